Context: an optimization exercise on an open-source flow, tuned for small area. The choices shown serve that exercise and are no tape-out recipe. Where RTL was checked, it was by simulation tests only, not by an equivalence proof against the original. Runs are listed by start time; runs that overlapped did not see each other's results, and the first one shown may already differ from the original design. The series may have gaps, and a smaller design here may also do less where the tests do not look. Only the layout flow was run in runs 7 and 8; the RTL was not checked for function there. In runs 12 to 16 the design's own scripts or RTL, not TritonCTS, make the clock network. The clock port is modelled as an ideal driver, which makes a skipped or thinned clock tree look cheaper than it is; a real chip needs a root buffer or a tree. No activity file was given, so power comes from the tool's default toggle rates.

**design/flow/design.v**
```verilog
`timescale 1ns / 1ps
module clock_divider(
    input i_clk, i_reset,
    output o_clk,
    output o_tick
    );
    reg [5:0] r_counter;
    reg r_clk;
    assign o_clk = r_clk;
    assign o_tick = (r_counter == 49) && !r_clk;
    always @(posedge i_clk or posedge i_reset) begin
        if(i_reset) begin
            r_counter <= 0;
            r_clk <= 1'b0;
        end
        else begin
            if(r_counter == 49) begin
                r_counter <= 0;
                r_clk <= ~r_clk;
            end
            else r_counter <= r_counter + 1;
        end
    end
endmodule
`timescale 1ns / 1ps
module clock_counter(
    input i_clk, i_reset, i_en,
    output [9:0] o_counter
    );
    reg [9:0] r_counter;
    assign o_counter = r_counter;
    always @(posedge i_clk or posedge i_reset) begin
        if(i_reset) begin
            r_counter <= 0;
        end
        else if(i_en) begin
            if(r_counter == 999) begin
                r_counter <= 0;
            end
            else r_counter <= r_counter + 1;
        end
    end
endmodule
`timescale 1ns / 1ps
module PWM(
    input [9:0] i_counter,
    output [3:0] o_pwm
    );
    assign o_pwm[0] = (i_counter < 300) ? 1'b1 : 1'b0;
    assign o_pwm[1] = (i_counter < 600) ? 1'b1 : 1'b0;
    assign o_pwm[2] = (i_counter < 800) ? 1'b1 : 1'b0;
    assign o_pwm[3] = (i_counter < 999) ? 1'b1 : 1'b0;
endmodule
`timescale 1ns / 1ps
module MUX_4x1(
    input [3:0] i_pwm,
    input [2:0] i_pwm_state,
    output o_pwm
    );
    reg r_pwm;
    assign o_pwm = r_pwm;
    always @(*) begin
        r_pwm <= 1'b0;
        case(i_pwm_state)
            3'b000 : r_pwm <= 1'b0;
            3'b001 : r_pwm <= i_pwm[0];
            3'b010 : r_pwm <= i_pwm[1];
            3'b011 : r_pwm <= i_pwm[2];
            3'b100 : r_pwm <= i_pwm[3];
        endcase
    end
endmodule
`timescale 1ns / 1ps
module clock_divider_FND(
    input i_clk, i_reset,
    output o_clk
    );
    reg r_clk;
    reg [15:0] r_counter;
    assign o_clk = r_clk;
    always @(posedge i_clk or posedge i_reset) begin
        if(i_reset) begin
            r_clk <= 1'b0;
            r_counter <= 0;
        end
        else begin
            if(r_counter == 49999) begin
                r_counter <= 0;
                r_clk <= ~r_clk;
            end
            else r_counter <= r_counter + 1;
        end
    end
endmodule
`timescale 1ns / 1ps
module button(
    input i_clk, i_reset, i_en, i_button,
    output o_button
    );
    parameter TRUE = 1'b1, FALSE = 1'b0, DEBOUNCE = 5_000,
                RELEASED = 1'b0, PUSHED = 1'b1;
    reg [31:0] r_counter;
    reg r_button, prevState;
    assign o_button = r_button;
    always @(posedge i_clk or posedge i_reset) begin
        if(i_reset) begin
            r_button <= FALSE;
            prevState <= RELEASED;
            r_counter <= 0;
        end
        else if(i_en) begin
            if(i_button == PUSHED && prevState == RELEASED &&  r_counter < DEBOUNCE) begin
                r_counter <= r_counter + 1;
                r_button <= FALSE;
            end
            else if(i_button == PUSHED && prevState == RELEASED && DEBOUNCE == r_counter) begin
                prevState <= PUSHED;
                r_counter <= 0;
                r_button <= FALSE;
            end
            else if(i_button == RELEASED && prevState == PUSHED && r_counter < DEBOUNCE) begin
                r_counter <= r_counter + 1;
                r_button <= FALSE;
            end
            else if(i_button == RELEASED && prevState == PUSHED && DEBOUNCE == r_counter) begin
                r_counter <= 0;
                prevState <= RELEASED;
                r_button <= TRUE;
            end
            else r_button <= FALSE;
        end
    end
endmodule
`timescale 1ns / 1ps
module FSM_motor(
    input [2:0] i_button,
    input i_reset, i_clk, i_en,
    output [2:0] o_pwm_state
    );
    parameter TRUE = 1'b1, FALSE = 1'b0;
    parameter PWM0 = 3'b000, PWM1 = 3'b001, PWM2 = 3'b010, PWM3 = 3'b011, PWM4 = 3'b100;
    reg [2:0] curState, nextState, r_pwm_state;
    assign o_pwm_state = r_pwm_state;
    always @(posedge i_clk or posedge i_reset) begin
        if(i_reset) begin
            curState <= PWM0;
        end
        else if(i_en) curState <= nextState;
    end
    always @(*) begin
        case (curState)
            PWM0:
            if(i_button[0] == TRUE) begin
                 nextState <= PWM1;
            end
            else nextState <= PWM0;
            PWM1:
            if(i_button[0] == TRUE) begin
                nextState <= PWM2;
            end
            else if(i_button[1] == TRUE) begin
                nextState <= PWM0;
            end
            else if(i_button[2] == TRUE) begin
                nextState <= PWM0;
            end
            else nextState <= PWM1;
            PWM2:
            if(i_button[0] == TRUE) begin
                nextState <= PWM3;
            end
            else if(i_button[1] == TRUE) begin
                nextState <= PWM1;
            end
            else if(i_button[2] == TRUE) begin
                nextState <= PWM0;
            end
            else nextState <= PWM2;
            PWM3:
            if(i_button[0] == TRUE) begin
                nextState <= PWM4;
            end
            else if(i_button[1] == TRUE) begin
                nextState <= PWM2;
            end
            else if(i_button[2] == TRUE) begin
                nextState <= PWM0;
            end
            else nextState <= PWM3;
            PWM4:
            if(i_button[0] == TRUE) begin
                nextState <= PWM4;
            end
            else if(i_button[1] == TRUE) begin
                nextState <= PWM3;
            end
            else if(i_button[2] == TRUE) begin
                nextState <= PWM0;
            end
            else nextState <= PWM4;
            default: nextState <= PWM0;
        endcase
    end
    always @(*) begin
        case (curState)
            PWM0 : r_pwm_state <= 3'b000;
            PWM1 : r_pwm_state <= 3'b001;
            PWM2 : r_pwm_state <= 3'b010;
            PWM3 : r_pwm_state <= 3'b011;
            PWM4 : r_pwm_state <= 3'b100;
            default: r_pwm_state <= 3'b000;
        endcase
    end
endmodule
`timescale 1ns / 1ps
module display_led_state(
    input [2:0] i_pwm_state,
    output [3:0] o_Led
    );
    reg [3:0] r_Led;
    assign o_Led = r_Led;
    always @(*) begin
        case(i_pwm_state)
            3'b000 : r_Led <= 4'b0000;
            3'b001 : r_Led <= 4'b1000;
            3'b010 : r_Led <= 4'b1100;
            3'b011 : r_Led <= 4'b1110;
            3'b100 : r_Led <= 4'b1111;
            default: r_Led <= 4'b0000;
        endcase
    end
endmodule
`timescale 1ns / 1ps
module display_fnd_state(
    input [2:0] i_pwm_state,
    output [3:0] o_Fnd
    );
    reg [3:0] r_Fnd;
    assign o_Fnd = r_Fnd;
    always @(*) begin
        case(i_pwm_state)
            3'b000 : r_Fnd <= 4'd0;
            3'b001 : r_Fnd <= 4'd1;
            3'b010 : r_Fnd <= 4'd2;
            3'b011 : r_Fnd <= 4'd3;
            3'b100 : r_Fnd <= 4'd4;
            default: r_Fnd <= 4'd0;
        endcase
    end
endmodule
`timescale 1ns / 1ps
module FND_position_decoder(
    input i_clk,
    output o_position
    );
    assign o_position = 1'b0;
endmodule
`timescale 1ns / 1ps
module BCDtoFND_decoder(
    input i_reset,
    input [3:0] i_Fnd,
    output [7:0] o_font
    );
    reg [7:0] r_font;
    assign o_font = r_font;
    always @(*) begin
        if(i_reset) begin
            r_font <= 8'hff;
        end
        else begin
            case (i_Fnd)
                4'h0 : r_font <= 8'hc0;
                4'h1 : r_font <= 8'hf9;
                4'h2 : r_font <= 8'ha4;
                4'h3 : r_font <= 8'hb0;
                4'h4 : r_font <= 8'h99;
                4'h5 : r_font <= 8'h92;
                4'h6 : r_font <= 8'h82;
                4'h7 : r_font <= 8'hf8;
                4'h8 : r_font <= 8'h80;
                4'h9 : r_font <= 8'h90;
                4'ha : r_font <= 8'h7f;
                default: r_font <= 8'hff;
            endcase
        end
    end
endmodule
`timescale 1ns / 1ps
module top_motor(
    input i_clk, i_reset,
    input [2:0] i_button,
    output o_pwm,
    output [3:0] o_Led,
    output [7:0] o_font,
    output o_position
    );
    wire w_clk_1MHz;
    wire w_tick_1MHz;
    wire [2:0] w_pwm_state;
    clock_divider clk_div(
    .i_clk(i_clk),
    .i_reset(i_reset),
    .o_clk(w_clk_1MHz),
    .o_tick(w_tick_1MHz)
    );
    wire [9:0] w_counter_pwm;
    clock_counter clk_cnt(
    .i_clk(i_clk),
    .i_reset(i_reset),
    .i_en(w_tick_1MHz),
    .o_counter(w_counter_pwm)
    );
    wire [3:0] w_pwm;
    PWM pwm(
    .i_counter(w_counter_pwm),
    .o_pwm(w_pwm)
    );
    MUX_4x1 mux_4x1(
    .i_pwm(w_pwm),
    .i_pwm_state(w_pwm_state),
    .o_pwm(o_pwm)
    );
    wire w_clk_1kHz;
    clock_divider_FND clk_div_fnd(
    .i_clk(i_clk),
    .i_reset(i_reset),
    .o_clk(w_clk_1kHz)
    );
    wire [2:0] w_button;
    button upButton(
    .i_clk(i_clk),
    .i_reset(i_reset),
    .i_en(w_tick_1MHz),
    .i_button(i_button[0]),
    .o_button(w_button[0])
    );
    button downButton(
    .i_clk(i_clk),
    .i_reset(i_reset),
    .i_en(w_tick_1MHz),
    .i_button(i_button[1]),
    .o_button(w_button[1])
    );
    button offButton(
    .i_clk(i_clk),
    .i_reset(i_reset),
    .i_en(w_tick_1MHz),
    .i_button(i_button[2]),
    .o_button(w_button[2])
    );
    FSM_motor fsm_motor(
    .i_button(w_button),
    .i_reset(i_reset),
    .i_clk(i_clk),
    .i_en(w_tick_1MHz),
    .o_pwm_state(w_pwm_state)
    );
    wire [3:0] w_Fnd;
    display_led_state display_led_state(
    .i_pwm_state(w_pwm_state),
    .o_Led(o_Led)
    );
    display_fnd_state display_fnd_state(
    .i_pwm_state(w_pwm_state),
    .o_Fnd(w_Fnd)
    );
    FND_position_decoder FND_position(
    .i_clk(w_clk_1kHz),
    .o_position(o_position)
    );
    BCDtoFND_decoder BCDtoFND_decoder(
        .i_reset(i_reset),
    .i_Fnd(w_Fnd),
    .o_font(o_font)
    );
endmodule
```
**design/flow/run.sh**
```bash
#!/bin/bash
# synth_recipe.tcl (not shown) runs the flow's synth.tcl, then flattens the netlist and writes it again
# the make line also repeats each setting of config.mk as NAME=value (left out here)
make -C /OpenROAD-flow-scripts/flow DESIGN_CONFIG=/design/flow/config.mk WORK_HOME=/design/flow/orfs CLKGATE_MAP_FILE= SYNTH_SCRIPT=/design/flow/synth_recipe.tcl finish
```
**design/flow/config.mk**
```make
export PLATFORM = sky130hd
export DESIGN_NAME = top_motor
export DESIGN_NICKNAME = top_motor
export VERILOG_FILES = /design/flow/design.v
export SDC_FILE = /design/flow/constraint.sdc
export NUM_CORES = 4
export LEC_CHECK = 0
export CAP_MARGIN = 20
export CORE_MARGIN = 2
export CORE_UTILIZATION = 40
export SLEW_MARGIN = 20
```
**design/flow/constraint.sdc**
```tcl
create_clock -name core_clock -period 10.0 [get_ports {i_clk}]
set_input_delay 2.0000 -clock core_clock [delete_from_list [all_inputs] [get_ports {i_clk}]]
set_output_delay 2.0000 -clock core_clock [all_outputs]
set_load 0.01 [all_outputs]
```
==> results.toml, run 1 <==
[outcome]
outcome = "timing/DRC/antenna clean"

[synth]
async_flop_share = 1.00
synth_top_family_by_area = "simple AND/OR/NAND/NOR gates"
yosys.area_share.simple = 0.223
ys_seq_elements = 122
synth_area_mm2 = 0.00562
yosys.area.top_type_share = 0.543
avgSynthCellArea_um2 = 10.1
yosys_warnings = 9
synth.area.mux_share = 0.0149
synth_edf_count = 0
synth_area_leaders = "dfrtp_1 (54%), clkbuf_1 (4.4%), xnor2_1 (3.3%)"
synth.largest_area_cell = "dfrtp_1"
yosysSeqAreaShare = 0.543
synth-xor-area-share = 0.0483
syn_nets = 573
synthFlopType = "dfrtp_1"
synth_compound_area_frac = 0.0793
synthCells = 554
synthAdderAreaFrac = 0.0312
synth_cell_types = 55

[critical_path]
cp-start-kind = "primary input"
path_cells = "clkdlybuf4s50_1 -> inv_4 -> o21ai_0 -> clkdlybuf4s50_1"
crit_path_end_kind = "primary output"
worst-setup-path-type = "primary input to primary output"
crit_top_cell = "clkdlybuf4s50_1"
cp.required_ns = 8.00
arrival_ns = 3.78
crit_fanout = 66
slowest_stage = "inv_4"
cp_slowest_stage_delay_ns = 0.58

[placement]
routabilityCongestion = 0.791
dpl.hpwl_um = 6600
io_buffers = 16
placed_cell_area_mm2 = 0.00575

[grt]
grt_pass1_vias = 3602
use_met1 = 0.205
grt_use_total = 0.147
overflow = 0
met2_usage = 0.211
antenna_found_initial = 0
grt_first_pass_wirelength_um = 17200
grt_max_degree = 67
grt_busiest_layer = "met2"
met3_usage = 0.0446

[cts]
h-tree-depth = 4
post_cts_resized = 0
path_clk_slew_ns = 0.05
cts_tree = "done"
numCtsBuffers = 17
cts_post_setup_buffers_inserted = 0
clock-root-buffer = "clkbuf_16"
clk_latency_ns = 0.42
clock_sinks = 122
clockBufferDepth = 2
holdBufCountCts = 0

[layout]
num_antenna_cells = 0
final_cell_mix = "dfrtp_1 (122), nand2_1 (38), nor2_1 (32)"
final_nets = 540
fin_area_mm2 = 0.00635
area_growth_pct = 13.0
final_common_cell = "dfrtp_1"
drive_gt1_frac = 0.0807
fillerInstances = 1233

[power_and_ir_drop]
combPwrFrac = 0.023
ir_drop_mv = 0.126
switchingPower_w = 0.000222
p_seq_frac = 0.438
p_leak_nw = 3.04
swShare = 0.196
clockPowerShare = 0.540
powerDensity_mw_per_mm2 = 178
p_int_w = 0.000909

[sta]
rsz0062_at_grt = "false"
slew_headroom = 0.431
tightest_slew_ns = 0.846
tns_ns = 0
slew_violations = 0
fin_crit_ns = 5.78
min_period_over_period = 0.578
max_freq_mhz = 173
hold_violations = 0
setup_viol = 0
fin_skew_ns = 0.0119

[floorplanning]
floorplan.initialDensity = 0.406
die_h_um = 123
num_rows = 43
io_pins = 19
core_area_mm2 = 0.0138
die_w_um = 123
die_area_mm2 = 0.0150

[drt]
initialDrtViolationCount = 312
route.detailed.drc = 0
totalWireLength_um = 9770
num_vias = 3753
avgViaCountPerCell = 5.26
wire_per_inst_um = 13.7
drt_first_pass_iters = 5
ant_nets = 0

[flow_run]
cap_violations = 0

[min_path]
holdCritPathClass = "flop to flop"
-- per-stage QoR --
stage	utilization	worst slack, ns	total power, W	instances	hold slack (ns)
floorplan	-	2.71	0.000521	554	0.421
global placement	0.416	4.20	0.000529	682	0.357
detailed placement	0.416	4.13	0.000530	682	0.358
CTS	0.459	4.12	0.00115	713	0.370
global route	0.459	3.98	0.00117	713	0.378
finish	0.459	4.22	0.00113	713	0.367
-- worst paths after layout --
kind	endpoint	from	slack (ns)	cells past startpoint
worst min-delay path	offButton.r_counter[18]	offButton.r_counter[18]	0.37	0
worst max-delay path	o_font[6]	i_reset	4.22	4
worst min register to register	offButton.r_counter[18]	offButton.r_counter[18]	0.37	0
min in group asynchronous	downButton.r_counter[4]	i_reset	2.13	2
max in group asynchronous	clk_div.r_counter[4]	i_reset	6.64	3
worst max register to register	upButton.r_counter[0]	clk_div.r_counter[1]	7.55	8
-- registers in the layout, indices dropped and copies added (netlist names), 3 cells and up --
signal and count:
offButton.r_counter 32, downButton.r_counter 32, fsm_motor.curState 3, clk_div.r_counter 6, clk_cnt.r_counter 10, upButton.r_counter 32
-- critical path, delay by kind of cell --
| family | cells | cell delay (ns) |
|---|---|---|
| buf+inv | 3 | 1.57 |
| compound gates | 1 | 0.20 |
-- power groups by stage --
stage | logic (W) | clock network (W) | registers [W]
2_1_floorplan | 0.0000174 | 0 | 0.000503
3_3_place_gp | 0.0000259 | 0 | 0.000503
3_5_place_dp | 0.0000264 | 0 | 0.000503
4_1_cts | 0.0000266 | 0.000628 | 0.000495
5_1_grt | 0.0000298 | 0.000650 | 0.000494
6_report | 0.0000255 | 0.000610 | 0.000495
-- area by class of cell --
type / instances / area (um^2) / area share
Inverter: 15 / 58.8 / 0.00926
Multi-Input combinational cell: 346 / 2230 / 0.352
Tap cell: 180 / 225 / 0.0355
Sequential cell: 122 / 3050 / 0.481
Timing Repair Buffer: 19 / 183 / 0.0288
Clock inverter: 9 / 120 / 0.0189
Clock buffer: 22 / 474 / 0.0747
-- cell usage after synthesis (all sizes together), types with 4 or more instances --
master / instances
and3: 12
mux2i: 5
nor2: 32
and2: 5
xnor2: 21
buf: 5
dfrtp: 122
inv: 15
nand2b: 4
o21ai: 23
nand2: 38
nand4: 22
nor2b: 5
a21oi: 17
or4: 7
nor4: 26
nor3: 21
and4: 6
xor2: 10
clkbuf: 66
nand3: 23
a22o: 4
or3: 4
ha: 14
-- kinds of logic (layout without fill, tap and decap cells) --
| kind of cell | after synthesis | in the layout |
|---|---|---|
| fa+ha+maj | 14 | 14 |
| buf+inv | 86 | 65 |
| flops | 122 | 122 |
| xor+xnor | 31 | 31 |
| mux | 8 | 8 |
| simple gates | 221 | 221 |
| compound gates | 70 | 70 |
| other cells | 2 | 2 |
-- per-layer routing --
| metal | part of all wire | vias up |
|---|---|---|
| li1 | - | 1868 |
| met1 | 0.50 | 1808 |
| met2 | 0.44 | 67 |
| met3 | 0.038 | 10 |
| met4 | 0.016 | 0 |
| met5 | 0 | - |
==> run 2: changes to the inputs <==
==> design/flow/design.v (replaced) <==
module clock_divider(
    input i_clk, i_reset,
    output o_tick
    );
    reg [6:0] r_div;
    assign o_tick = (r_div == 7'd89);
    always @(posedge i_clk or posedge i_reset) begin
        if (i_reset) r_div <= 7'd118;
        else r_div <= {r_div[5:0], r_div[6] ^ r_div[2] ^ o_tick};
    end
endmodule
module clock_counter(input i_clk, i_reset, i_en, output [3:0] o_lt);
    reg [9:0] r_counter;
    wire [10:0] c;
    assign c[0] = i_en;
    genvar i;
    generate for (i = 0; i < 10; i = i + 1) begin : g
        assign c[i+1] = c[i] & r_counter[i];
    end endgenerate
    always @(posedge i_clk or posedge i_reset)
        if (i_reset) r_counter <= 10'd24;
        else r_counter <= (r_counter ^ c[9:0]) | {5'd0, c[10], c[10], 3'd0};
    assign o_lt = {~&r_counter, r_counter < 10'd824, r_counter < 10'd624, r_counter < 10'd324};
endmodule
module button(
    input i_clk, i_reset, i_en, i_button,
    output o_release
    );
    reg [12:0] r_counter;
    reg r_state;
    wire w_step = i_en & (i_button ^ r_state);
    wire w_full = (r_counter == 13'd7232);
    wire w_flip = w_step & w_full;
    assign o_release = w_flip & r_state;
    always @(posedge i_clk or posedge i_reset) begin
        if (i_reset) begin
            r_counter <= 13'd6272;
            r_state <= 1'b0;
        end
        else begin
            if (w_step) r_counter <= {r_counter[11:0], r_counter[12] ^ r_counter[2] ^ w_full};
            r_state <= r_state ^ w_flip;
        end
    end
endmodule
module FSM_motor(
    input [2:0] i_release,
    input i_reset, i_clk, i_en,
    output [3:0] o_level
    );
    reg [1:0] r_act;
    reg [3:0] r_level;
    assign o_level = r_level;
    always @(posedge i_clk or posedge i_reset) begin
        if (i_reset) begin
            r_act <= 2'd0;
            r_level <= 4'b0000;
        end
        else if (i_en) begin
            r_act <= i_release[0] ? 2'd1 : i_release[1] ? 2'd2 : i_release[2] ? 2'd3 : 2'd0;
            case (r_act)
                2'd1: r_level <= {1'b1, r_level[3:1]};
                2'd2: r_level <= {r_level[2:0], 1'b0};
                2'd3: r_level <= 4'b0000;
                default: ;
            endcase
        end
    end
endmodule
module BCDtoFND_decoder(
    input i_reset,
    input [3:0] i_level,
    input [3:0] i_lt,
    output o_pwm,
    output [3:0] o_Led,
    output [7:0] o_font
    );
    wire t1 = i_level[3], t2 = i_level[2], t3 = i_level[1], t4 = i_level[0];
    wire l1 = t1 & ~t2;
    assign o_pwm = (t1 & i_lt[0]) | (t2 & i_lt[1]) | (t3 & i_lt[2]) | (t4 & i_lt[3]);
    assign o_Led = i_level;
    wire [7:0] w_font = {1'b1, ~t2, t1 & ~t4, l1 | t3, l1 | t4, t2 & ~t3, 1'b0, l1 | t4};
    assign o_font = w_font | {8{i_reset}};
endmodule
module top_motor(
    input i_clk, i_reset,
    input [2:0] i_button,
    output o_pwm,
    output [3:0] o_Led,
    output [7:0] o_font,
    output o_position
    );
    wire w_tick;
    clock_divider clk_div(.i_clk(i_clk), .i_reset(i_reset), .o_tick(w_tick));
    wire [3:0] w_lt;
    clock_counter clk_cnt(.i_clk(i_clk), .i_reset(i_reset), .i_en(w_tick), .o_lt(w_lt));
    wire [2:0] w_rel;
    button upButton  (.i_clk(i_clk), .i_reset(i_reset), .i_en(w_tick), .i_button(i_button[0]), .o_release(w_rel[0]));
    button downButton(.i_clk(i_clk), .i_reset(i_reset), .i_en(w_tick), .i_button(i_button[1]), .o_release(w_rel[1]));
    button offButton (.i_clk(i_clk), .i_reset(i_reset), .i_en(w_tick), .i_button(i_button[2]), .o_release(w_rel[2]));
    wire [3:0] w_level;
    FSM_motor fsm_motor(.i_release(w_rel), .i_reset(i_reset), .i_clk(i_clk), .i_en(w_tick), .o_level(w_level));
    BCDtoFND_decoder dec(.i_reset(i_reset), .i_level(w_level), .i_lt(w_lt),
        .o_pwm(o_pwm), .o_Led(o_Led), .o_font(o_font));
    assign o_position = 1'b0;
endmodule
==> design/flow/flow/run.sh (new file) <==
#!/bin/bash
# Own layout flow: the standard ORFS flow with three changes:
#  - synthesis maps the logic with an area-oriented ABC script (flow/abc.script)
#    instead of ORFS's speed script; the rest of the synthesis is unchanged;
#  - port buffers are the smallest buffer cell;
#  - clock tree synthesis uses small clock buffers and no dummy loads.
# Every make run writes its full output to a log file in the work folder.
set -euo pipefail
W=$PWD
rm -rf "$W/scripts_area"
cp -r "$FLOW_HOME/scripts" "$W/scripts_area"
cp "$W/flow/abc.script" "$W/scripts_area/abc_speed.script"

bash standard.sh synth SCRIPTS_DIR="$W/scripts_area" > "$W/log_1_synth.txt" 2>&1
bash standard.sh floorplan place \
  BUFFER_PORTS_ARGS="-buffer_cell sky130_fd_sc_hd__buf_1" > "$W/log_2_place.txt" 2>&1
bash standard.sh cts \
  CTS_ARGS="-sink_clustering_enable -repair_clock_nets -buf_list sky130_fd_sc_hd__clkbuf_8 -dont_use_dummy_load" \
  > "$W/log_3_cts.txt" 2>&1
bash standard.sh finish > "$W/log_4_finish.txt" 2>&1
==> design/flow/flow/abc.script (new file) <==
strash
ifraig
dc2
strash
dch -f
map -a
topo
==> design/flow/standard.sh (new file) <==
#!/bin/bash
# synth_recipe.tcl (not shown) runs the flow's synth.tcl, then flattens the netlist and writes it again
# the make line also repeats each setting of config.mk as NAME=value (left out here)
make -C /OpenROAD-flow-scripts/flow DESIGN_CONFIG=/design/flow/config.mk WORK_HOME=/design/flow/orfs CLKGATE_MAP_FILE= SYNTH_SCRIPT=/design/flow/synth_recipe.tcl "${@:-finish}"
--- a/design/flow/config.mk
+++ b/design/flow/config.mk
@@ -7,5 +7,6 @@
 export LEC_CHECK = 0
 export CAP_MARGIN = 20
 export CORE_MARGIN = 2
-export CORE_UTILIZATION = 40
+export CORE_UTILIZATION = 70
+export PLACE_DENSITY = 0.8
 export SLEW_MARGIN = 20
removed: design/flow/run.sh
==> run 2 against run 1 <==
- still clean
- combinational power shrank 29%
- routed wire length shrank 53%
- clock power shrank 74%
- clock skew shrank 0.0031 ns
- critical endpoint is now o_font[2]
- largest power group is now sequential cells
- highest routed layer unchanged
==> results.toml, run 2 <==
[synth]
synth_edf_count = 0
yosys_warnings = 4
synth_most_common_cell = "nand2_1"
synth_area_leaders = "dfrtp_1 (45%), dfstp_2 (15%), nand2_1 (9.2%)"
avgSynthCellArea_um2 = 9.75
yosysSeqAreaShare = 0.601
syn_nets = 299
synth.largest_area_cell = "dfrtp_1"
yosys-top-cells-count = "nand2_1 (67), dfrtp_1 (49), clkinv_1 (28)"
async_flop_share = 1.00
synth_cell_types = 24
synthCells = 281
ys_seq_elements = 65
yosys.area.top_type_share = 0.448
synthFlopType = "dfrtp_1"
synth_area_mm2 = 0.00274

[sta]
fin_skew_ns = 0.00884
setup_slack_ns = 4.83
tns_ns = 0
max_freq_mhz = 193
rsz0062_at_grt = "false"
min_period_over_period = 0.517
hold_violations = 0
slew_headroom = 0.469
setup_viol = 0
fin_crit_ns = 5.17
hold_slack_ns = 0.366
tightest_slew_ns = 0.797
slew_violations = 0

[placement]
io_buffers = 16
routabilityCongestion = 0.778
post-place-ws_ns = 4.78
dpl.hpwl_um = 3110

[layout]
fillerInstances = 258
final_common_cell = "nand2_1"
drive_gt1_frac = 0.111
final_nets = 326
area_growth_pct = 8.91
largest_registers = "downButton.r_counter (13), offButton.r_counter (13), upButton.r_counter (13)"
final_cell_mix = "nand2_1 (67), dfrtp_1 (49), clkinv_1 (27)"
num_antenna_cells = 0

[critical_path]
arrival_ns = 3.17
cp-start-kind = "primary input"
crit_fanout = 70
slowest_stage = "buf_4"
path_cells = "buf_1 -> inv_2 -> buf_4 -> o21ai_0 -> buf_1"
cp.required_ns = 8.00
crit_path_end_kind = "primary output"
worst-setup-path-type = "primary input to primary output"
crit_top_cell = "buf_1"
cp_slowest_stage_delay_ns = 0.61

[flow_run]
cap_violations = 0

[cts]
holdBufCountCts = 0
clockBufferDepth = 2
h-tree-depth = 3
path_clk_slew_ns = 0.06
post_cts_resized = 0
cts_tree = "done"
cts_post_setup_buffers_inserted = 0
clk_latency_ns = 0.33
numCtsBuffers = 9
clock-root-buffer = "clkbuf_8"
clock_sinks = 65

[drt]
initialDrtViolationCount = 121
num_vias = 1933
route.detailed.drc = 0
drt_first_pass_iters = 4
wire_per_inst_um = 13.1
ant_nets = 0
avgViaCountPerCell = 5.46
totalWireLength_um = 4640

[power_and_ir_drop]
p_total_w = 0.000455
ir_drop_mv = 0.122
powerDensity_mw_per_mm2 = 153
p_leak_nw = 1.37

[floorplanning]
die_area_mm2 = 0.00443
die_w_um = 66.6
core_area_mm2 = 0.00372
floorplan.initialDensity = 0.737
num_rows = 22
io_pins = 19
die_h_um = 66.6

[outcome]
outcome = "timing/DRC/antenna clean"

[grt]
grt_first_pass_wirelength_um = 8130
overflow = 0
grt_pass1_vias = 1861
grt_use_total = 0.256
antenna_found_initial = 0
grt_max_degree = 71

[min_path]
holdCritPathClass = "flop to flop"
run 2: cell count changes after synthesis, moves of 18 or more:
cell      change
dfrtp_1      -73
nand2_1      +29
xnor2_1      -18
clkbuf_1     -66
clkinv_1     +28
nor4_1       -18
nand4_1      -19
run 2: final cells by class:
cell class / count / area, um^2 / share of cell area
Clock buffer: 9 / 124 / 0.0415
Inverter: 28 / 105 / 0.0352
Multi-Input combinational cell: 184 / 957 / 0.321
Sequential cell: 65 / 1650 / 0.552
Timing Repair Buffer: 20 / 90.1 / 0.0302
Tap cell: 48 / 60.1 / 0.0201
run 2: critical path: cells and delay by family:
family / cells / cell delay, ns
AO/OA/AOI/OAI: 1 / 0.22
buffers and inverters: 4 / 0.92
run 2: path summary, 6_finish.rpt:
path | start | endpoint | slack [ns] | depth (start not counted)
worst min-delay path | clk_div.r_div[0] | clk_div.r_div[1] | 0.37 | 0
worst max-delay path | i_reset | o_font[2] | 4.83 | 5
max in group asynchronous | i_reset | clk_div.r_div[0] | 7.58 | 3
worst min register to register | clk_div.r_div[0] | clk_div.r_div[1] | 0.37 | 0
worst max register to register | clk_div.r_div[2] | clk_cnt.r_counter[3] | 6.64 | 15
min in group asynchronous | i_reset | upButton.r_counter[2] | 1.90 | 3
run 2: power breakdown:
group          switching [W]  internal, W  leakage (nW)
clock              0.0000813    0.0000800        0.0647
sequential        0.00000440     0.000271         0.795
combinational      0.0000125   0.00000568         0.513
run 2: layer usage:
metal	vias up	global-route usage	routed length, um
met5	-	0	0
met1	906	0.325	2130
met3	11	0.0811	164
li1	979	-	-
met4	0	0.117	99
met2	37	0.404	2240
run 2: cells by family after synthesis:
family / after synthesis / synth area share
adders and majority gates: 13 / 0.0594
AOI/OAI and AO/OA: 50 / 0.100
xor gates and xnor gates: 3 / 0.00960
buffers and inverters: 32 / 0.0493
DFF: 65 / 0.601
and+or+nand+nor: 116 / 0.178
other: 2 / 0.00274
run 2: metrics by stage:
step,std cells,cell area (um^2),utilization
final,354,2980,0.803
after global routing,354,2980,0.803
after CTS,354,2980,0.803
after detailed placement,345,2860,0.769
after global placement,345,2860,0.769
after floorplan,281,2740,-
==> run 3: changes to the inputs <==
--- a/design/flow/flow/run.sh
+++ b/design/flow/flow/run.sh
@@ -15,6 +15,6 @@
 bash standard.sh floorplan place \
   BUFFER_PORTS_ARGS="-buffer_cell sky130_fd_sc_hd__buf_1" > "$W/log_2_place.txt" 2>&1
 bash standard.sh cts \
-  CTS_ARGS="-sink_clustering_enable -repair_clock_nets -buf_list sky130_fd_sc_hd__clkbuf_8 -dont_use_dummy_load" \
+  CTS_ARGS="-sink_clustering_enable -repair_clock_nets -buf_list sky130_fd_sc_hd__clkbuf_4 -dont_use_dummy_load" \
   > "$W/log_3_cts.txt" 2>&1
 bash standard.sh finish > "$W/log_4_finish.txt" 2>&1
==> run 3 against run 2 <==
- still clean
- cell area is 1.9% lower
- critical path depth did not move
- via count is 0.26% higher
- clock power is 27% lower
- highest routed layer unchanged
==> results.toml, run 3 <==
[drt]
drt_first_pass_iters = 4
ant_nets = 0
wire_per_inst_um = 12.8
initialDrtViolationCount = 160
num_vias = 1938
totalWireLength_um = 4520
route.detailed.drc = 0
avgViaCountPerCell = 5.47

[synth]
ys_seq_elements = 65
avgSynthCellArea_um2 = 9.75
synthAdderAreaFrac = 0.0594
synth_edf_count = 0
synth.largest_area_cell = "dfrtp_1"
yosys_warnings = 4
synth_compound_area_frac = 0.100
synth_top_family_by_area = "simple AND/OR/NAND/NOR gates"
yosys.area_share.simple = 0.178
synth_most_common_cell = "nand2_1"
synth.area.mux_share = 0
synthFlopType = "dfrtp_1"
async_flop_share = 1.00
synth_cell_types = 24
yosys-top-cells-count = "nand2_1 (67), dfrtp_1 (49), clkinv_1 (28)"
synth_area_leaders = "dfrtp_1 (45%), dfstp_2 (15%), nand2_1 (9.2%)"
yosys.area.top_type_share = 0.448
yosysSeqAreaShare = 0.601
syn_nets = 299
synthCells = 281
synth_area_mm2 = 0.00274
synth-xor-area-share = 0.00959

[layout]
drive_gt1_frac = 0.111
final_nets = 326
final_util = 0.788
fillerInstances = 267
largest_registers = "downButton.r_counter (13), offButton.r_counter (13), upButton.r_counter (13)"
final_cell_mix = "nand2_1 (67), dfrtp_1 (49), clkinv_1 (27)"
final_common_cell = "nand2_1"
fin_area_mm2 = 0.00293
num_antenna_cells = 0
area_growth_pct = 6.85

[critical_path]
path_cells = "buf_1 -> inv_2 -> buf_4 -> o21ai_0 -> buf_1"
arrival_ns = 3.16
cp_num_buf_inv = 4
worstReg2RegStart = "clk_div.r_div[2]"
cp_top_family = "buffers and inverters"
cp_slowest_stage_delay_ns = 0.62
slowest_stage = "buf_4"
reg2reg_slack_ns = 6.63
crit_path_end_kind = "primary output"
crit_top_cell = "buf_1"
r2r_end = "clk_cnt.r_counter[3]"
crit_fanout = 70
cp.required_ns = 8.00
worst-setup-path-type = "primary input to primary output"
cp-start-kind = "primary input"
r2r_cells = 15

[sta]
tns_ns = 0
max_freq_mhz = 194
tightest_slew_ns = 0.804
setup_viol = 0
fin_crit_ns = 5.16
hold_slack_ns = 0.357
min_period_over_period = 0.516
slew_violations = 0
fin_skew_ns = 0.0239
slew_headroom = 0.464
hold_violations = 0
rsz0062_at_grt = "false"

[grt]
grt_max_degree = 71
use_met1 = 0.318
grt_busiest_layer = "met2"
overflow = 0
antenna_found_initial = 0
grt_use_total = 0.248
met2_usage = 0.385
grt_pass1_vias = 1863
met3_usage = 0.0861
grt_first_pass_wirelength_um = 7890

[placement]
routabilityCongestion = 0.778
dpl.hpwl_um = 3110
placed_cell_area_mm2 = 0.00286
io_buffers = 16

[floorplanning]
die_area_mm2 = 0.00443
die_h_um = 66.6
floorplan.initialDensity = 0.737
io_pins = 19
num_rows = 22
core_area_mm2 = 0.00372
die_w_um = 66.6

[cts]
cts_post_setup_buffers_inserted = 0
numCtsBuffers = 9
post_cts_resized = 0
path_clk_slew_ns = 0.10
clock-root-buffer = "clkbuf_4"
h-tree-depth = 3
clockBufferDepth = 2
clock_sinks = 65
cts_tree = "done"
holdBufCountCts = 0
clk_latency_ns = 0.40

[min_path]
min_to = "clk_div.r_div[1]"
holdCritStartpoint = "clk_div.r_div[0]"
hold_path_depth = 0
holdCritPathClass = "flop to flop"

[power_and_ir_drop]
p_leak_nw = 1.35
ir_drop_mv = 0.102
powerDensity_mw_per_mm2 = 140

[flow_run]
cap_violations = 0

[outcome]
outcome = "timing/DRC/antenna clean"
## run 3: layout make-up
type	count	area, um^2	area share
well taps	48	60.1	0.0205
inverters	28	105	0.0359
repair buffers	20	90.1	0.0308
flip-flops and latches	65	1650	0.563
clock buffers	9	67.6	0.0231
multi-input cells	184	957	0.327
## run 3: logic make-up after synthesis
kind of cell | count (synthesis)
buffers and inverters | 32
other | 2
adders and majority gates | 13
and+or+nand+nor | 116
DFF | 65
xor gates and xnor gates | 3
AOI/OAI and AO/OA | 50
## run 3: power by group
group / internal [W] / total, W / switching [W]
sequential: 0.000271 / 0.000275 / 0.00000423
combinational: 0.00000568 / 0.0000183 / 0.0000126
clock: 0.0000418 / 0.000118 / 0.0000761
## run 3: per-stage QoR
stage	worst slack (ns)	total power [W]	std cells
after global routing	4.61	0.000432	354
after CTS	4.78	0.000415	354
final	4.84	0.000411	354
after floorplan	3.73	0.000293	281
after detailed placement	4.78	0.000298	345
after global placement	4.85	0.000297	345
## run 3: worst max-delay path by stage
| stage | from | depth (start not counted) | end | slack, ns |
|---|---|---|---|---|
| after global routing | i_reset | 5 | o_font[2] | 4.61 |
| after global placement | i_reset | 5 | o_font[5] | 4.85 |
| after detailed placement | i_reset | 5 | o_font[2] | 4.78 |
| after CTS | i_reset | 5 | o_font[2] | 4.78 |
| final | i_reset | 5 | o_font[2] | 4.84 |
| after floorplan | i_reset | 3 | o_font[3] | 3.73 |
## run 3: routing by layer
| metal | part of all wire | vias to the layer above |
|---|---|---|
| li1 | - | 985 |
| met1 | 0.48 | 910 |
| met2 | 0.47 | 35 |
| met3 | 0.032 | 8 |
| met4 | 0.017 | 0 |
| met5 | 0 | - |
==> run 4: changes to the inputs <==
==> design/flow/flow/abc.script (replaced) <==
strash
dch -f
amap
topo
==> run 4 against run 3 <==
- still clean on timing, DRC and antenna
- critical path depth did not move
- synthesized cell count decreased by 23%
- cell count is 18% lower
==> results.toml, run 4 <==
[synth]
synthCells = 217
synth_most_common_cell = "dfrtp_1"
synth.largest_area_cell = "dfrtp_1"
synth_edf_count = 0
synth_area_leaders = "dfrtp_1 (46%), dfstp_2 (16%), o22a_1 (12%)"
synth_area_mm2 = 0.00268
syn_nets = 235
async_flop_share = 1.00
avgSynthCellArea_um2 = 12.3
yosysSeqAreaShare = 0.615
yosys.area.top_type_share = 0.458
yosys-top-cells-count = "dfrtp_1 (49), o22a_1 (37), clkinv_1 (17), nor2_1 (17), dfstp_2 (16)"
yosys_warnings = 4
synthFlopType = "dfrtp_1"
ys_seq_elements = 65
synth_cell_types = 28

[placement]
routabilityCongestion = 0.821
post-place-ws_ns = 4.61
dpl.hpwl_um = 3110
dp_cells = 278
io_buffers = 16

[outcome]
outcome = "timing/DRC/antenna clean"

[floorplanning]
die_area_mm2 = 0.00434
die_w_um = 65.8
io_pins = 19
core_area_mm2 = 0.00366
die_h_um = 65.8
floorplan.initialDensity = 0.731
num_rows = 22

[cts]
cts_post_setup_buffers_inserted = 0
holdBufCountCts = 0
cts_tree = "done"
numCtsBuffers = 9
clk_latency_ns = 0.40
clock_sinks = 65
h-tree-depth = 3
post_cts_resized = 0
clockBufferDepth = 2
clock-root-buffer = "clkbuf_4"
path_clk_slew_ns = 0.10

[drt]
drt_first_pass_iters = 5
initialDrtViolationCount = 87
num_vias = 1754
totalWireLength_um = 4410
ant_nets = 0
avgViaCountPerCell = 6.07
wire_per_inst_um = 15.2
route.detailed.drc = 0

[layout]
regArea_mm2 = 0.00165
final_cell_mix = "dfrtp_1 (49), o22a_1 (37), nor2_1 (17)"
fillerInstances = 255
largest_registers = "downButton.r_counter (13), offButton.r_counter (13), upButton.r_counter (13)"
final_nets = 261
final_common_cell = "dfrtp_1"
drive_gt1_frac = 0.120
final_cells = 289
area_growth_pct = 6.64
num_antenna_cells = 0
multi_input_area_um2 = 937

[critical_path]
crit_fanout = 52
worst-setup-path-type = "primary input to primary output"
cp-start-kind = "primary input"
arrival_ns = 3.33
cp.required_ns = 8.00
reg2reg_slack_ns = 6.74
r2r_end = "fsm_motor.r_act[0]"
worstReg2RegStart = "clk_div.r_div[5]"
crit_path_end_kind = "primary output"
r2r_cells = 10

[power_and_ir_drop]
switchingPower_w = 0.0000809
p_leak_nw = 1.34
swShare = 0.209
ir_drop_mv = 0.105
combPwrFrac = 0.022
p_seq_frac = 0.680
clockPowerShare = 0.299
powerDensity_mw_per_mm2 = 136
p_int_w = 0.000306

[grt]
grt_first_pass_wirelength_um = 7710
grt_use_total = 0.244
overflow = 0
grt_pass1_vias = 1746
antenna_found_initial = 0
grt_max_degree = 53

[sta]
fin_skew_ns = 0.0308
max_freq_mhz = 188
fin_crit_ns = 5.33
setup_slack_ns = 4.67
slew_violations = 0
tns_ns = 0
tightest_slew_ns = 1.05
setup_viol = 0
rsz0062_at_grt = "false"
hold_violations = 0
slew_headroom = 0.294
min_period_over_period = 0.533

[min_path]
holdCritPathClass = "flop to flop"
hold_path_depth = 0
min_to = "clk_div.r_div[5]"
holdCritStartpoint = "clk_div.r_div[4]"

[flow_run]
cap_violations = 0
-- run 4: changes by cell type after synthesis, sizes merged, moves of 3 or more --
cell | previous run | this run
nor4 | 7 | 0
nor2 | 24 | 17
nand2 | 67 | 9
xnor2 | 3 | 0
or3 | 0 | 4
or4 | 0 | 3
o22a | 0 | 37
clkinv | 28 | 17
nand3 | 7 | 3
or4b | 0 | 3
a21oi | 17 | 6
o21ai | 24 | 6
and3 | 0 | 5
-- run 4: kinds of logic (layout without fill, tap and decap cells) --
family                   Yosys count  count (layout)  synth area share
flip-flops                        65              65             0.615
adder cells (fa/ha/maj)           13              13            0.0607
buffers and inverters             21              45            0.0350
AND/OR/NAND/NOR                   51              51            0.0972
AO/OA/AOI/OAI                     65              65             0.189
other                              2               2           0.00280
-- run 4: worst max-delay path by stage --
| stage | depth (start not counted) | slack, ns | end | start |
|---|---|---|---|---|
| 2_1_floorplan | 2 | 3.96 | o_font[2] | i_reset |
| 3_3_place_gp | 5 | 4.70 | o_font[2] | i_reset |
| 3_5_place_dp | 5 | 4.61 | o_font[2] | i_reset |
| 4_1_cts | 5 | 4.60 | o_font[2] | i_reset |
| 5_1_grt | 5 | 4.47 | o_font[2] | i_reset |
| 6_report | 5 | 4.67 | o_font[2] | i_reset |
-- run 4: stage by stage --
step	util	total power, W	area [um^2]	hold slack [ns]
2_1_floorplan	-	0.000275	2680	0.354
3_3_place_gp	0.758	0.000276	2780	0.356
3_5_place_dp	0.758	0.000277	2780	0.359
4_1_cts	0.776	0.000392	2840	0.356
5_1_grt	0.780	0.000405	2860	0.357
6_report	0.780	0.000387	2860	0.348
-- run 4: power by group through the flow --
stage,logic [W],clock network (W),registers [W]
floorplan,0.00000660,0,0.000268
global placement,0.00000838,0,0.000268
detailed placement,0.00000868,0,0.000268
CTS,0.00000873,0.000120,0.000263
global route,0.00000977,0.000132,0.000263
finish,0.00000835,0.000116,0.000263
-- run 4: cell type report --
| type | instances | share of cell area |
|---|---|---|
| flip-flops and latches | 65 | 0.577 |
| multi-input cells | 131 | 0.328 |
| repair buffers | 19 | 0.0280 |
| clock buffers | 9 | 0.0237 |
| inverters | 17 | 0.0223 |
| well taps | 48 | 0.0210 |
-- run 4: routing by layer --
metal	up-vias	part of all wire	global-route usage
met5	-	0	0
li1	859	-	-
met3	6	0.044	0.0716
met2	37	0.49	0.376
met4	0	0.013	0.120
met1	852	0.45	0.321
-- run 4: critical path: stages --
cell     delay (ns)
buf_1          0.10
inv_2          0.26
buf_4          0.58
o21ai_0        0.20
buf_1          0.17
==> run 5: changes to the inputs <==
==> design/flow/design.v (replaced) <==
module top_motor(
    input i_clk, i_reset,
    input [2:0] i_button,
    output o_pwm,
    output [3:0] o_Led,
    output [7:0] o_font,
    output o_position
    );
    reg [6:0] r_div;
    wire w_tick = (r_div == 7'd99);    
    wire w_c13  = (r_div == 7'd62);    
    wire w_c26  = (r_div == 7'd102);   
    wire w_c39  = (r_div == 7'd60);    
    wire w_c49  = (r_div == 7'd67);    
    always @(posedge i_clk or posedge i_reset) begin
        if (i_reset) r_div <= 7'd12;
        else r_div <= {r_div[5:0], r_div[6] ^ r_div[0] ^ w_tick};
    end
    reg [49:0] r_ring;
    reg [2:0] r_state;    
    reg [2:1] r_diff;     
    reg r_carry;          
    reg r_clear;          
    reg [1:0] r_act;      
    reg [3:0] r_level;    
    reg r_pwm;
    wire w_full = r_ring[46] & r_ring[42] & r_ring[41] & r_ring[40] & r_ring[37];           
    wire w_wrap = &{r_ring[49:47], r_ring[44:40]};                                          
    wire w_step = w_tick ? (i_button[0] ^ r_state[0]) :
                  w_c13  ? r_diff[1] :
                  r_diff[2];
    wire w_start_n = w_tick | w_c13 | w_c26;
    wire w_clear = w_start_n ? (w_step & w_full) :
                   w_c39 ? w_wrap :
                   w_c49 ? 1'b0 : r_clear;
    wire w_carry = w_start_n ? (w_step & ~w_full) :
                   w_c39 ? ~w_wrap :
                   w_c49 ? 1'b0 : r_carry;
    wire w_head = ~w_clear & (r_ring[49] ^ w_carry);
    wire [2:0] w_flip = {w_c26, w_c13, w_tick} & {3{w_start_n & w_step & w_full}};
    wire [2:0] w_release = w_flip & r_state;
    reg [3:0] w_next_level;
    always @(*) begin
        case (r_act)
            2'd1: w_next_level = {1'b1, r_level[3:1]};
            2'd2: w_next_level = {r_level[2:0], 1'b0};
            2'd3: w_next_level = 4'b0000;
            default: w_next_level = r_level;
        endcase
    end
    wire [9:0] w_q = {r_ring[1], r_ring[2], r_ring[3], r_ring[4], r_ring[5],
                      r_ring[6], r_ring[7], r_ring[8], r_ring[9], r_ring[10]};
    wire w_pwm_next = (w_next_level[3] & (w_q < 10'd300)) | (w_next_level[2] & (w_q < 10'd600)) |
                      (w_next_level[1] & (w_q < 10'd800)) | (w_next_level[0] & (w_q != 10'd999));
    always @(posedge i_clk or posedge i_reset) begin
        if (i_reset) begin
            r_ring <= 50'd1 << 11;
            r_state <= 3'b000;
            r_diff <= 2'b00;
            r_carry <= 1'b0;
            r_clear <= 1'b0;
            r_act <= 2'd0;
            r_level <= 4'b0000;
            r_pwm <= 1'b0;
        end
        else begin
            r_ring <= {r_ring[48:0], w_head};
            r_carry <= w_carry & r_ring[49];
            r_clear <= w_clear;
            r_state <= r_state ^ w_flip;
            if (w_tick) r_diff <= i_button[2:1] ^ r_state[2:1];
            if (w_tick) begin
                r_act <= w_release[0] ? 2'd1 : 2'd0;
                r_level <= w_next_level;
                r_pwm <= w_pwm_next;
            end
            else if (r_act == 2'd0) begin
                if (w_release[1]) r_act <= 2'd2;
                else if (w_release[2]) r_act <= 2'd3;
            end
        end
    end
    wire t1 = r_level[3], t2 = r_level[2], t3 = r_level[1], t4 = r_level[0];
    wire l1 = t1 & ~t2;
    assign o_pwm = r_pwm;
    assign o_Led = r_level;
    assign o_font = {1'b1, ~t2, t1 & ~t4, l1 | t3, l1 | t4, t2 & ~t3, 1'b0, l1 | t4} | {8{i_reset}};
    assign o_position = 1'b0;
endmodule
==> run 5 against run 4 <==
- still clean on timing, DRC and antenna
- synthesized cell count is 15% lower
- die area down 9.4%
- clock skew increased by 0.0045 ns
- register-to-register slack better by 0.12 ns
- hold slack lost 0.034 ns
- setup slack gained 0.16 ns
- sequential power rose by 9.1%
- cell count decreased by 14%
- critical endpoint is now o_font[6]
- largest power group unchanged
==> results.toml, run 5 <==
[floorplanning]
core_area_mm2 = 0.00331
die_w_um = 62.7
num_rows = 21
io_pins = 19
die_h_um = 62.7
floorplan.initialDensity = 0.728
die_area_mm2 = 0.00393

[sta]
slew_violations = 0
min_period_over_period = 0.517
slew_headroom = 0.488
setup_viol = 0
fin_crit_ns = 5.17
hold_violations = 0
fin_skew_ns = 0.0352
tightest_slew_ns = 0.767
rsz0062_at_grt = "false"
tns_ns = 0
max_freq_mhz = 194

[grt]
grt_busiest_layer = "met2"
met3_usage = 0.103
use_met1 = 0.315
grt_use_total = 0.238
met2_usage = 0.356
overflow = 0
grt_max_degree = 68
antenna_found_initial = 0
grt_pass1_vias = 1440
grt_first_pass_wirelength_um = 6810

[critical_path]
crit_top_cell = "buf_1"
worst-setup-path-type = "primary input to primary output"
r2r_end = "r_act[0]"
reg2reg_slack_ns = 6.86
cp_num_buf_inv = 4
r2r_cells = 13
crit_fanout = 67
path_cells = "buf_1 -> inv_2 -> buf_4 -> nand2_1 -> buf_1"
cp_slowest_stage_delay_ns = 0.64
cp_top_family = "buffers and inverters"
slowest_stage = "buf_4"
crit_path_end_kind = "primary output"
arrival_ns = 3.17
cp.required_ns = 8.00
cp-start-kind = "primary input"
worstReg2RegStart = "r_div[0]"

[synth]
synth.area.mux_share = 0
synth.largest_area_cell = "dfrtp_1"
avgSynthCellArea_um2 = 13.0
async_flop_share = 1.00
synth-xor-area-share = 0.00363
ys_seq_elements = 71
synth_area_leaders = "dfrtp_1 (71%), dfstp_2 (3.3%), buf_4 (2.5%)"
syn_nets = 194
synth_area_mm2 = 0.00241
yosys_warnings = 1
yosys.area_share.simple = 0.102
yosysSeqAreaShare = 0.738
synth_most_common_cell = "dfrtp_1"
synth_cell_types = 30
yosys.area.top_type_share = 0.706
yosys-top-cells-count = "dfrtp_1 (68), nand2_1 (16), clkinv_1 (15)"
synth_compound_area_frac = 0.0841
synthAdderAreaFrac = 0.0208
synth_edf_count = 0
synthCells = 185
synthFlopType = "dfrtp_1"
synth_top_family_by_area = "simple AND/OR/NAND/NOR gates"

[power_and_ir_drop]
combPwrFrac = 0.022
p_int_w = 0.000330
ir_drop_mv = 0.134
p_leak_nw = 1.19
swShare = 0.206
p_seq_frac = 0.690
powerDensity_mw_per_mm2 = 164
clockPowerShare = 0.288
switchingPower_w = 0.0000856

[drt]
ant_nets = 0
num_vias = 1418
initialDrtViolationCount = 189
drt_first_pass_iters = 4
totalWireLength_um = 3820
wire_per_inst_um = 15.3
avgViaCountPerCell = 5.69
route.detailed.drc = 0

[cts]
cts_tree = "done"
clk_latency_ns = 0.41
h-tree-depth = 3
clock_sinks = 71
cts_post_setup_buffers_inserted = 0
path_clk_slew_ns = 0.12
holdBufCountCts = 0
clockBufferDepth = 2
clock-root-buffer = "clkbuf_4"
post_cts_resized = 0
numCtsBuffers = 9

[outcome]
outcome = "timing/DRC/antenna clean"

[layout]
drive_gt1_frac = 0.0690
final_nets = 214
top_register = "r_ring"
area_growth_pct = 5.50
largest_reg_flops = 50
final_util = 0.768
largest_registers = "r_ring (50), r_div (7), r_level (4)"
num_antenna_cells = 0
fin_area_mm2 = 0.00254
final_cell_mix = "dfrtp_1 (68), nand2_1 (16), buf_1 (16)"
final_common_cell = "dfrtp_1"

[placement]
routabilityCongestion = 0.867
dpl.hpwl_um = 2540
placed_cell_area_mm2 = 0.00248
io_buffers = 16

[min_path]
hold_path_depth = 0
holdCritPathClass = "flop to flop"
min_to = "r_ring[24]"
holdCritStartpoint = "r_ring[23]"

[flow_run]
cap_violations = 0
-- run 5: cell count changes after synthesis, sizes merged, moves of 4 or more --
cell / change
ha: -9
dfstp: -13
dfrtp: +19
buf: +4
and3: -5
nor2: -6
nand2: +7
o21ai: +5
nor4: +4
o22a: -36
-- run 5: layer usage --
layer	wire length (um)	share of wire	vias up
met1	1670	0.44	702
li1	-	-	660
met2	1860	0.49	48
met3	249	0.065	8
met5	0	0	-
met4	30	0.0079	0
-- run 5: worst reg2reg max path, cell delays in order (launching register included) --
cell and delay [ns]:
dfrtp_1 0.35, clkinv_1 0.12, or2_0 0.26, nor4_1 0.37
nand2_1 0.35, o311ai_0 0.31, nand4b_1 0.19, or2_0 0.30
nor4_1 0.21, ha_1 0.20, o21ai_0 0.10, nor2_1 0.11
nor2_1 0.04, o21ai_0 0.15
-- run 5: layout make-up --
| cell class | instances | area, um^2 |
|---|---|---|
| Clock buffer | 9 | 67.6 |
| Fill cell | 238 | 767 |
| Inverter | 15 | 56.3 |
| Multi-Input combinational cell | 91 | 514 |
| Sequential cell | 71 | 1780 |
| Tap cell | 46 | 57.6 |
| Timing Repair Buffer | 17 | 67.6 |
-- run 5: metrics by stage --
stage               std cells  power, W  hold slack, ns  worst slack (ns)
global route              249  0.000436           0.324              4.60
detailed placement        240  0.000302           0.335              4.77
CTS                       249  0.000421           0.319              4.77
finish                    249  0.000416           0.314              4.83
floorplan                 185  0.000300           0.331              3.77
global placement          240  0.000302           0.337              4.86
-- run 5: power by group through the flow --
stage | logic, W | clock network [W] | registers, W
after global placement | 0.00000898 | 0 | 0.000293
after floorplan | 0.00000744 | 0 | 0.000293
after detailed placement | 0.00000956 | 0 | 0.000293
after global routing | 0.0000110 | 0.000138 | 0.000287
after CTS | 0.00000958 | 0.000125 | 0.000287
final | 0.00000916 | 0.000120 | 0.000287
-- run 5: worst max-delay path by stage --
stage	start	endpoint	slack, ns	cells past startpoint
floorplan	i_reset	o_font[2]	3.77	2
global placement	i_reset	o_font[6]	4.86	5
detailed placement	i_reset	o_font[6]	4.77	5
CTS	i_reset	o_font[6]	4.77	5
global route	i_reset	o_font[6]	4.60	5
finish	i_reset	o_font[6]	4.83	5
-- run 5: logic make-up (layout without fill, tap and decap cells) --
group,Yosys count,count (layout)
buffers and inverters,23,41
other,2,2
and+or+nand+nor,50,50
AOI/OAI and AO/OA,34,34
DFF,71,71
adders and majority gates,4,4
xor gates and xnor gates,1,1
==> run 6: changes to the inputs <==
--- a/design/flow/design.v
+++ b/design/flow/design.v
@@ -12,11 +12,15 @@
     wire w_c26  = (r_div == 7'd102);   
     wire w_c39  = (r_div == 7'd60);    
     wire w_c49  = (r_div == 7'd67);    
+    wire w_c89  = (r_div == 7'd93);    
     always @(posedge i_clk or posedge i_reset) begin
         if (i_reset) r_div <= 7'd12;
         else r_div <= {r_div[5:0], r_div[6] ^ r_div[0] ^ w_tick};
     end
-    reg [49:0] r_ring;
+    reg [49:1] r_ring_hi;
+    reg r_ring_lo;
+    wire [49:0] r_ring = {r_ring_hi, r_ring_lo};
+    reg r_init;           
     reg [2:0] r_state;    
     reg [2:1] r_diff;     
     reg r_carry;          
@@ -36,7 +40,8 @@
     wire w_carry = w_start_n ? (w_step & ~w_full) :
                    w_c39 ? ~w_wrap :
                    w_c49 ? 1'b0 : r_carry;
-    wire w_head = ~w_clear & (r_ring[49] ^ w_carry);
+    wire w_head_run = ~w_clear & (r_ring[49] ^ w_carry);
+    wire w_head = (r_init & ~w_tick) ? w_c89 : w_head_run;
     wire [2:0] w_flip = {w_c26, w_c13, w_tick} & {3{w_start_n & w_step & w_full}};
     wire [2:0] w_release = w_flip & r_state;
     reg [3:0] w_next_level;
@@ -54,22 +59,18 @@
                       (w_next_level[1] & (w_q < 10'd800)) | (w_next_level[0] & (w_q != 10'd999));
     always @(posedge i_clk or posedge i_reset) begin
         if (i_reset) begin
-            r_ring <= 50'd1 << 11;
+            r_ring_lo <= 1'b0;
+            r_init <= 1'b1;
             r_state <= 3'b000;
-            r_diff <= 2'b00;
-            r_carry <= 1'b0;
-            r_clear <= 1'b0;
             r_act <= 2'd0;
             r_level <= 4'b0000;
             r_pwm <= 1'b0;
         end
         else begin
-            r_ring <= {r_ring[48:0], w_head};
-            r_carry <= w_carry & r_ring[49];
-            r_clear <= w_clear;
+            r_ring_lo <= w_head;
             r_state <= r_state ^ w_flip;
-            if (w_tick) r_diff <= i_button[2:1] ^ r_state[2:1];
             if (w_tick) begin
+                r_init <= 1'b0;
                 r_act <= w_release[0] ? 2'd1 : 2'd0;
                 r_level <= w_next_level;
                 r_pwm <= w_pwm_next;
@@ -80,6 +81,12 @@
             end
         end
     end
+    always @(posedge i_clk) begin
+        r_ring_hi <= r_ring[48:0];
+        r_carry <= w_carry & r_ring[49];
+        r_clear <= w_clear;
+        if (w_tick) r_diff <= i_button[2:1] ^ r_state[2:1];
+    end
     wire t1 = r_level[3], t2 = r_level[2], t3 = r_level[1], t4 = r_level[0];
     wire l1 = t1 & ~t2;
     assign o_pwm = r_pwm;
==> design/flow/flow/abc.script (replaced) <==
strash
ifraig
dc2
strash
dch -f
amap
topo
==> run 6 against run 5 <==
- core utilization shrank 0.26 points
- still clean on timing, DRC and antenna
- global-route usage fell by 0.41 points
- count of clock-buffer cells in the layout stayed put
- setup slack improved by 0.027 ns
- critical path depth down 1
- clock power about the same
- hold slack better by 0.0089 ns
- flip-flop and latch count up 1
- area after synthesis fell by 8.9%
- routed wire length decreased by 13%
- combinational power is 44% lower
- non-clock buffer count shrank 1
- largest cell class unchanged
==> results.toml, run 6 <==
[cts]
cts_post_setup_buffers_inserted = 0
clock-root-buffer = "clkbuf_4"
numCtsBuffers = 9
h-tree-depth = 3
holdBufCountCts = 0
clock_sinks = 72
clk_latency_ns = 0.39
clockBufferDepth = 2
post_cts_resized = 0
path_clk_slew_ns = 0.09
cts_tree = "done"

[grt]
grt_max_degree = 23
overflow = 0
grt_use_total = 0.234
grt_first_pass_wirelength_um = 5730
antenna_found_initial = 0
grt_pass1_vias = 1282

[synth]
yosys-top-cells-count = "dfxtp_1 (51), nor2_1 (19), clkinv_1 (17)"
syn_nets = 199
synthCells = 190
synthFlopType = "dfxtp_1"
yosys.area.top_type_share = 0.465
synth_area_mm2 = 0.00220
synth_cell_types = 29
synth_area_leaders = "dfxtp_1 (46%), dfrtp_1 (18%), dfstp_2 (3.6%)"
async_flop_share = 0.264
synth.largest_area_cell = "dfxtp_1"
yosys_warnings = 1
synth_edf_count = 2
synth_most_common_cell = "dfxtp_1"
yosysSeqAreaShare = 0.711
avgSynthCellArea_um2 = 11.6
ys_seq_elements = 72

[floorplanning]
io_pins = 19
die_h_um = 60.0
floorplan.initialDensity = 0.725
num_rows = 20
core_area_mm2 = 0.00303
die_area_mm2 = 0.00360
die_w_um = 60.0

[sta]
setup_viol = 0
tns_ns = 0
max_freq_mhz = 195
slew_headroom = 0.423
hold_violations = 0
tightest_slew_ns = 0.863
rsz0062_at_grt = "false"
fin_skew_ns = 0.0284
fin_crit_ns = 5.14
min_period_over_period = 0.514
slew_violations = 0

[drt]
avgViaCountPerCell = 5.39
totalWireLength_um = 3330
num_vias = 1354
route.detailed.drc = 0
ant_nets = 0
initialDrtViolationCount = 105
wire_per_inst_um = 13.3
drt_first_pass_iters = 4

[power_and_ir_drop]
powerDensity_mw_per_mm2 = 177
p_seq_frac = 0.703
combPwrFrac = 0.013
p_leak_nw = 0.906
swShare = 0.192
ir_drop_mv = 0.146
p_int_w = 0.000332
switchingPower_w = 0.0000788
clockPowerShare = 0.284

[layout]
final_cell_mix = "dfxtp_1 (51), nor2_1 (19), clkinv_1 (17)"
final_common_cell = "dfxtp_1"
final_nets = 218
largest_reg_flops = 49
fin_area_mm2 = 0.00232
num_antenna_cells = 0
top_register = "r_ring_hi"
largest_registers = "r_ring_hi (49), r_div (7), r_level (4)"
area_growth_pct = 5.58
drive_gt1_frac = 0.0580
fillerInstances = 197

[placement]
dpl.hpwl_um = 2360
placed_cell_area_mm2 = 0.00225
io_buffers = 16
routabilityCongestion = 0.861

[min_path]
holdCritStartpoint = "r_ring_hi[38]"
hold_path_depth = 0
holdCritPathClass = "flop to flop"
min_to = "r_ring_hi[39]"

[outcome]
outcome = "timing/DRC/antenna clean"

[critical_path]
slowest_stage = "clkinv_1"
crit_top_cell = "buf_1"
cp-start-kind = "primary input"
r2r_end = "r_act[0]"
worst-setup-path-type = "primary input to primary output"
r2r_cells = 11
crit_fanout = 22
crit_path_end_kind = "primary output"
reg2reg_slack_ns = 6.59
arrival_ns = 3.14
path_cells = "buf_1 -> clkinv_1 -> o21ai_0 -> buf_1"
cp_slowest_stage_delay_ns = 0.58
cp.required_ns = 8.00
cp_top_family = "buffers and inverters"
worstReg2RegStart = "r_div[2]"
cp_num_buf_inv = 3

[flow_run]
cap_violations = 0
[run 6: changes by cell type in the layout (fill, tap and decap cells not counted), sizes merged, moves of 3 or more]
cell,previous run,this run
clkinv,14,17
nor3,3,7
nand2,16,11
dfxtp,0,51
o21ai,11,7
dfrtp,68,16
nor2,11,19
[run 6: power groups by stage]
stage	sequential (W)	clock (W)	combinational, W
CTS	0.000289	0.000123	0.00000528
global placement	0.000295	0	0.00000509
floorplan	0.000295	0	0.00000435
global route	0.000289	0.000135	0.00000596
finish	0.000289	0.000117	0.00000517
detailed placement	0.000295	0	0.00000529
[run 6: cell families after synthesis]
| family | synth area share |
|---|---|
| other | 0.00342 |
| and+or+nand+nor | 0.117 |
| AOI/OAI and AO/OA | 0.0900 |
| adders and majority gates | 0.0228 |
| DFF | 0.711 |
| buffers and inverters | 0.0564 |
[run 6: per-layer routing]
layer / vias to the layer above / global-route usage / wire length [um] / share of wire
li1: 676 / - / - / -
met1: 636 / 0.282 / 1490 / 0.45
met2: 36 / 0.345 / 1570 / 0.47
met3: 6 / 0.123 / 193 / 0.058
met4: 0 / 0.111 / 80 / 0.024
met5: - / 0 / 0 / 0
[run 6: worst max-delay path by stage]
stage / startpoint / to / cells past startpoint
global route: i_reset / o_font[5] / 4
finish: i_reset / o_font[2] / 4
global placement: i_reset / o_font[2] / 4
detailed placement: i_reset / o_font[5] / 4
CTS: i_reset / o_font[2] / 4
floorplan: i_reset / o_font[2] / 2
[run 6: area by class of cell]
type                       instances  area [um^2]  share of cell area
sequential                        72         1560               0.673
multi-input combinational         93          512               0.221
clock buffer                       9         67.6              0.0291
inverter                          17         63.8              0.0275
timing repair buffer              16         60.1              0.0259
tap                               44         55.1              0.0237
[run 6: per-stage QoR]
stage	power, W	hold WS [ns]	cells	setup WS, ns	util
finish	0.000411	0.323	251	4.86	0.766
global route	0.000430	0.321	251	4.64	0.766
CTS	0.000417	0.323	251	4.82	0.766
detailed placement	0.000301	0.312	242	4.82	0.743
global placement	0.000300	0.310	242	4.89	0.743
floorplan	0.000300	0.310	190	5.22	-
[run 6: worst register-to-register path, cell delays in order, from the launching register on]
cell and delay (ns):
dfstp_2 0.39, nor2_1 0.09, nand3_1 0.10, nor2_1 0.69, clkinv_1 0.50, a211oi_1 0.30, o21ai_0 0.13, or3_1 0.38
nor2_1 0.13, ha_1 0.17, nor2_1 0.06, o32a_1 0.33
==> run 7: changes to the inputs <==
--- a/design/flow/design.v
+++ b/design/flow/design.v
@@ -11,7 +11,8 @@
     wire w_c13  = (r_div == 7'd62);    
     wire w_c26  = (r_div == 7'd102);   
     wire w_c39  = (r_div == 7'd60);    
-    wire w_c49  = (r_div == 7'd67);    
+    wire w_c46  = (r_div == 7'd40);    
+    wire w_c50  = (r_div == 7'd6);     
     wire w_c89  = (r_div == 7'd93);    
     always @(posedge i_clk or posedge i_reset) begin
         if (i_reset) r_div <= 7'd12;
@@ -29,17 +30,20 @@
     reg [3:0] r_level;    
     reg r_pwm;
     wire w_full = r_ring[46] & r_ring[42] & r_ring[41] & r_ring[40] & r_ring[37];           
-    wire w_wrap = &{r_ring[49:47], r_ring[44:40]};                                          
+    wire w_wrap_l = r_ring[49] & r_ring[48] & r_ring[44] & r_ring[43];                      
+    wire w_wrap_h = r_ring[49] & r_ring[46];                                                
     wire w_step = w_tick ? (i_button[0] ^ r_state[0]) :
                   w_c13  ? r_diff[1] :
                   r_diff[2];
     wire w_start_n = w_tick | w_c13 | w_c26;
     wire w_clear = w_start_n ? (w_step & w_full) :
-                   w_c39 ? w_wrap :
-                   w_c49 ? 1'b0 : r_clear;
+                   w_c39 ? w_wrap_l :
+                   w_c46 ? (r_clear & w_wrap_h) :
+                   w_c50 ? 1'b0 : r_clear;
     wire w_carry = w_start_n ? (w_step & ~w_full) :
-                   w_c39 ? ~w_wrap :
-                   w_c49 ? 1'b0 : r_carry;
+                   w_c39 ? ~w_wrap_l :
+                   w_c46 ? (r_clear & ~w_wrap_h) :
+                   w_c50 ? 1'b0 : r_carry;
     wire w_head_run = ~w_clear & (r_ring[49] ^ w_carry);
     wire w_head = (r_init & ~w_tick) ? w_c89 : w_head_run;
     wire [2:0] w_flip = {w_c26, w_c13, w_tick} & {3{w_start_n & w_step & w_full}};
@@ -53,10 +57,10 @@
             default: w_next_level = r_level;
         endcase
     end
-    wire [9:0] w_q = {r_ring[1], r_ring[2], r_ring[3], r_ring[4], r_ring[5],
-                      r_ring[6], r_ring[7], r_ring[8], r_ring[9], r_ring[10]};
-    wire w_pwm_next = (w_next_level[3] & (w_q < 10'd300)) | (w_next_level[2] & (w_q < 10'd600)) |
-                      (w_next_level[1] & (w_q < 10'd800)) | (w_next_level[0] & (w_q != 10'd999));
+    wire [6:0] w_ql = {r_ring[4], r_ring[5], r_ring[6], r_ring[7], r_ring[8], r_ring[9], r_ring[10]};
+    wire [3:0] w_qh = {r_ring[0], r_ring[1], r_ring[2], r_ring[3]};
+    wire w_pwm_next = (w_next_level[3] & (w_qh < 4'd3)) | (w_next_level[2] & (w_qh < 4'd6)) |
+                      (w_next_level[1] & ~w_qh[3]) | (w_next_level[0] & ~(w_qh == 4'd9 && w_ql == 7'd99));
     always @(posedge i_clk or posedge i_reset) begin
         if (i_reset) begin
             r_ring_lo <= 1'b0;
==> run 7 against run 6 <==
- clock skew fell by 0.0095 ns
- non-clock buffer count rose by 1
- largest power group unchanged
- via count fell by 1.0%
- core utilization barely moved
- still clean on timing, DRC and antenna
- area after synthesis fell by 0.57%
- synthesized cell count fell by 2.6%
- critical endpoint unchanged
- combinational power barely moved
- highest routed layer unchanged
- setup slack improved by 0.018 ns
- critical path depth did not move
- count of clock-buffer cells in the layout did not move
==> results.toml, run 7 <==
[sta]
slew_headroom = 0.553
min_period_over_period = 0.512
fin_skew_ns = 0.0189
setup_viol = 0
fin_crit_ns = 5.12
hold_violations = 0
slew_violations = 0
tightest_slew_ns = 0.667
tns_ns = 0
max_freq_mhz = 195
rsz0062_at_grt = "false"

[critical_path]
worst-path-stages = 4
cp.required_ns = 8.00
crit_end = "o_font[2]"
cp_top_family = "buffers and inverters"
cp_num_buf_inv = 3
arrival_ns = 3.12
path_cells = "buf_1 -> clkinv_1 -> o21ai_0 -> buf_1"
cp-start-kind = "primary input"
reg2reg_slack_ns = 6.99
r2r_cells = 13
worstReg2RegStart = "r_div[0]"
crit_top_cell = "buf_1"
worst-setup-path-type = "primary input to primary output"
cp_slowest_stage_delay_ns = 0.56
crit_fanout = 22
r2r_end = "r_act[0]"
startpoint = "i_reset"
crit_path_end_kind = "primary output"
slowest_stage = "clkinv_1"

[floorplanning]
core_area_mm2 = 0.00300
floorplan.initialDensity = 0.727
die_w_um = 59.9
die_area_mm2 = 0.00358
io_pins = 19
die_h_um = 59.9
num_rows = 20

[power_and_ir_drop]
p_leak_nw = 0.921
p_total_w = 0.000415
ir_drop_mv = 0.141
powerDensity_mw_per_mm2 = 180

[drt]
dr_wl_met3_um = 132
met1Wirelength_um = 1530
avgViaCountPerCell = 5.68
num_vias = 1340
ant_nets = 0
initialDrtViolationCount = 95
wire_per_inst_um = 14.7
route.detailed.drc = 0
drt_first_pass_iters = 4
totalWireLength_um = 3460
dr.max_layer_used = "met4"
wl_met2_um = 1740

[layout]
num_antenna_cells = 0
largest_registers = "r_ring_hi (49), r_div (7), r_level (4)"
final_cell_mix = "dfxtp_1 (51), nor2_1 (20), clkinv_1 (17)"
final_nets = 214
drive_gt1_frac = 0.0640
largest_reg_flops = 49
area_growth_pct = 5.33
fin_area_mm2 = 0.00230
final_common_cell = "dfxtp_1"
final_cells = 236
fillerInstances = 197
top_register = "r_ring_hi"
final_util = 0.766

[cts]
holdBufCountCts = 0
numCtsBuffers = 9
clockBufferDepth = 2
cts_tree = "done"
clk_latency_ns = 0.38
clock_sinks = 72
clock-root-buffer = "clkbuf_4"
h-tree-depth = 3
path_clk_slew_ns = 0.10
cts_post_setup_buffers_inserted = 0
post_cts_resized = 0

[grt]
antenna_found_initial = 0
grt_use_total = 0.227
grt_pass1_vias = 1285
grt_max_degree = 23
grt_first_pass_wirelength_um = 5730
overflow = 0

[synth]
yosysSeqAreaShare = 0.715
syn_nets = 194
ys_seq_elements = 72
synth_edf_count = 2
async_flop_share = 0.264
synth_area_leaders = "dfxtp_1 (47%), dfrtp_1 (18%), dfstp_2 (3.6%)"
yosys_warnings = 1
yosys.area.top_type_share = 0.468
synth_most_common_cell = "dfxtp_1"
synth_area_mm2 = 0.00218
synth_cell_types = 32
synthCells = 185
avgSynthCellArea_um2 = 11.8
synthFlopType = "dfxtp_1"
synth.largest_area_cell = "dfxtp_1"
yosys-top-cells-count = "dfxtp_1 (51), nor2_1 (20), clkinv_1 (17)"

[min_path]
holdCritStartpoint = "r_ring_hi[19]"
holdCritPathClass = "flop to flop"

[placement]
io_buffers = 16
placed_cell_area_mm2 = 0.00223
routabilityCongestion = 0.773
dpl.hpwl_um = 2460
dp_cells = 227

[flow_run]
cap_violations = 0

[outcome]
outcome = "timing/DRC/antenna clean"
## run 7: cell types whose count changed after synthesis, moves of 2 or more
cell,delta
o22ai_1,-2
nor3_1,-5
a211oi_1,-2
nor4_1,-2
o21ai_0,+2
a21oi_1,-2
o32ai_1,+2
## run 7: area by class of cell
type	count	area [um^2]	share of cell area
sequential	72	1560	0.678
multi-input combinational	88	499	0.217
clock buffer	9	67.6	0.0294
timing repair buffer	17	67.6	0.0294
inverter	17	63.8	0.0277
tap	33	41.3	0.0180
## run 7: metal layers
metal / vias up / track usage
li1: 661 / -
met1: 639 / 0.271
met2: 32 / 0.359
met3: 8 / 0.0866
met4: 0 / 0.114
met5: - / 0
## run 7: cell families after synthesis
logic type | share of synthesized area
AO/OA/AOI/OAI | 0.0957
buffers and inverters | 0.0567
flip-flops | 0.715
adder cells (fa/ha/maj) | 0.0229
other | 0.00344
AND/OR/NAND/NOR | 0.107
## run 7: power by group
group | leakage [nW] | total (W) | internal [W] | switching (W)
logic | 0.201 | 0.00000515 | 0.00000136 | 0.00000379
clock network | 0.0414 | 0.000121 | 0.0000419 | 0.0000791
registers | 0.678 | 0.000289 | 0.000289 | 0
total | 0.921 | 0.000415 | 0.000332 | 0.0000828
## run 7: stage by stage
| step | setup slack, ns | hold WS, ns |
|---|---|---|
| 2_1_floorplan | 5.22 | 0.310 |
| 3_3_place_gp | 4.90 | 0.312 |
| 3_5_place_dp | 4.83 | 0.312 |
| 4_1_cts | 4.83 | 0.327 |
| 5_1_grt | 4.67 | 0.336 |
| 6_report | 4.88 | 0.328 |
## run 7: worst min path at each step
stage	end	slack (ns)	cells after the start
2_1_floorplan	r_ring_hi[12]	0.31	0
3_3_place_gp	r_ring_hi[13]	0.31	0
3_5_place_dp	r_ring_hi[25]	0.31	0
4_1_cts	r_ring_hi[15]	0.33	0
5_1_grt	r_ring_hi[17]	0.34	0
6_report	r_ring_hi[20]	0.33	0
==> run 8: changes to the inputs <==
==> design/flow/flow/abc.script (replaced) <==
strash
&get -n
&deepsyn -T 20
&put
dch -f
amap
topo
==> run 8 against run 7 <==
- power is 0.11% lower
- sequential share of layout area increased by 0.19 points
- routed wire length up 2.1%
- via count fell by 3.2%
- combinational power rose by 14%
- largest power group unchanged
==> results.toml, run 8 <==
[layout]
fillerInstances = 196
final_cell_mix = "dfxtp_1 (51), nor2_1 (17), clkinv_1 (16), buf_1 (16), dfrtp_1 (16)"
drive_gt1_frac = 0.0647
num_antenna_cells = 0
final_nets = 212
area_growth_pct = 5.34
top_register = "r_ring_hi"
final_common_cell = "dfxtp_1"
largest_reg_flops = 49
regArea_mm2 = 0.00156
largest_registers = "r_ring_hi (49), r_div (7), r_level (4)"
fin_area_mm2 = 0.00229
multi_input_area_um2 = 497

[sta]
setup_viol = 0
slew_violations = 0
tns_ns = 0
min_period_over_period = 0.533
rsz0062_at_grt = "false"
slew_headroom = 0.510
fin_crit_ns = 5.33
hold_violations = 0
max_freq_mhz = 188
fin_skew_ns = 0.0392
tightest_slew_ns = 0.731

[floorplanning]
die_area_mm2 = 0.00357
num_rows = 20
core_area_mm2 = 0.00300
io_pins = 19
floorplan.initialDensity = 0.725
die_h_um = 59.8
die_w_um = 59.8

[synth]
synthFlopType = "dfxtp_1"
syn_nets = 192
synth_area_leaders = "dfxtp_1 (47%), dfrtp_1 (18%), dfstp_2 (3.6%)"
synthCells = 183
yosys-top-cells-count = "dfxtp_1 (51), nor2_1 (17), clkinv_1 (16), dfrtp_1 (16)"
yosysSeqAreaShare = 0.717
synth_cell_types = 31
synth.largest_area_cell = "dfxtp_1"
async_flop_share = 0.264
avgSynthCellArea_um2 = 11.9
ys_seq_elements = 72
yosys.area.top_type_share = 0.469
synth_area_mm2 = 0.00218
yosys_warnings = 1
synth_most_common_cell = "dfxtp_1"
synth_edf_count = 2

[flow_run]
cap_violations = 0

[grt]
grt_pass1_vias = 1210
grt_max_degree = 24
grt_first_pass_wirelength_um = 5710
overflow = 0
antenna_found_initial = 0
grt_use_total = 0.239

[cts]
post_cts_resized = 0
cts_post_setup_buffers_inserted = 0
holdBufCountCts = 0
clock_sinks = 72
clk_latency_ns = 0.40
clockBufferDepth = 2
path_clk_slew_ns = 0.11
clock-root-buffer = "clkbuf_4"
numCtsBuffers = 9
h-tree-depth = 3
cts_tree = "done"

[placement]
routabilityCongestion = 0.793
dpl.hpwl_um = 2570
placed_cell_area_mm2 = 0.00223
io_buffers = 16

[drt]
wire_per_inst_um = 15.1
ant_nets = 0
drt_first_pass_iters = 4
route.detailed.drc = 0
initialDrtViolationCount = 25
num_vias = 1297
totalWireLength_um = 3530
avgViaCountPerCell = 5.54

[min_path]
holdCritPathClass = "flop to flop"

[power_and_ir_drop]
ir_drop_mv = 0.134
p_leak_nw = 0.891
powerDensity_mw_per_mm2 = 181

[critical_path]
worst-setup-path-type = "primary input to primary output"
arrival_ns = 3.33
cp-start-kind = "primary input"
crit_fanout = 23
cp.required_ns = 8.00
crit_path_end_kind = "primary output"

[outcome]
outcome = "timing/DRC/antenna clean"
==> run 8: where the power goes <==
group	internal (W)	switching [W]	total [W]	leakage, nW
Sequential	0.000290	0.000000583	0.000290	0.677
Combinational	0.00000164	0.00000424	0.00000588	0.172
Clock	0.0000418	0.0000766	0.000118	0.0414
Total	0.000333	0.0000815	0.000415	0.891
==> run 8: critical path: stages <==
cell and delay [ns]:
buf_1 0.10, clkinv_1 0.59, o21ai_0 0.30, or2_0 0.17
buf_1 0.17
==> run 8: stage by stage <==
stage	hold WS (ns)	total power, W	setup WS [ns]	cells	util
2_1_floorplan	0.310	0.000301	4.93	183	-
3_3_place_gp	0.311	0.000302	4.72	225	0.741
3_5_place_dp	0.312	0.000303	4.61	225	0.741
4_1_cts	0.318	0.000419	4.62	234	0.764
5_1_grt	0.297	0.000433	4.45	234	0.764
6_report	0.317	0.000415	4.67	234	0.764
==> run 8: final timing paths <==
| path | slack, ns | to | from | cells past startpoint |
|---|---|---|---|---|
| worst max-delay path | 4.67 | o_font[3] | i_reset | 5 |
| worst min-delay path | 0.32 | r_ring_hi[36] | r_ring_hi[35] | 0 |
| worst max register to register | 7.28 | r_ring_lo | r_div[0] | 12 |
| worst min register to register | 0.32 | r_ring_hi[36] | r_ring_hi[35] | 0 |
| max in group asynchronous | 7.98 | r_div[3] | i_reset | 2 |
| min in group asynchronous | 1.61 | r_div[5] | i_reset | 2 |
==> run 8: cell type report <==
type                       count  area share
sequential                    72       0.680
multi-input combinational     87       0.217
timing repair buffer          17      0.0295
tap                           33      0.0180
clock buffer                   9      0.0295
inverter                      16      0.0262
==> run 8: routing by layer <==
layer,track usage,up-vias,part of all wire
met5,0,-,0
met1,0.288,615,0.43
li1,-,645,-
met2,0.356,25,0.50
met4,0.165,0,0.032
met3,0.0866,12,0.037
==> run 8: cells by family (layout without fill, tap and decap cells) <==
| kind of cell | after synthesis | count (layout) | share of synthesized area |
|---|---|---|---|
| compound gates | 30 | 30 | 0.0868 |
| fa+ha+maj | 4 | 4 | 0.0230 |
| buf+inv | 24 | 42 | 0.0552 |
| flops | 72 | 72 | 0.717 |
| other cells | 2 | 2 | 0.00345 |
| simple gates | 51 | 51 | 0.115 |
==> run 9: changes to the inputs <==
==> design/flow/design.v: back to that of run 6 <==
==> run 9 against run 8 <==
- hold slack got worse by 0.012 ns
- sequential power about the same
- fmax rose by 1.5%
- via count is 1.6% lower
- routed wire length down 5.4%
- clock skew decreased by 0.0020 ns
- cell count down 2.6%
- critical path type unchanged
- highest routed layer unchanged
==> results.toml, run 9 <==
[outcome]
outcome = "timing/DRC/antenna clean"

[synth]
avgSynthCellArea_um2 = 12.2
synthFlopType = "dfxtp_1"
yosys.area.top_type_share = 0.472
yosysSeqAreaShare = 0.721
synthCells = 178
async_flop_share = 0.264
synth_edf_count = 2
synth_most_common_cell = "dfxtp_1"
synth_area_mm2 = 0.00216
synth_cell_types = 32
syn_nets = 187
synth.largest_area_cell = "dfxtp_1"
yosys_warnings = 1
yosys-top-cells-count = "dfxtp_1 (51), clkinv_1 (16), dfrtp_1 (16)"
ys_seq_elements = 72
synth_area_leaders = "dfxtp_1 (47%), dfrtp_1 (19%), dfstp_2 (3.6%)"

[power_and_ir_drop]
p_seq_frac = 0.700
p_int_w = 0.000332
p_leak_nw = 0.938
powerDensity_mw_per_mm2 = 182
switchingPower_w = 0.0000807
ir_drop_mv = 0.125
clockPowerShare = 0.288
combPwrFrac = 0.013
swShare = 0.196

[drt]
wire_per_inst_um = 14.6
avgViaCountPerCell = 5.60
num_vias = 1276
totalWireLength_um = 3340
drt_first_pass_iters = 4
initialDrtViolationCount = 81
route.detailed.drc = 0
ant_nets = 0

[layout]
fin_area_mm2 = 0.00227
largest_registers = "r_ring_hi (49), r_div (7), r_level (4)"
final_cell_mix = "dfxtp_1 (51), clkinv_1 (16), buf_1 (16), dfrtp_1 (16), nor2_1 (14)"
drive_gt1_frac = 0.0615
final_common_cell = "dfxtp_1"
area_growth_pct = 5.03
top_register = "r_ring_hi"
final_nets = 206
largest_reg_flops = 49
num_antenna_cells = 0
final_cells = 228

[critical_path]
crit_top_cell = "buf_1"
path_cells = "buf_1 -> clkinv_1 -> o21ai_0 -> or2_0 -> buf_1"
cp-start-kind = "primary input"
cp_num_buf_inv = 3
crit_fanout = 23
crit_path_end_kind = "primary output"
cp_slowest_stage_delay_ns = 0.56
arrival_ns = 3.26
cp_top_family = "buffers and inverters"
slowest_stage = "clkinv_1"
cp.required_ns = 8.00
worst-setup-path-type = "primary input to primary output"

[floorplanning]
die_w_um = 59.6
core_area_mm2 = 0.00300
die_h_um = 59.6
die_area_mm2 = 0.00355
num_rows = 20
io_pins = 19
floorplan.initialDensity = 0.720

[flow_run]
cap_violations = 0

[cts]
holdBufCountCts = 0
path_clk_slew_ns = 0.11
clockBufferDepth = 2
cts_tree = "done"
cts_post_setup_buffers_inserted = 0
clock_sinks = 72
h-tree-depth = 3
clock-root-buffer = "clkbuf_4"
clk_latency_ns = 0.40
numCtsBuffers = 9
post_cts_resized = 0

[sta]
rsz0062_at_grt = "false"
min_period_over_period = 0.526
fin_skew_ns = 0.0372
hold_slack_ns = 0.305
tightest_slew_ns = 0.690
hold_violations = 0
tns_ns = 0
setup_viol = 0
max_freq_mhz = 190
slew_headroom = 0.537
fin_crit_ns = 5.26
slew_violations = 0

[grt]
grt_pass1_vias = 1341
overflow = 0
grt_max_degree = 24
antenna_found_initial = 0
grt_first_pass_wirelength_um = 5700
grt_use_total = 0.234

[placement]
routabilityCongestion = 0.824
placed_cell_area_mm2 = 0.00220
dp_cells = 219
dpl.hpwl_um = 2380
io_buffers = 16

[min_path]
holdCritPathClass = "flop to flop"
==> run 9: metal layers <==
| layer | global-route usage | vias up | wire (um) |
|---|---|---|---|
| met2 | 0.355 | 35 | 1580 |
| met5 | 0 | - | 0 |
| met4 | 0.121 | 0 | 77 |
| met1 | 0.269 | 599 | 1500 |
| li1 | - | 636 | - |
| met3 | 0.124 | 6 | 180 |
==> run 9: worst register-to-register path: stages (launching register included) <==
cell	delay, ns
dfstp_2	0.54
clkinv_1	0.09
nand4_1	0.12
nor3_1	0.08
nand2_1	0.27
clkinv_1	0.31
o32a_1	0.42
nand4b_1	0.24
nand2_1	0.12
o22ai_1	0.08
ha_1	0.28
clkinv_1	0.06
o32ai_1	0.39
==> run 9: final timing paths <==
| path | cells past startpoint | end | slack [ns] | startpoint |
|---|---|---|---|---|
| setup / recovery | 5 | o_font[3] | 4.74 | i_reset |
| hold / removal | 0 | r_ring_hi[30] | 0.31 | r_ring_hi[29] |
| setup reg to reg | 12 | r_ring_lo | 6.89 | r_div[3] |
| hold reg to reg | 0 | r_ring_hi[30] | 0.31 | r_ring_hi[29] |
| max in group asynchronous | 2 | r_init | 8.00 | i_reset |
| min in group asynchronous | 2 | r_div[0] | 1.59 | i_reset |
==> run 9: kinds of logic (layout without fill, tap and decap cells) <==
group	Yosys count	count (layout)	synth area share
AND/OR/NAND/NOR	45	45	0.103
adder cells (fa/ha/maj)	4	4	0.0231
buffers and inverters	24	41	0.0555
other	2	2	0.00347
AO/OA/AOI/OAI	31	31	0.0937
flip-flops	72	72	0.721
==> run 9: final cells by class <==
type,count,area [um^2]
multi-input cells,82,483
clock buffers,9,67.6
well taps,33,41.3
flip-flops and latches,72,1560
repair buffers,16,60.1
inverters,16,60.1
fillers,216,731
==> run 9: through the flow <==
step / total power (W) / util / setup slack [ns]
6_report: 0.000413 / 0.757 / 4.74
5_1_grt: 0.000429 / 0.757 / 4.44
4_1_cts: 0.000418 / 0.757 / 4.69
3_5_place_dp: 0.000301 / 0.734 / 4.68
3_3_place_gp: 0.000300 / 0.734 / 4.75
2_1_floorplan: 0.000300 / - / 4.93
==> run 9: power by group through the flow <==
stage / clock (W) / combinational [W] / sequential (W)
finish: 0.000119 / 0.00000522 / 0.000289
global route: 0.000134 / 0.00000617 / 0.000289
CTS: 0.000123 / 0.00000533 / 0.000289
detailed placement: 0 / 0.00000533 / 0.000295
global placement: 0 / 0.00000513 / 0.000295
floorplan: 0 / 0.00000444 / 0.000295
==> run 10: changes to the inputs <==
--- a/design/flow/design.v
+++ b/design/flow/design.v
@@ -21,7 +21,8 @@
     reg r_ring_lo;
     wire [49:0] r_ring = {r_ring_hi, r_ring_lo};
     reg r_init;           
-    reg [2:0] r_state;    
+    reg [2:1] r_state;    
+    wire [2:0] w_state = {r_state, r_ring[0]};
     reg [2:1] r_diff;     
     reg r_carry;          
     reg r_clear;          
@@ -30,7 +31,7 @@
     reg r_pwm;
     wire w_full = r_ring[46] & r_ring[42] & r_ring[41] & r_ring[40] & r_ring[37];           
     wire w_wrap = &{r_ring[49:47], r_ring[44:40]};                                          
-    wire w_step = w_tick ? (i_button[0] ^ r_state[0]) :
+    wire w_step = w_tick ? (i_button[0] ^ w_state[0]) :
                   w_c13  ? r_diff[1] :
                   r_diff[2];
     wire w_start_n = w_tick | w_c13 | w_c26;
@@ -43,7 +44,7 @@
     wire w_head_run = ~w_clear & (r_ring[49] ^ w_carry);
     wire w_head = (r_init & ~w_tick) ? w_c89 : w_head_run;
     wire [2:0] w_flip = {w_c26, w_c13, w_tick} & {3{w_start_n & w_step & w_full}};
-    wire [2:0] w_release = w_flip & r_state;
+    wire [2:0] w_release = w_flip & w_state;
     reg [3:0] w_next_level;
     always @(*) begin
         case (r_act)
@@ -61,14 +62,14 @@
         if (i_reset) begin
             r_ring_lo <= 1'b0;
             r_init <= 1'b1;
-            r_state <= 3'b000;
+            r_state <= 2'b00;
             r_act <= 2'd0;
             r_level <= 4'b0000;
             r_pwm <= 1'b0;
         end
         else begin
             r_ring_lo <= w_head;
-            r_state <= r_state ^ w_flip;
+            r_state <= r_state ^ w_flip[2:1];
             if (w_tick) begin
                 r_init <= 1'b0;
                 r_act <= w_release[0] ? 2'd1 : 2'd0;
@@ -82,10 +83,10 @@
         end
     end
     always @(posedge i_clk) begin
-        r_ring_hi <= r_ring[48:0];
+        r_ring_hi <= {r_ring[48:1], r_ring[0] ^ w_flip[0]};
         r_carry <= w_carry & r_ring[49];
         r_clear <= w_clear;
-        if (w_tick) r_diff <= i_button[2:1] ^ r_state[2:1];
+        if (w_tick) r_diff <= i_button[2:1] ^ r_state;
     end
     wire t1 = r_level[3], t2 = r_level[2], t3 = r_level[1], t4 = r_level[0];
     wire l1 = t1 & ~t2;
==> run 10 against run 9 <==
- hold slack better by 0.019 ns
- flip-flop and latch count fell by 1
- via count is 0.47% lower
- power fell by 1.6%
- non-clock buffer count stayed put
- core utilization fell by 0.25 points
- sequential power decreased by 1%
- critical path type unchanged
- critical endpoint is now o_font[0]
- largest cell class unchanged
==> results.toml, run 10 <==
[synth]
yosys-top-cells-count = "dfxtp_1 (51), clkinv_1 (18), dfrtp_1 (15)"
synth_cell_types = 31
synth_edf_count = 2
synthCells = 180
ys_seq_elements = 71
yosysSeqAreaShare = 0.718
yosys_warnings = 1
synth_most_common_cell = "dfxtp_1"
avgSynthCellArea_um2 = 11.9
syn_nets = 189
synth.largest_area_cell = "dfxtp_1"
synth_area_mm2 = 0.00214
yosys.area.top_type_share = 0.478
async_flop_share = 0.254
synthFlopType = "dfxtp_1"
synth_area_leaders = "dfxtp_1 (48%), dfrtp_1 (18%), dfstp_2 (3.7%)"

[sta]
fin_skew_ns = 0.0240
setup_viol = 0
tns_ns = 0
max_freq_mhz = 191
slew_headroom = 0.337
tightest_slew_ns = 0.986
min_period_over_period = 0.524
slew_violations = 0
setup_slack_ns = 4.76
rsz0062_at_grt = "false"
fin_crit_ns = 5.24
hold_violations = 0

[cts]
cts_post_setup_buffers_inserted = 0
holdBufCountCts = 0
clk_latency_ns = 0.39
cts_tree = "done"
h-tree-depth = 3
path_clk_slew_ns = 0.09
post_cts_resized = 0
clock-root-buffer = "clkbuf_4"
clock_sinks = 71
clockBufferDepth = 2
numCtsBuffers = 9

[layout]
top_register = "r_ring_hi"
num_antenna_cells = 0
largest_reg_flops = 49
fin_area_mm2 = 0.00225
final_util = 0.754
area_growth_pct = 5.09
drive_gt1_frac = 0.0609
fillerInstances = 190
largest_registers = "r_ring_hi (49), r_div (7), r_level (4)"
final_common_cell = "dfxtp_1"
final_cell_mix = "dfxtp_1 (51), clkinv_1 (18), buf_1 (16)"
final_nets = 208
final_cells = 230

[grt]
grt_use_total = 0.223
grt_max_degree = 23
grt_pass1_vias = 1233
antenna_found_initial = 0
overflow = 0
grt_first_pass_wirelength_um = 5380

[critical_path]
crit_path_end_kind = "primary output"
arrival_ns = 3.24
worst-setup-path-type = "primary input to primary output"
cp.required_ns = 8.00
crit_fanout = 22
cp-start-kind = "primary input"

[outcome]
outcome = "timing/DRC/antenna clean"

[drt]
initialDrtViolationCount = 85
drt_first_pass_iters = 4
route.detailed.drc = 0
ant_nets = 0
totalWireLength_um = 3330
avgViaCountPerCell = 5.52
num_vias = 1270
wire_per_inst_um = 14.5

[floorplanning]
core_area_mm2 = 0.00298
die_h_um = 59.3
num_rows = 20
io_pins = 19
die_area_mm2 = 0.00351
die_w_um = 59.3
floorplan.initialDensity = 0.718

[power_and_ir_drop]
powerDensity_mw_per_mm2 = 181
ir_drop_mv = 0.140
p_int_w = 0.000328
clockPowerShare = 0.286
swShare = 0.193
combPwrFrac = 0.013
switchingPower_w = 0.0000783
p_seq_frac = 0.701
p_leak_nw = 0.860

[placement]
dp_cells = 221
dpl.hpwl_um = 2420
placed_cell_area_mm2 = 0.00218
io_buffers = 16
post-place-ws_ns = 4.71
routabilityCongestion = 0.862

[min_path]
holdCritPathClass = "flop to flop"

[flow_run]
cap_violations = 0
==> run 10: worst max-delay path, cell delays in order <==
cell and delay [ns]:
buf_1 0.09, clkinv_1 0.55, o21ai_0 0.29, or2_0 0.16
buf_1 0.16
==> run 10: final timing paths <==
path / endpoint / slack, ns / cells after the start / from
worst max-delay path: o_font[0] / 4.76 / 5 / i_reset
worst min-delay path: r_ring_hi[18] / 0.32 / 0 / r_ring_hi[17]
worst max register to register: r_ring_lo / 6.90 / 10 / r_div[3]
worst min register to register: r_ring_hi[18] / 0.32 / 0 / r_ring_hi[17]
max in group asynchronous: r_init / 8.01 / 2 / i_reset
min in group asynchronous: r_level[2] / 1.60 / 2 / i_reset
==> run 10: layout make-up <==
type,instances,area [um^2],area share
Timing Repair Buffer,16,60.1,0.0267
Inverter,18,67.6,0.0301
Multi-Input combinational cell,83,474,0.211
Tap cell,33,41.3,0.0184
Clock buffer,9,67.6,0.0301
Sequential cell,71,1540,0.684
==> run 10: logic make-up (layout without fill, tap and decap cells) <==
family	Yosys count	count (layout)	synth area share
AOI/OAI and AO/OA	31	31	0.0931
adders and majority gates	4	4	0.0234
and+or+nand+nor	46	46	0.102
buffers and inverters	26	43	0.0597
other	2	2	0.00351
DFF	71	71	0.718
==> run 10: layer usage <==
metal | up-vias | global-route usage | part of all wire | wire, um
met1 | 601 | 0.256 | 0.41 | 1370
met5 | - | 0 | 0 | 0
li1 | 629 | - | - | -
met2 | 32 | 0.353 | 0.52 | 1750
met3 | 8 | 0.0983 | 0.050 | 167
met4 | 0 | 0.114 | 0.015 | 49
==> run 10: metrics by stage <==
step / total power [W] / hold WS, ns
after floorplan: 0.000296 / 0.310
after global placement: 0.000296 / 0.313
after detailed placement: 0.000296 / 0.312
after CTS: 0.000410 / 0.329
after global routing: 0.000421 / 0.329
final: 0.000406 / 0.325
==> run 10: power groups by stage <==
stage	clock, W	combinational (W)	sequential [W]
after global routing	0.000131	0.00000600	0.000285
after detailed placement	0	0.00000526	0.000291
after CTS	0.000120	0.00000526	0.000285
after floorplan	0	0.00000430	0.000291
final	0.000116	0.00000514	0.000285
after global placement	0	0.00000496	0.000291
==> run 11: changes to the inputs <==
==> design/flow/flow/abc.script (replaced) <==
strash
&get -n
&deepsyn -T 20
&put
&get -n
&dch -f
&nf -a -R 1000
&put
strash
&get -n
&dch -f
&nf -a -R 1000
&put
topo
==> run 11 against run 10 <==
- still clean on timing, DRC and antenna
- register-to-register slack better by 0.33 ns
- cell count is 5.7% lower
- hold slack worse by 0.0097 ns
- setup slack better by 0.15 ns
- first-iteration DRC count is 21% higher
- largest power group unchanged
- highest routed layer unchanged
==> results.toml, run 11 <==
[placement]
dpl.hpwl_um = 2330
routabilityCongestion = 0.804
io_buffers = 16
dp_cells = 208

[cts]
numCtsBuffers = 9
h-tree-depth = 3
post_cts_resized = 0
cts_tree = "done"
clock_sinks = 71
cts_post_setup_buffers_inserted = 0
clk_latency_ns = 0.40
clock-root-buffer = "clkbuf_4"
clockBufferDepth = 2
path_clk_slew_ns = 0.11
holdBufCountCts = 0

[drt]
drt_first_pass_iters = 17
route.detailed.drc = 0
totalWireLength_um = 3310
ant_nets = 0
wire_per_inst_um = 15.3
initialDrtViolationCount = 103
avgViaCountPerCell = 5.69
num_vias = 1234

[synth]
yosys.area.top_type_share = 0.483
yosysSeqAreaShare = 0.726
synth.largest_area_cell = "dfxtp_1"
ys_seq_elements = 71
synth_area_leaders = "dfxtp_1 (48%), dfrtp_1 (18%), dfstp_2 (3.7%)"
avgSynthCellArea_um2 = 12.5
synthFlopType = "dfxtp_1"
synth_most_common_cell = "dfxtp_1"
synth_cell_types = 36
syn_nets = 178
synth_edf_count = 2
yosys_warnings = 1
async_flop_share = 0.254
synth_area_mm2 = 0.00211
synthCells = 169
yosys-top-cells-count = "dfxtp_1 (51), nand2_1 (18), dfrtp_1 (15)"

[sta]
hold_violations = 0
tns_ns = 0
rsz0062_at_grt = "false"
setup_viol = 0
tightest_slew_ns = 0.726
fin_crit_ns = 5.09
min_period_over_period = 0.509
slew_violations = 0
slew_headroom = 0.511
fin_skew_ns = 0.0301
max_freq_mhz = 196

[grt]
grt_use_total = 0.227
overflow = 0
grt_pass1_vias = 1216
grt_first_pass_wirelength_um = 5430
antenna_found_initial = 0
grt_max_degree = 22

[critical_path]
crit_fanout = 21
crit_top_cell = "buf_1"
cp_slowest_stage_delay_ns = 0.54
cp-start-kind = "primary input"
path_cells = "buf_1 -> clkinv_1 -> o21ai_0 -> buf_1"
slowest_stage = "clkinv_1"
cp_num_buf_inv = 3
cp_top_family = "buffers and inverters"
cp.required_ns = 8.00
arrival_ns = 3.09
crit_path_end_kind = "primary output"
worst-setup-path-type = "primary input to primary output"

[outcome]
outcome = "timing/DRC/antenna clean"

[layout]
largest_reg_flops = 49
final_nets = 197
final_util = 0.792
area_growth_pct = 5.03
final_cells = 217
top_register = "r_ring_hi"
final_cell_mix = "dfxtp_1 (51), nand2_1 (18), buf_1 (16)"
num_antenna_cells = 0
final_common_cell = "dfxtp_1"
drive_gt1_frac = 0.0645
largest_registers = "r_ring_hi (49), r_div (7), r_level (4)"

[floorplanning]
num_rows = 19
die_w_um = 59.0
floorplan.initialDensity = 0.754
io_pins = 19
core_area_mm2 = 0.00281
die_h_um = 59.0
die_area_mm2 = 0.00348

[power_and_ir_drop]
powerDensity_mw_per_mm2 = 184
p_leak_nw = 0.925
ir_drop_mv = 0.164

[flow_run]
cap_violations = 0

[min_path]
holdCritPathClass = "flop to flop"
run 11: cells by family (layout without fill, tap and decap cells):
group | Yosys count | count (layout) | share of synthesized area
buf+inv | 13 | 30 | 0.0373
fa+ha+maj | 4 | 4 | 0.0237
other cells | 2 | 2 | 0.00355
simple gates | 49 | 49 | 0.112
compound gates | 26 | 26 | 0.0811
flops | 71 | 71 | 0.726
xor+xnor | 4 | 4 | 0.0166
run 11: power breakdown:
part	switching [W]	internal, W
clock network	0.0000774	0.0000418
registers	0	0.000285
logic	0.00000375	0.00000137
total	0.0000811	0.000328
run 11: final cells by class:
| class | instances | area [um^2] |
|---|---|---|
| fillers | 183 | 584 |
| multi-input cells | 85 | 500 |
| inverters | 5 | 18.8 |
| clock buffers | 9 | 67.6 |
| well taps | 31 | 38.8 |
| flip-flops and latches | 71 | 1540 |
| repair buffers | 16 | 60.1 |
run 11: final timing paths:
kind / start / to / slack, ns / cells past startpoint
worst min register to register: r_ring_hi[17] / r_ring_hi[18] / 0.31 / 0
worst max register to register: r_div[4] / r_ring_lo / 7.23 / 10
worst min-delay path: r_ring_hi[17] / r_ring_hi[18] / 0.31 / 0
max in group asynchronous: i_reset / r_init / 8.01 / 2
min in group asynchronous: i_reset / r_act[1] / 1.62 / 2
worst max-delay path: i_reset / o_font[5] / 4.91 / 4
run 11: through the flow:
stage / hold slack [ns] / setup slack, ns / cell area [um^2] / power (W)
2_1_floorplan: 0.310 / 5.25 / 2110 / 0.000296
3_3_place_gp: 0.313 / 4.93 / 2150 / 0.000296
3_5_place_dp: 0.314 / 4.85 / 2150 / 0.000296
4_1_cts: 0.321 / 4.86 / 2220 / 0.000414
5_1_grt: 0.326 / 4.72 / 2220 / 0.000425
6_report: 0.315 / 4.91 / 2220 / 0.000409
run 11: metal layers:
| layer | GRT usage | share of wire | vias up |
|---|---|---|---|
| li1 | - | - | 599 |
| met4 | 0.114 | 0.0088 | 0 |
| met2 | 0.349 | 0.52 | 43 |
| met3 | 0.123 | 0.064 | 2 |
| met5 | 0 | 0 | - |
| met1 | 0.256 | 0.41 | 590 |
==> run 12: changes to the inputs <==
==> design/flow/flow/run.sh (replaced) <==
#!/bin/bash
# Own layout flow: the standard ORFS flow with four changes:
#  - synthesis maps the logic with an area-oriented ABC script (flow/abc.script)
#    instead of ORFS's speed script; the rest of the synthesis is unchanged;
#  - port buffers are the smallest buffer cell;
#  - the clock tree is a balanced two-level tree built by flow/clock_tree.tcl
#    (two clkbuf_16 leaf buffers under one clkbuf_2 root) in place of
#    TritonCTS's H-tree; the rest of ORFS's CTS step (timing repair,
#    detailed placement) runs as usual.
# Every make run writes its full output to a log file in the work folder.
set -euo pipefail
W=$PWD
rm -rf "$W/scripts_area" "$W/scripts_cts"
cp -r "$FLOW_HOME/scripts" "$W/scripts_area"
cp "$W/flow/abc.script" "$W/scripts_area/abc_speed.script"
cp -r "$FLOW_HOME/scripts" "$W/scripts_cts"
python3 - "$W/scripts_cts/cts.tcl" "$W/flow/clock_tree.tcl" <<'PY'
import sys
path, tree = sys.argv[1], sys.argv[2]
t = open(path).read()
old = "log_cmd clock_tree_synthesis {*}$cts_args\n"
assert old in t
t = t.replace(old, "source %s\nbuild_tree 2 sky130_fd_sc_hd__clkbuf_16 sky130_fd_sc_hd__clkbuf_2\nset_propagated_clock [all_clocks]\n" % tree)
open(path, "w").write(t)
PY

bash standard.sh synth SCRIPTS_DIR="$W/scripts_area" > "$W/log_1_synth.txt" 2>&1
bash standard.sh floorplan place \
  BUFFER_PORTS_ARGS="-buffer_cell sky130_fd_sc_hd__buf_1" > "$W/log_2_place.txt" 2>&1
bash standard.sh cts SCRIPTS_DIR="$W/scripts_cts" > "$W/log_3_cts.txt" 2>&1
bash standard.sh finish > "$W/log_4_finish.txt" 2>&1
==> design/flow/flow/clock_tree.tcl (new file) <==
# Two-level clock tree built by hand, in place of TritonCTS's H-tree: the
# clock sinks are split into k clusters of nearly equal size (a capacitated
# k-means on their placed positions), each cluster gets one leaf buffer at its
# centroid, and one root buffer at the centroid of the leaves is the only
# cell the clock port drives. The tree is balanced: every sink is two buffers
# from the port. Detailed placement legalizes the new buffers afterwards.
proc build_tree {k leafcell rootcell} {
  set block [ord::get_db_block]
  set clk_net [$block findNet i_clk]
  set sinks {}
  foreach it [$clk_net getITerms] { lappend sinks $it }
  set pts {}
  foreach it $sinks {
    set bb [[$it getInst] getBBox]
    lappend pts [list [expr {([$bb xMin] + [$bb xMax]) / 2.0}] [expr {([$bb yMin] + [$bb yMax]) / 2.0}]]
  }
  set n [llength $pts]
  # init centers: spread by sorting on x+y
  set idx [lsort -integer -indices [lmap p $pts {expr {int([lindex $p 0] + [lindex $p 1])}}]]
  set centers {}
  for {set c 0} {$c < $k} {incr c} {
    lappend centers [lindex $pts [lindex $idx [expr {int(($c + 0.5) * $n / $k)}]]]
  }
  set cap [expr {int(ceil(double($n) / $k))}]
  for {set iter 0} {$iter < 30} {incr iter} {
    # capacitated assignment: greedy by distance
    set pairs {}
    for {set i 0} {$i < $n} {incr i} {
      set p [lindex $pts $i]
      for {set c 0} {$c < $k} {incr c} {
        set q [lindex $centers $c]
        lappend pairs [list [expr {abs([lindex $p 0]-[lindex $q 0]) + abs([lindex $p 1]-[lindex $q 1])}] $i $c]
      }
    }
    set pairs [lsort -real -index 0 $pairs]
    set assign [lrepeat $n -1]; set cnt [lrepeat $k 0]
    foreach pr $pairs {
      lassign $pr d i c
      if {[lindex $assign $i] >= 0 || [lindex $cnt $c] >= $cap} continue
      lset assign $i $c; lset cnt $c [expr {[lindex $cnt $c] + 1}]
    }
    set sx [lrepeat $k 0.0]; set sy [lrepeat $k 0.0]
    for {set i 0} {$i < $n} {incr i} {
      set c [lindex $assign $i]; set p [lindex $pts $i]
      lset sx $c [expr {[lindex $sx $c] + [lindex $p 0]}]; lset sy $c [expr {[lindex $sy $c] + [lindex $p 1]}]
    }
    set centers {}
    for {set c 0} {$c < $k} {incr c} { lappend centers [list [expr {[lindex $sx $c] / max(1,[lindex $cnt $c])}] [expr {[lindex $sy $c] / max(1,[lindex $cnt $c])}]] }
  }
  set rmaster [[ord::get_db] findMaster $rootcell]
  set lmaster [[ord::get_db] findMaster $leafcell]
  set root [odb::dbInst_create $block $rmaster clkbuf_root]
  set rnet [odb::dbNet_create $block clknet_root]
  $rnet setSigType CLOCK
  [$root findITerm A] connect $clk_net
  [$root findITerm X] connect $rnet
  set rx 0; set ry 0
  for {set c 0} {$c < $k} {incr c} {
    set leaf [odb::dbInst_create $block $lmaster clkbuf_leaf_$c]
    set lnet [odb::dbNet_create $block clknet_leaf_$c]
    $lnet setSigType CLOCK
    [$leaf findITerm A] connect $rnet
    [$leaf findITerm X] connect $lnet
    set q [lindex $centers $c]
    $leaf setLocation [expr {int([lindex $q 0])}] [expr {int([lindex $q 1])}]
    $leaf setPlacementStatus PLACED
    set rx [expr {$rx + [lindex $q 0]}]; set ry [expr {$ry + [lindex $q 1]}]
    for {set i 0} {$i < $n} {incr i} {
      if {[lindex $assign $i] == $c} { set it [lindex $sinks $i]; $it disconnect; $it connect $lnet }
    }
  }
  $root setLocation [expr {int($rx / $k)}] [expr {int($ry / $k)}]
  $root setPlacementStatus PLACED
}
--- a/design/flow/config.mk
+++ b/design/flow/config.mk
@@ -7,6 +7,6 @@
 export LEC_CHECK = 0
 export CAP_MARGIN = 20
 export CORE_MARGIN = 2
-export CORE_UTILIZATION = 70
+export CORE_UTILIZATION = 55
 export PLACE_DENSITY = 0.8
 export SLEW_MARGIN = 20
==> run 12 against run 11 <==
- sequential power is essentially flat
- flip-flop and latch count is the same
- cell count grew 5.1%
- highest routed layer unchanged
- via count shrank 4.0%
- power shrank 1.4%
- setup slack lost 0.0087 ns
- global-route usage shrank 7.5 points
- critical path type unchanged
- cell area grew 0.39%
- sequential share of layout area shrank 0.27 points
==> results.toml, run 12 <==
[grt]
grt_use_total = 0.153
grt_pass1_vias = 1116
grt_first_pass_wirelength_um = 5290
grt_max_degree = 37
overflow = 0
grt_busiest_layer = "met2"
met2_usage = 0.255
use_met1 = 0.229
antenna_found_initial = 0
met3_usage = 0.00681

[critical_path]
worst-setup-path-type = "primary input to primary output"
cp.required_ns = 8.00
crit_path_end_kind = "primary output"
crit_fanout = 21
r2r_cells = 9
arrival_ns = 3.10
cp-start-kind = "primary input"

[synth]
avgSynthCellArea_um2 = 12.5
synth_area_mm2 = 0.00211
ys_seq_elements = 71
synth_edf_count = 2
yosys.area.top_type_share = 0.483
synthFlopType = "dfxtp_1"
yosys_warnings = 1
synthCells = 169
synth_most_common_cell = "dfxtp_1"
synth_cell_types = 36
synth_area_leaders = "dfxtp_1 (48%), dfrtp_1 (18%), dfstp_2 (3.7%)"
yosysSeqAreaShare = 0.726
yosys-top-cells-count = "dfxtp_1 (51), nand2_1 (18), dfrtp_1 (15)"
async_flop_share = 0.254
syn_nets = 178
synth.largest_area_cell = "dfxtp_1"

[power_and_ir_drop]
clockPowerShare = 0.280
p_total_w = 0.000403
p_int_w = 0.000326
ir_drop_mv = 0.0964
powerDensity_mw_per_mm2 = 181
combPwrFrac = 0.013
p_leak_nw = 0.912
swShare = 0.192
p_seq_frac = 0.707
switchingPower_w = 0.0000774

[layout]
drive_gt1_frac = 0.0333
final_cell_mix = "dfxtp_1 (51), nand2_1 (18), buf_1 (16)"
num_antenna_cells = 0
largest_reg_flops = 49
final_common_cell = "dfxtp_1"
area_growth_pct = 5.44
largest_registers = "r_ring_hi (49), r_div (7), r_level (4)"
fin_area_mm2 = 0.00223
final_nets = 191
fillerInstances = 293
top_register = "r_ring_hi"

[min_path]
hold_path_depth = 0
holdCritPathClass = "flop to flop"

[floorplanning]
die_w_um = 66.0
floorplan.initialDensity = 0.573
io_pins = 19
die_h_um = 66.0
num_rows = 22
core_area_mm2 = 0.00369
die_area_mm2 = 0.00436

[drt]
ant_nets = 0
totalWireLength_um = 3110
num_vias = 1185
drt_first_pass_iters = 4
avgViaCountPerCell = 5.20
wire_per_inst_um = 13.6
route.detailed.drc = 0
initialDrtViolationCount = 96

[cts]
path_clk_slew_ns = 0.12
cts_post_setup_buffers_inserted = 0
holdBufCountCts = 0
clk_latency_ns = 0.37
post_cts_resized = 0

[sta]
min_period_over_period = 0.510
setup_slack_ns = 4.90
rsz0062_at_grt = "false"
slew_violations = 0
max_freq_mhz = 196
setup_viol = 0
fin_crit_ns = 5.10
tightest_slew_ns = 0.849
tns_ns = 0
slew_headroom = 0.429
fin_skew_ns = 0.00816
hold_violations = 0

[flow_run]
cap_violations = 0

[placement]
routabilityCongestion = 0.847
post-place-ws_ns = 4.86
placed_cell_area_mm2 = 0.00217
dpl.hpwl_um = 2180
io_buffers = 16

[outcome]
outcome = "timing/DRC/antenna clean"
[run 12: cell type report]
type / instances / area [um^2] / share of cell area
Buffer: 3 / 55.1 / 0.0247
Inverter: 5 / 18.8 / 0.00842
Multi-Input combinational cell: 85 / 500 / 0.224
Sequential cell: 71 / 1540 / 0.689
Tap cell: 48 / 60.1 / 0.0269
Timing Repair Buffer: 16 / 60.1 / 0.0269
[run 12: worst paths after layout]
kind                               startpoint             to  slack (ns)
min in group asynchronous             i_reset     r_level[1]        1.64
worst max register to register       r_div[3]      r_ring_lo        7.24
max in group asynchronous             i_reset         r_init        8.02
worst min-delay path            r_ring_hi[45]  r_ring_hi[46]        0.34
worst min register to register  r_ring_hi[45]  r_ring_hi[46]        0.34
worst max-delay path                  i_reset      o_font[5]        4.90
[run 12: power groups by stage]
stage / Clock [W] / Sequential, W / Combinational (W)
finish: 0.000113 / 0.000285 / 0.00000513
global route: 0.000124 / 0.000285 / 0.00000598
CTS: 0.000114 / 0.000285 / 0.00000528
detailed placement: 0 / 0.000291 / 0.00000526
global placement: 0 / 0.000291 / 0.00000514
floorplan: 0 / 0.000291 / 0.00000429
[run 12: through the flow]
step,utilization,hold WS [ns],cells
final,0.604,0.338,228
after global routing,0.604,0.346,228
after CTS,0.604,0.342,228
after detailed placement,0.590,0.312,225
after global placement,0.590,0.313,225
after floorplan,-,0.310,169
[run 12: critical path, cell delays in order]
cell and delay [ns]:
buf_1 0.13, clkinv_1 0.54, o21ai_0 0.24, buf_1 0.17
[run 12: cell families (layout without fill, tap and decap cells)]
group / count (synthesis) / in the layout / share of synthesized area
DFF: 71 / 71 / 0.726
AOI/OAI and AO/OA: 26 / 26 / 0.0811
adders and majority gates: 4 / 4 / 0.0237
buffers and inverters: 13 / 24 / 0.0373
and+or+nand+nor: 49 / 49 / 0.112
xor gates and xnor gates: 4 / 4 / 0.0166
other: 2 / 2 / 0.00355
[run 12: metal layers]
layer  up-vias  routed length [um]  share of wire
li1        587                   -              -
met1       579                1480           0.48
met2        14                1510           0.49
met3         5                  60          0.019
met4         0                  48          0.015
met5         -                   0              0
==> run 13: changes to the inputs <==
--- a/design/flow/config.mk
+++ b/design/flow/config.mk
@@ -7,6 +7,6 @@
 export LEC_CHECK = 0
 export CAP_MARGIN = 20
 export CORE_MARGIN = 2
-export CORE_UTILIZATION = 55
+export CORE_UTILIZATION = 45
 export PLACE_DENSITY = 0.8
 export SLEW_MARGIN = 20
==> run 13 against run 12 <==
- die area rose by 21%
- setup slack worse by 0.0064 ns
- hold slack improved by 0.0011 ns
- critical path depth unchanged
- cell area increased by 0.22%
- synthesized cell count did not move
- flip-flop and latch count stayed put
- sequential share of layout area is 0.15 points lower
- core utilization is 10 points lower
- clock skew is 0.0034 ns lower
==> results.toml, run 13 <==
[power_and_ir_drop]
powerDensity_mw_per_mm2 = 180
ir_drop_mv = 0.117
p_leak_nw = 0.912

[drt]
totalWireLength_um = 2970
initialDrtViolationCount = 51
num_vias = 1162
route.detailed.drc = 0
drt_first_pass_iters = 4
avgViaCountPerCell = 5.01
wire_per_inst_um = 12.8
ant_nets = 0

[grt]
grt_max_degree = 37
grt_pass1_vias = 1113
grt_use_total = 0.118
grt_first_pass_wirelength_um = 5180
overflow = 0
antenna_found_initial = 0

[outcome]
outcome = "timing/DRC/antenna clean"

[layout]
final_cell_mix = "dfxtp_1 (51), nand2_1 (18), buf_1 (16)"
fin_area_mm2 = 0.00223
top_register = "r_ring_hi"
num_antenna_cells = 0
largest_registers = "r_ring_hi (49), r_div (7), r_level (4)"
largest_reg_flops = 49
final_util = 0.503
area_growth_pct = 5.68
final_nets = 191
final_common_cell = "dfxtp_1"
final_cells = 232
drive_gt1_frac = 0.0333

[synth]
synth_compound_area_frac = 0.0811
yosys.area.top_type_share = 0.483
synth_most_common_cell = "dfxtp_1"
synth-xor-area-share = 0.0166
synth_cell_types = 36
synth.largest_area_cell = "dfxtp_1"
synth_edf_count = 2
synth_top_family_by_area = "simple AND/OR/NAND/NOR gates"
yosysSeqAreaShare = 0.726
synth_area_leaders = "dfxtp_1 (48%), dfrtp_1 (18%), dfstp_2 (3.7%)"
async_flop_share = 0.254
syn_nets = 178
ys_seq_elements = 71
synthCells = 169
synthAdderAreaFrac = 0.0237
yosys-top-cells-count = "dfxtp_1 (51), nand2_1 (18), dfrtp_1 (15)"
yosys.area_share.simple = 0.112
synth_area_mm2 = 0.00211
synthFlopType = "dfxtp_1"
synth.area.mux_share = 0
yosys_warnings = 1
avgSynthCellArea_um2 = 12.5

[floorplanning]
die_area_mm2 = 0.00526
floorplan.initialDensity = 0.476
io_pins = 19
core_area_mm2 = 0.00444
num_rows = 24
die_h_um = 72.6
die_w_um = 72.6

[cts]
path_clk_slew_ns = 0.11
clk_latency_ns = 0.37
holdBufCountCts = 0
post_cts_resized = 0
cts_post_setup_buffers_inserted = 0

[sta]
rsz0062_at_grt = "false"
tightest_slew_ns = 0.761
fin_skew_ns = 0.00474
max_freq_mhz = 196
setup_viol = 0
hold_violations = 0
slew_violations = 0
slew_headroom = 0.488
tns_ns = 0
fin_crit_ns = 5.11
min_period_over_period = 0.511

[critical_path]
r2r_end = "r_ring_lo"
arrival_ns = 3.11
crit_top_cell = "buf_1"
cp_slowest_stage_delay_ns = 0.55
slowest_stage = "clkinv_1"
r2r_cells = 10
worst-setup-path-type = "primary input to primary output"
crit_fanout = 21
reg2reg_slack_ns = 7.28
cp.required_ns = 8.00
crit_path_end_kind = "primary output"
worstReg2RegStart = "r_div[4]"
path_cells = "buf_1 -> clkinv_1 -> o21ai_0 -> buf_1"
cp-start-kind = "primary input"

[min_path]
holdCritPathClass = "flop to flop"
min_to = "r_ring_hi[13]"
holdCritStartpoint = "r_ring_hi[12]"
hold_path_depth = 0

[placement]
placed_cell_area_mm2 = 0.00218
io_buffers = 16
dpl.hpwl_um = 2120
routabilityCongestion = 0.701
dp_cells = 229

[flow_run]
cap_violations = 0
run 13: cell counts after synthesis:
Identical to the previous run, type by type.
run 13: kinds of logic (layout without fill, tap and decap cells):
logic type / count (synthesis) / in the layout
simple gates: 49 / 49
buf+inv: 13 / 24
flops: 71 / 71
xor+xnor: 4 / 4
fa+ha+maj: 4 / 4
other cells: 2 / 2
compound gates: 26 / 26
run 13: report_power, final:
group | internal, W | switching [W] | total [W]
Sequential | 0.000285 | 0 | 0.000285
Combinational | 0.00000136 | 0.00000385 | 0.00000522
Clock | 0.0000394 | 0.0000718 | 0.000111
Total | 0.000326 | 0.0000756 | 0.000401
run 13: cell type report:
cell class,count,area (um^2)
fill,395,2210
sequential,71,1540
multi-input combinational,85,500
tap,52,65.1
timing repair buffer,16,60.1
buffer,3,55.1
inverter,5,18.8
run 13: how the worst max path moves through the flow:
stage / start / endpoint / slack (ns) / depth (start not counted)
6_report: i_reset / o_font[5] / 4.89 / 4
5_1_grt: i_reset / o_font[5] / 4.69 / 4
4_1_cts: i_reset / o_font[6] / 4.86 / 4
3_5_place_dp: i_reset / o_font[6] / 4.86 / 4
3_3_place_gp: i_reset / o_font[5] / 4.90 / 4
2_1_floorplan: i_reset / o_font[2] / 5.25 / 2
run 13: layer usage:
layer | wire (um) | up-vias | global-route usage
met3 | 40 | 2 | 0.00833
met5 | 0 | - | 0
met2 | 1450 | 6 | 0.198
li1 | - | 589 | -
met1 | 1450 | 565 | 0.176
met4 | 29 | 0 | 0.0123
run 13: critical path: cells and delay by family:
| family | cells | cell delay, ns |
|---|---|---|
| compound gates | 1 | 0.25 |
| buf+inv | 3 | 0.85 |
run 13: stage by stage:
stage,total power [W],hold slack (ns),setup slack (ns)
final,0.000401,0.339,4.89
after CTS,0.000405,0.340,4.86
after global routing,0.000416,0.346,4.69
after detailed placement,0.000297,0.312,4.86
after global placement,0.000296,0.312,4.90
after floorplan,0.000296,0.310,5.25
==> run 14: changes to the inputs <==
==> design/flow/flow/abc.script (replaced) <==
strash
&get -n
&deepsyn -T 20
&put
&get -n
&dch -f
&nf -a -R 1000 -p
&put
strash
&get -n
&dch -f
&nf -a -R 1000 -p
&put
topo
==> run 14 against run 13 <==
- still clean on timing, DRC and antenna
- fmax rose by 0.61%
- global-route usage down 0.36 points
- die area down 0.29%
- combinational power shrank 1%
- highest routed layer unchanged
==> results.toml, run 14 <==
[outcome]
outcome = "timing/DRC/antenna clean"

[sta]
min_period_over_period = 0.508
tightest_slew_ns = 0.698
slew_violations = 0
max_freq_mhz = 197
fin_skew_ns = 0.00468
setup_slack_ns = 4.92
setup_viol = 0
rsz0062_at_grt = "false"
hold_violations = 0
slew_headroom = 0.530
fin_crit_ns = 5.08
tns_ns = 0

[drt]
route.detailed.drc = 0
num_vias = 1163
ant_nets = 0
avgViaCountPerCell = 5.01
wire_per_inst_um = 12.8
drt_first_pass_iters = 4
totalWireLength_um = 2970
initialDrtViolationCount = 71

[cts]
path_clk_slew_ns = 0.12
holdBufCountCts = 0
post_cts_resized = 0
cts_post_setup_buffers_inserted = 0
clk_latency_ns = 0.36

[critical_path]
crit_fanout = 21
r2r_cells = 11
cp-start-kind = "primary input"
worst-setup-path-type = "primary input to primary output"
startpoint = "i_reset"
arrival_ns = 3.08
reg2reg_slack_ns = 7.33
cp.required_ns = 8.00
worstReg2RegStart = "r_div[3]"
crit_path_end_kind = "primary output"
crit_end = "o_font[5]"
r2r_end = "r_act[0]"

[layout]
final_cell_mix = "dfxtp_1 (51), nand2_1 (16), buf_1 (16)"
top_register = "r_ring_hi"
largest_reg_flops = 49
final_nets = 191
final_common_cell = "dfxtp_1"
largest_registers = "r_ring_hi (49), r_div (7), r_level (4)"
drive_gt1_frac = 0.0333
fin_area_mm2 = 0.00223
num_antenna_cells = 0
area_growth_pct = 5.70

[synth]
yosys-top-cells-count = "dfxtp_1 (51), nand2_1 (16), dfrtp_1 (15)"
synth_edf_count = 2
yosys.area.top_type_share = 0.484
synth_cell_types = 34
synth.largest_area_cell = "dfxtp_1"
synth_area_mm2 = 0.00211
ys_seq_elements = 71
syn_nets = 178
synth_area_leaders = "dfxtp_1 (48%), dfrtp_1 (18%), dfstp_2 (3.7%)"
avgSynthCellArea_um2 = 12.5
yosysSeqAreaShare = 0.728
synthFlopType = "dfxtp_1"
synth_most_common_cell = "dfxtp_1"
synthCells = 169
async_flop_share = 0.254
yosys_warnings = 1

[min_path]
hold_path_depth = 0
holdCritPathClass = "flop to flop"

[floorplanning]
core_area_mm2 = 0.00444
floorplan.initialDensity = 0.474
io_pins = 19
die_h_um = 72.4
num_rows = 24
die_w_um = 72.4
die_area_mm2 = 0.00525

[power_and_ir_drop]
p_leak_nw = 0.911
ir_drop_mv = 0.0957
p_total_w = 0.000402
powerDensity_mw_per_mm2 = 181

[grt]
antenna_found_initial = 0
grt_first_pass_wirelength_um = 5000
grt_pass1_vias = 1145
grt_max_degree = 37
grt_use_total = 0.115
overflow = 0

[placement]
routabilityCongestion = 0.749
post-place-ws_ns = 4.87
placed_cell_area_mm2 = 0.00217
io_buffers = 16
dpl.hpwl_um = 2160

[flow_run]
cap_violations = 0
-- run 14: metrics by stage --
stage | hold slack [ns] | util | std cells
floorplan | 0.310 | - | 169
finish | 0.340 | 0.501 | 232
CTS | 0.340 | 0.501 | 232
global route | 0.346 | 0.501 | 232
global placement | 0.312 | 0.489 | 229
detailed placement | 0.312 | 0.489 | 229
-- run 14: cell type report --
cell class | count | area (um^2)
inverters | 5 | 18.8
fillers | 390 | 2220
well taps | 52 | 65.1
flip-flops and latches | 71 | 1540
repair buffers | 16 | 60.1
plain buffers | 3 | 55.1
multi-input cells | 85 | 494
-- run 14: cells by family (layout without fill, tap and decap cells) --
group / count (synthesis) / in the layout / share of synthesized area
xor+xnor: 4 / 4 / 0.0166
simple gates: 48 / 48 / 0.110
flops: 71 / 71 / 0.728
compound gates: 27 / 27 / 0.0801
fa+ha+maj: 4 / 4 / 0.0237
other cells: 2 / 2 / 0.00356
buf+inv: 13 / 24 / 0.0374
-- run 14: report_power, final --
| group | switching [W] | internal, W |
|---|---|---|
| clock | 0.0000726 | 0.0000395 |
| sequential | 0 | 0.000285 |
| combinational | 0.00000381 | 0.00000136 |
| total | 0.0000764 | 0.000326 |
-- run 14: critical path, stage by stage --
cell and delay (ns):
buf_1 0.12, clkinv_1 0.54, o21ai_0 0.23, buf_1 0.18
-- run 14: how the worst min path moves through the flow --
stage / endpoint / start / slack [ns]
final: r_ring_hi[27] / r_ring_hi[26] / 0.34
after global routing: r_ring_hi[21] / r_ring_hi[20] / 0.35
after CTS: r_ring_hi[27] / r_ring_hi[26] / 0.34
after detailed placement: r_ring_hi[15] / r_ring_hi[14] / 0.31
after global placement: r_ring_hi[23] / r_ring_hi[22] / 0.31
after floorplan: r_ring_hi[12] / r_ring_hi[11] / 0.31
-- run 14: per-layer routing --
metal | wire length (um) | part of all wire | GRT usage
met4 | 56 | 0.019 | 0.0267
met3 | 81 | 0.027 | 0.0125
met5 | 0 | 0 | 0
met2 | 1410 | 0.48 | 0.199
met1 | 1420 | 0.48 | 0.156
==> run 15: changes to the inputs <==
--- a/design/flow/design.v
+++ b/design/flow/design.v
@@ -20,20 +20,20 @@
     reg [49:1] r_ring_hi;
     reg r_ring_lo;
     wire [49:0] r_ring = {r_ring_hi, r_ring_lo};
-    reg r_init;           
     reg [2:1] r_state;    
     wire [2:0] w_state = {r_state, r_ring[0]};
-    reg [2:1] r_diff;     
+    reg r_diff2;          
     reg r_carry;          
     reg r_clear;          
-    reg [1:0] r_act;      
+    reg [1:0] r_act;
     reg [3:0] r_level;    
     reg r_pwm;
+    wire w_init = r_pwm & ~r_level[3];
     wire w_full = r_ring[46] & r_ring[42] & r_ring[41] & r_ring[40] & r_ring[37];           
     wire w_wrap = &{r_ring[49:47], r_ring[44:40]};                                          
     wire w_step = w_tick ? (i_button[0] ^ w_state[0]) :
-                  w_c13  ? r_diff[1] :
-                  r_diff[2];
+                  w_c13  ? r_act[1] :
+                  r_diff2;
     wire w_start_n = w_tick | w_c13 | w_c26;
     wire w_clear = w_start_n ? (w_step & w_full) :
                    w_c39 ? w_wrap :
@@ -42,7 +42,7 @@
                    w_c39 ? ~w_wrap :
                    w_c49 ? 1'b0 : r_carry;
     wire w_head_run = ~w_clear & (r_ring[49] ^ w_carry);
-    wire w_head = (r_init & ~w_tick) ? w_c89 : w_head_run;
+    wire w_head = (w_init & ~w_tick) ? w_c89 : w_head_run;
     wire [2:0] w_flip = {w_c26, w_c13, w_tick} & {3{w_start_n & w_step & w_full}};
     wire [2:0] w_release = w_flip & w_state;
     reg [3:0] w_next_level;
@@ -61,36 +61,32 @@
     always @(posedge i_clk or posedge i_reset) begin
         if (i_reset) begin
             r_ring_lo <= 1'b0;
-            r_init <= 1'b1;
             r_state <= 2'b00;
             r_act <= 2'd0;
             r_level <= 4'b0000;
-            r_pwm <= 1'b0;
+            r_pwm <= 1'b1;
         end
         else begin
             r_ring_lo <= w_head;
             r_state <= r_state ^ w_flip[2:1];
             if (w_tick) begin
-                r_init <= 1'b0;
-                r_act <= w_release[0] ? 2'd1 : 2'd0;
+                r_act <= {i_button[1] ^ r_state[1], w_release[0]};
                 r_level <= w_next_level;
                 r_pwm <= w_pwm_next;
             end
-            else if (r_act == 2'd0) begin
-                if (w_release[1]) r_act <= 2'd2;
-                else if (w_release[2]) r_act <= 2'd3;
-            end
+            else if (w_c13) r_act[1] <= ~r_act[0] & w_release[1];
+            else if (r_act == 2'd0 && w_release[2]) r_act <= 2'd3;
         end
     end
     always @(posedge i_clk) begin
         r_ring_hi <= {r_ring[48:1], r_ring[0] ^ w_flip[0]};
         r_carry <= w_carry & r_ring[49];
         r_clear <= w_clear;
-        if (w_tick) r_diff <= i_button[2:1] ^ r_state;
+        if (w_tick) r_diff2 <= i_button[2] ^ r_state[2];
     end
     wire t1 = r_level[3], t2 = r_level[2], t3 = r_level[1], t4 = r_level[0];
     wire l1 = t1 & ~t2;
-    assign o_pwm = r_pwm;
+    assign o_pwm = r_pwm & r_level[3];
     assign o_Led = r_level;
     assign o_font = {1'b1, ~t2, t1 & ~t4, l1 | t3, l1 | t4, t2 & ~t3, 1'b0, l1 | t4} | {8{i_reset}};
     assign o_position = 1'b0;
==> run 15 against run 14 <==
- setup slack worse by 0.25 ns
- register-to-register slack better by 0.03 ns
- core utilization increased by 0.058 points
- routed wire length decreased by 0.24%
- largest cell class unchanged
- highest routed layer unchanged
- clock skew grew 0.0027 ns
- first-iteration DRC count decreased by 21%
- die area decreased by 0.90%
- fmax decreased by 4.7%
- cell area down 0.56%
- hold slack worse by 0.0033 ns
==> results.toml, run 15 <==
[outcome]
outcome = "timing/DRC/antenna clean"

[sta]
max_freq_mhz = 188
setup_slack_ns = 4.67
fin_skew_ns = 0.00736
tns_ns = 0
hold_violations = 0
slew_violations = 0
min_period_over_period = 0.533
slew_headroom = 0.576
rsz0062_at_grt = "false"
hold_slack_ns = 0.337
tightest_slew_ns = 0.632
setup_viol = 0
fin_crit_ns = 5.33

[layout]
num_antenna_cells = 0
final_common_cell = "dfxtp_1"
final_cell_mix = "dfxtp_1 (51), buf_1 (16), dfrtp_1 (14)"
top_register = "r_ring_hi"
fin_area_mm2 = 0.00222
largest_registers = "r_ring_hi (49), r_div (7), r_level (4)"
area_growth_pct = 6.11
final_nets = 190
drive_gt1_frac = 0.0391
largest_reg_flops = 49

[critical_path]
cp.required_ns = 8.00
crit_fanout = 19
arrival_ns = 3.33
crit_path_end_kind = "primary output"
worst-setup-path-type = "primary input to primary output"
cp-start-kind = "primary input"

[floorplanning]
floorplan.initialDensity = 0.473
die_area_mm2 = 0.00520
io_pins = 19
core_area_mm2 = 0.00441
num_rows = 24
die_h_um = 72.1
die_w_um = 72.1

[synth]
synth_area_mm2 = 0.00209
synth_cell_types = 38
yosysSeqAreaShare = 0.709
synthCells = 167
synthFlopType = "dfxtp_1"
avgSynthCellArea_um2 = 12.5
synth_most_common_cell = "dfxtp_1"
synth.largest_area_cell = "dfxtp_1"
async_flop_share = 0.246
ys_seq_elements = 69
yosys_warnings = 1
synth_area_leaders = "dfxtp_1 (49%), dfrtp_1 (17%), dfstp_2 (3.8%)"
yosys.area.top_type_share = 0.489
syn_nets = 176
synth_edf_count = 1
yosys-top-cells-count = "dfxtp_1 (51), dfrtp_1 (14), o21ai_0 (12)"

[drt]
wire_per_inst_um = 12.8
drt_first_pass_iters = 4
avgViaCountPerCell = 4.99
totalWireLength_um = 2960
route.detailed.drc = 0
num_vias = 1153
ant_nets = 0
initialDrtViolationCount = 56

[grt]
grt_max_degree = 36
grt_pass1_vias = 1080
grt_first_pass_wirelength_um = 4970
grt_use_total = 0.115
overflow = 0
antenna_found_initial = 0

[min_path]
holdCritPathClass = "flop to flop"

[cts]
post_cts_resized = 0
path_clk_slew_ns = 0.11
cts_post_setup_buffers_inserted = 0
holdBufCountCts = 0
clk_latency_ns = 0.36

[flow_run]
cap_violations = 0

[placement]
placed_cell_area_mm2 = 0.00216
io_buffers = 16
routabilityCongestion = 0.853
post-place-ws_ns = 4.61
dpl.hpwl_um = 2080

[power_and_ir_drop]
ir_drop_mv = 0.0963
powerDensity_mw_per_mm2 = 176
p_leak_nw = 0.918
run 15: stage by stage:
step | cells | util | total power (W)
global route | 231 | 0.502 | 0.000403
finish | 231 | 0.502 | 0.000390
floorplan | 167 | - | 0.000287
CTS | 231 | 0.502 | 0.000394
global placement | 228 | 0.490 | 0.000288
detailed placement | 228 | 0.490 | 0.000288
run 15: logic make-up (layout without fill, tap and decap cells):
logic type,Yosys count,after routing,share of synthesized area
flops,69,69,0.709
simple gates,41,41,0.104
xor+xnor,3,3,0.0126
fa+ha+maj,4,4,0.0240
compound gates,34,34,0.101
other cells,2,2,0.00360
mux,2,2,0.0102
buf+inv,12,24,0.0359
run 15: critical path: stages:
cell	delay, ns
buf_1	0.14
clkinv_1	0.54
nand2_1	0.26
o21ai_0	0.13
nand2b_1	0.10
buf_1	0.15
run 15: final cells by class:
type | instances | area (um^2)
plain buffers | 3 | 55.1
fillers | 402 | 2200
inverters | 4 | 15.0
multi-input cells | 86 | 533
flip-flops and latches | 69 | 1480
well taps | 52 | 65.1
repair buffers | 17 | 67.6
run 15: final timing paths:
check,to,slack (ns),cells past startpoint,from
worst max-delay path,o_font[3],4.67,6,i_reset
worst min-delay path,r_ring_hi[36],0.34,0,r_ring_hi[35]
worst max register to register,r_ring_lo,7.36,12,r_div[3]
worst min register to register,r_ring_hi[36],0.34,0,r_ring_hi[35]
max in group asynchronous,r_div[3],8.00,2,i_reset
min in group asynchronous,r_level[3],1.65,2,i_reset
run 15: per-layer routing:
layer / part of all wire / GRT usage
met1: 0.53 / 0.177
met2: 0.44 / 0.186
met3: 0.025 / 0.00833
met4: 0.0057 / 0.0147
met5: 0 / 0
run 15: power breakdown:
group          internal, W  leakage (nW)  switching, W
combinational   0.00000135         0.242    0.00000372
sequential        0.000276         0.647             0
clock            0.0000394        0.0288     0.0000689
total             0.000317         0.918     0.0000726
==> run 16: changes to the inputs <==
==> design/flow/flow/abc.script (replaced) <==
strash
&get -n
&deepsyn -T 20
&put
&get -n
&dch -f
&nf -a -R 1000 -p -C 32
&put
strash
&get -n
&dch -f
&nf -a -R 1000 -p -C 32
&put
topo
==> run 16 against run 15 <==
- clock power barely moved
- first-iteration DRC count is 13% higher
- die area fell by 0.73%
- cell count rose by 0.43%
- cell area fell by 0.79%
- combinational power shrank 3%
- fmax up 5.4%
- still clean
- flip-flop and latch count unchanged
==> results.toml, run 16 <==
[grt]
grt_busiest_layer = "met2"
met2_usage = 0.210
grt_pass1_vias = 1171
overflow = 0
grt_use_total = 0.125
grt_first_pass_wirelength_um = 5380
met3_usage = 0.0141
antenna_found_initial = 0
use_met1 = 0.181
grt_max_degree = 36

[floorplanning]
io_pins = 19
die_w_um = 71.9
floorplan.initialDensity = 0.473
die_area_mm2 = 0.00516
die_h_um = 71.9
core_area_mm2 = 0.00438
num_rows = 24

[layout]
drive_gt1_frac = 0.0389
top_register = "r_ring_hi"
largest_reg_flops = 49
num_antenna_cells = 0
final_cell_mix = "dfxtp_1 (51), buf_1 (16), dfrtp_1 (14)"
largest_registers = "r_ring_hi (49), r_div (7), r_level (4)"
final_common_cell = "dfxtp_1"
final_nets = 191
area_growth_pct = 6.10

[sta]
fin_crit_ns = 5.05
fin_skew_ns = 0.0103
tightest_slew_ns = 0.776
slew_violations = 0
slew_headroom = 0.477
rsz0062_at_grt = "false"
min_period_over_period = 0.505
hold_violations = 0
tns_ns = 0
setup_viol = 0
max_freq_mhz = 198

[power_and_ir_drop]
ir_drop_mv = 0.143
p_total_w = 0.000390
powerDensity_mw_per_mm2 = 177
p_leak_nw = 0.884

[flow_run]
cap_violations = 0

[synth]
syn_nets = 178
yosysSeqAreaShare = 0.714
synth_area_mm2 = 0.00207
synth_area_leaders = "dfxtp_1 (49%), dfrtp_1 (17%), dfstp_2 (3.8%)"
synthFlopType = "dfxtp_1"
synth_edf_count = 1
ys_seq_elements = 69
yosys_warnings = 1
async_flop_share = 0.246
yosys-top-cells-count = "dfxtp_1 (51), dfrtp_1 (14), nand2_1 (13)"
avgSynthCellArea_um2 = 12.3
synth_cell_types = 36
synthCells = 169
synth_most_common_cell = "dfxtp_1"
synth.largest_area_cell = "dfxtp_1"
yosys.area.top_type_share = 0.493

[critical_path]
cp-start-kind = "primary input"
cp_num_buf_inv = 3
arrival_ns = 3.05
cp_slowest_stage_delay_ns = 0.52
slowest_stage = "clkinv_1"
crit_path_end_kind = "primary output"
cp_top_family = "buffers and inverters"
cp.required_ns = 8.00
worst-setup-path-type = "primary input to primary output"
path_cells = "buf_1 -> clkinv_1 -> o21ai_0 -> buf_1"
crit_fanout = 20
crit_top_cell = "buf_1"

[outcome]
outcome = "timing/DRC/antenna clean"

[cts]
clk_latency_ns = 0.37
post_cts_resized = 0
path_clk_slew_ns = 0.11
holdBufCountCts = 0
cts_post_setup_buffers_inserted = 0

[drt]
initialDrtViolationCount = 63
avgViaCountPerCell = 5.15
num_vias = 1194
drt_first_pass_iters = 4
route.detailed.drc = 0
ant_nets = 0
totalWireLength_um = 3020
wire_per_inst_um = 13.0

[placement]
dpl.hpwl_um = 2190
io_buffers = 16
routabilityCongestion = 0.838

[min_path]
holdCritPathClass = "flop to flop"
==> run 16: routing by layer <==
metal | wire [um] | vias up
met5 | 0 | -
met4 | 23 | 0
met3 | 88 | 4
met2 | 1470 | 13
met1 | 1440 | 579
li1 | - | 598
==> run 16: kinds of logic (layout without fill, tap and decap cells) <==
family / count (synthesis) / count (layout) / synth area share
buffers and inverters: 15 / 26 / 0.0417
adders and majority gates: 4 / 4 / 0.0242
and+or+nand+nor: 42 / 42 / 0.0990
xor gates and xnor gates: 3 / 3 / 0.0127
AOI/OAI and AO/OA: 34 / 34 / 0.104
DFF: 69 / 69 / 0.714
other: 2 / 2 / 0.00362
==> run 16: layout make-up <==
class	count	area, um^2
Tap cell	52	65.1
Fill cell	398	2190
Multi-Input combinational cell	85	512
Sequential cell	69	1480
Buffer	3	55.1
Inverter	7	26.3
Timing Repair Buffer	16	60.1
==> run 16: power by group <==
group	switching, W	leakage [nW]	internal, W
Combinational	0.00000361	0.214	0.00000130
Sequential	0	0.641	0.000276
Clock	0.0000691	0.0288	0.0000392
Total	0.0000727	0.884	0.000317
==> run 16: worst paths after layout <==
kind	startpoint	to	slack [ns]	depth (start not counted)
worst max-delay path	i_reset	o_font[2]	4.95	4
worst min-delay path	r_ring_hi[17]	r_ring_hi[18]	0.34	0
worst max register to register	r_div[3]	r_pwm	7.25	11
worst min register to register	r_ring_hi[17]	r_ring_hi[18]	0.34	0
max in group asynchronous	i_reset	r_div[2]	8.04	2
min in group asynchronous	i_reset	r_ring_lo	1.62	2
==> run 16: stage by stage <==
stage,worst slack (ns),util,instances,cell area [um^2],hold WS (ns)
5_1_grt,4.67,0.501,232,2200,0.346
6_report,4.95,0.501,232,2200,0.335
4_1_cts,4.90,0.500,232,2190,0.339
2_1_floorplan,5.28,-,169,2070,0.310
3_5_place_dp,4.92,0.487,229,2140,0.312
3_3_place_gp,4.92,0.487,229,2140,0.312
==> run 16: worst reg2reg max path: cells and delay by family (launching register included) <==
family / cells / cell delay, ns
AO/OA/AOI/OAI: 5 / 1.34
AND/OR/NAND/NOR: 5 / 0.56
buffers and inverters: 1 / 0.22
flip-flops: 1 / 0.55

## what the ideal ports hide
No port has a modelled driver above. Below, the same layouts with a new extraction and two added sets of constraints. Step 1 assumes that a clkbuf_16 drives the clock port and a buf_2 every other input. Step 2 also shifts input and output timing later by t, the mid clock arrival at the registers, as if the neighbouring blocks saw the same clock. Slacks: ideal ports / drivers / drivers and shift; pairs: ideal ports / drivers.
run	t, ns	slack for setup (ns)	worst setup path after step 2
run 1	0.452	4.224 / 4.201 / 4.201	input to output
run 2	0.349	4.828 / 4.808 / 4.808	input to output
run 3	0.409	4.835 / 4.815 / 4.815	input to output
run 4	0.409	4.670 / 4.646 / 4.646	input to output
run 5	0.416	4.833 / 4.812 / 4.812	input to output
run 6	0.398	4.860 / 4.838 / 4.838	input to output
run 7	0.393	4.878 / 4.852 / 4.852	input to output
run 8	0.407	4.667 / 4.642 / 4.642	input to output
run 9	0.404	4.744 / 4.722 / 4.722	input to output
run 10	0.399	4.756 / 4.732 / 4.732	input to output
run 11	0.408	4.908 / 4.872 / 4.872	input to output
run 12	0.394	4.900 / 4.857 / 4.857	input to output
run 13	0.392	4.893 / 4.871 / 4.871	input to output
run 14	0.378	4.924 / 4.901 / 4.901	input to output
run 15	0.377	4.672 / 4.648 / 4.648	input to output
run 16	0.392	4.946 / 4.924 / 4.924	input to output
After both steps setup and hold are still met in every run listed. The setup slack of run 12, which loses most, moves by -0.043 ns with the drivers and by -0.043 ns with both steps.
